This design comes from an exercise in tuning for small area and a short achievable clock period on the open sky130 flow, not from production work.
Where RTL was checked, it was by simulation tests only, not by an equivalence proof against the original.
The runs stand in the order in which they began. Some may have run side by side, so a run need not build on the results above it, and the first need not be the original design.
Some runs may be left out. An edit can pass the tests and still lose a function that they never use.
For run 2, only the layout was checked, not whether the RTL still works.
No activity file was given, so power comes from the tool's default toggle rates.

==> design.v <==
`timescale 1ns / 1ps
module if_decode(instr, op_code, dest, op_reg1, imm_or_reg, op_reg2, sft_reg, imm, sft_imm);
parameter word_size = 32;
input [word_size-1:0]instr;
output imm_or_reg;
output [3:0]op_code,op_reg1,op_reg2,dest;
output [7:0]sft_reg;
output [3:0]sft_imm;
output [7:0]imm;
assign imm_or_reg = instr[25];
assign op_code = instr[24:21];
assign op_reg1 = instr[19:16];
assign dest = instr[15:12];
assign sft_reg = instr[11:4];
assign op_reg2 = instr[3:0];
assign sft_imm = instr[11:8];
assign imm = instr[7:0];
endmodule
`timescale 1ns / 1ps
module execute(nzcv_old,op_code,opr1,opr2,depi,dep,result,is_write,nzcv);
input depi;
input [3:0]nzcv_old;
input [3:0]op_code;
input [31:0]opr1,opr2,dep;
output reg [31:0]result;
output reg [3:0]nzcv;
reg [31:0]operand2;
reg cin, cout;
output reg is_write;
always @(*)
begin
    result = 32'b0;
    nzcv = nzcv_old;
    cin = 1'b0;
    cout = 1'b0;
    is_write = 1'b0;
    if(depi==1)
        operand2 = dep;
    else
        operand2 = opr2;
    case(op_code)
    4'b0000: 
    begin
        result = opr1 & operand2;
        if(result==0)
            nzcv[3] = 1'b1;
        else
            nzcv[3] = 1'b0;
        nzcv[2:0] = nzcv_old[2:0];
        is_write = 1;
    end 
    4'b0001:
    begin
        result = opr1 ^ operand2;
        if(result==0)
            nzcv[3] = 1'b1;
        else
            nzcv[3] = 1'b0;
        nzcv[2:0] = nzcv_old[2:0];
        is_write = 1;
    end 
    4'b0010:
    begin
        result = opr1 - operand2;
        if(result==0)
            nzcv[3] = 1'b1;
        else
            nzcv[3] = 1'b0;
        nzcv[2:0] = nzcv_old[2:0];
        is_write = 1;
    end
    4'b0011:
    begin
        result = operand2 - opr1;
        if(result==0)
            nzcv[3] = 1'b1;
        else
            nzcv[3] = 1'b0;
        nzcv[2:0] = nzcv_old[2:0];
        is_write = 1;
    end
    4'b0100:
    begin 
        {cin, result[30:0]} = opr1[30:0]+operand2[30:0];
        {cout, result[31]} = opr1[31]+operand2[31]+cin;
        nzcv[1] = cout;  
        nzcv[0] = cout^cin;
        nzcv[3:2] = nzcv_old[3:2];
        is_write = 1;
    end
    4'b0101:
    begin
        {cin, result[30:0]} = opr1[30:0]+operand2[30:0] + nzcv_old[1];
        {cout, result[31]} = opr1[31]+operand2[31]+cin;
        nzcv[1] = cout;  
        nzcv[0] = cout^cin;
        nzcv[3:2] = nzcv_old[3:2];
        is_write = 1;
    end 
    4'b0110:
    begin
        {cin, result[30:0]} = opr1[30:0]+ ~operand2[30:0]+ nzcv_old[1] -1; 
        {cout, result[31]} = cin + opr1[31]+ ~operand2[31];
	    nzcv[1]  = cout;	 
	    nzcv[0] = cin^cout;
	    nzcv[3:2] = nzcv_old[3:2];
	    is_write = 1;
    end
    4'b0111:
    begin
        {cin, result[30:0]} = operand2[30:0]+ ~opr1[30:0]+ nzcv_old[1] -1; 
	    {cout, result[31]} = cin + operand2[31] + ~opr1[31];
		nzcv[1] = cout;	 
		nzcv[0] = cin^cout;
        nzcv[3:2] = nzcv_old[3:2];
        is_write = 1;
    end
    4'b1000:
    begin
        result = opr1 & operand2;
        if(result==0)
            nzcv[3] = 1'b1;
        else
            nzcv[3] = 1'b0;
        nzcv[2:0] = nzcv_old[2:0];
        is_write = 0;
    end
    4'b1001:
    begin
        result = opr1 ^ operand2;
        if(result==0)
            nzcv[3] = 1'b1;
        else
            nzcv[3] = 1'b0;
        nzcv[2:0] = nzcv_old[2:0];
        is_write = 0;
    end
    4'b1010:
    begin 
        {cin, result[30:0]} = opr1[30:0]+operand2[30:0];
        {cout, result[31]} = opr1[31]+operand2[31]+cin;
        nzcv[1] = cout;  
        nzcv[0] = cout^cin;
        nzcv[3:2] = nzcv_old[3:2];
        is_write = 0;
    end
    4'b1011:
    begin
        {cin, result[30:0]} = opr1[30:0]+operand2[30:0];
        {cout, result[31]} = opr1[31]+operand2[31]+cin;
        nzcv[1] = cout;  
        nzcv[0] = cout^cin;
        nzcv[3:2] = nzcv_old[3:2];
        is_write = 0;
    end
    4'b1100:
    begin
        result = opr1 | operand2;
        if(result==0)
            nzcv[3] = 1'b1;
        else
            nzcv[3] = 1'b0;
        nzcv[2:0] = nzcv_old[2:0];
        is_write = 0;
    end
    4'b1101:
    begin
        result = operand2;
        if(result==0)
            nzcv[3] = 1'b1;
        else
            nzcv[3] = 1'b0;
        nzcv[2:0] = nzcv_old[2:0];
        is_write = 0;
    end
    4'b1110:
    begin
        result = opr1 & (~operand2);
        if(result==0)
            nzcv[3] = 1'b1;
        else
            nzcv[3] = 1'b0;
        nzcv[2:0] = nzcv_old[2:0];
        is_write = 0;
    end
    4'b1111:
    begin
        result = ~operand2;
        if(result==0)
            nzcv[3] = 1'b1;
        else
            nzcv[3] = 1'b0;
        nzcv[2:0] = nzcv_old[2:0];
        is_write = 0;
    end
    default:
        nzcv = nzcv_old;
    endcase    
end
endmodule
`timescale 1ns / 1ps
module write_back(clk,rst,instr,pos_show,pc,show);
input clk, rst;
input [31:0]instr;
input [3:0]pos_show;
output [3:0]pc;
output reg [15:0]show;
parameter reg_size = 32;
parameter r_file_size = 16;
reg [reg_size-1:0]register[r_file_size-1:0];
reg [3:0]PC;
integer k;
reg d;
reg [3:0]nzcv_old;
wire [3:0]nzcv;
wire [3:0]op_code,dest,op_reg1,op_reg2;
wire i_or_reg,is_write;
wire [7:0]imm,sft_reg;
wire [3:0]sft_imm;
reg [3:0]op_code_ex;
reg [reg_size-1:0]opr1,opr2;
reg [3:0]dest_old;
reg [31:0]result_old;
wire [31:0]result;
assign pc = PC;
if_decode first_stage(.instr(instr),
                      .op_code(op_code),
                      .dest(dest),
                      .op_reg1(op_reg1),
                      .imm_or_reg(i_or_reg), 
                      .op_reg2(op_reg2),
                      .sft_reg(sft_reg),
                      .imm(imm),
                      .sft_imm(sft_imm));
execute second_stage(.nzcv_old(nzcv_old),
                     .op_code(op_code_ex),
                     .opr1(opr1),
                     .opr2(opr2),
                     .depi(d),
                     .dep(result_old),
                     .result(result),
                     .is_write(is_write),
                     .nzcv(nzcv));
always @(posedge clk)
begin 
    show <= register[pos_show][15:0];
    op_code_ex <= op_code;
    if(rst==1'b1)
    begin
        PC <= 4'b0000;
	for(k = 0; k < r_file_size-1; k = k+1)
	begin
    		register[k] = k*16;
	end
	register[r_file_size-1] = 4'b0000;
	dest_old <= 4'b0000;
	result_old <= 32'b0000_0000_0000_0000_0000_0000_0000_0000;
	nzcv_old <= 4'b0000;
	opr1 <= 32'b0;
	opr2 <= 32'b0;
	d <= 1'b0;
    end
    else
    begin
        if(PC==4'b1111)
            PC <= 4'b0000;
        else
            PC <= PC+4'b0001;
        if(is_write==1)
            register[dest_old] = result;
        register[0] = 0;
        if(dest_old==op_reg2)
            d <= 1;
        else
            d <= 0;
        dest_old <= dest;
        result_old <= result;
        nzcv_old <= nzcv;
        opr1 <= register[op_reg1];
        if(i_or_reg==1)
            opr2 <= imm>>(2*sft_imm);
        else
            if(sft_reg[0]==0)
                case(sft_reg[2:1])
                2'b00:  opr2 <= register[op_reg2]>>sft_reg[7:3];  
                2'b01:  opr2 <= register[op_reg2]<<sft_reg[7:3];
                2'b10:  opr2 <= register[op_reg2]>>>sft_reg[7:3]; 
                2'b11:  opr2 <= register[op_reg2]<<<sft_reg[7:3]; 
                endcase
           else
                case(sft_reg[2:1])
                2'b00:  opr2 <= register[op_reg2]>>register[sft_reg[7:4]][4:0];  
                2'b01:  opr2 <= register[op_reg2]<<register[sft_reg[7:4]][4:0];
                2'b10:  opr2 <= register[op_reg2]>>>register[sft_reg[7:4]][4:0];
                2'b11:  opr2 <= register[op_reg2]<<<register[sft_reg[7:4]][4:0];
                endcase 
    end
end  
endmodule
==> run.sh <==
#!/bin/bash
# synth_recipe.tcl (not shown) runs the flow's synth.tcl, then flattens the netlist and writes it again
# the make line also repeats each setting of config.mk as NAME=value (left out here)
make -C /OpenROAD-flow-scripts/flow DESIGN_CONFIG=/design/flow/config.mk WORK_HOME=/design/flow/orfs CLKGATE_MAP_FILE= SYNTH_SCRIPT=/design/flow/synth_recipe.tcl finish
==> config.mk <==
export PLATFORM = sky130hd
export DESIGN_NAME = write_back
export DESIGN_NICKNAME = write_back
export VERILOG_FILES = /design/flow/design.v
export SDC_FILE = /design/flow/constraint.sdc
export NUM_CORES = 4
export LEC_CHECK = 0
export CAP_MARGIN = 20
export CORE_MARGIN = 2
export CORE_UTILIZATION = 40
export SLEW_MARGIN = 20
==> constraint.sdc <==
create_clock -name core_clock -period 10.0 [get_ports {clk}]
set_input_delay 2.0000 -clock core_clock [delete_from_list [all_inputs] [get_ports {clk}]]
set_output_delay 2.0000 -clock core_clock [all_outputs]
set_load 0.01 [all_outputs]
==> reports/results.ini, run 1 <==
[power]
combPwrFrac_pct = 32.5
p_sw_share_pct = 39.5
p_clk_share_pct = 36.5
p_leak_nw = 20.5
power_density_nw_per_um2 = 140
p_int_w = 0.00494
ir_worst_vdd_mv = 0.133
seqPwrFrac_pct = 31.0
p_switching_w = 0.00323

[synthesis]
synthCells = 7051
synthFlopType = dfxtp_1
yosys.cell_types.count = 103
synth-seq-cells = 606
syn_avg_cell_area_sq_um = 7.40
synthesis.nets = 7348
yosysTopAreaCellShare_pct = 23.2
yosys.area.top_type = dfxtp_1
synth.area.top_cells = dfxtp_1 (23%), nor2_1 (7.3%), mux2i_1 (6.3%)
netlist_area_sq_um = 52200
async_flop_share_pct = 0
synth_edf_count = 0
ys_seq_area_share_pct = 23.2
ys.warnings.count = 3

[cells_and_area]
drive_above_1_share_pct = 9.89
final_util_pct = 45.0
area_delta_synth_final_pct = 11.6
fin_nets = 7198

[clocking]
cts_setup_buffers = 0
numCtsBuffers = 74
clock_path_buffers = 3
cts.repair.resized = 0
clockRootBuffer = clkbuf_16
h-tree-depth = 3
clk_latency_ps = 730
cts_sinks = 606
clk_pin_slew_ps = 60
ctsHoldBuffers = 0
cts_tree = built

[grt]
groute.usage.overall_pct = 46.5
grt_pass1_wl_microns = 444000
grt_max_degree = 194
antenna_found_initial = 35
grt_overflow = 0
grt_pass1_vias = 58500

[die]
dieArea_sq_um = 133000
initial_core_util_pct = 40.3
die_w_microns = 365
chipHeight_microns = 365
ioPinCount = 58
rows = 132
design.core.area_sq_um = 129000

[setup_path]
start_kind = flop
cp-end-kind = flop
rr_endpoint = opr2[3]
worstPathMaxFanout = 17
r2r-start = d
critPathSlowestCell = nor3_1
critPathKind = reg2reg
worstPathRequired_ps = 10540
rrSetupSlack_ps = 810
crit_top_cell = buf_4
r2r_cells = 28
max_stage_delay_ps = 750
cp_data_arrival_time_ps = 9730

[sta]
fin_crit_sh_pct = 91.9
relSlewSlack_pct = 6.09
setup_viol = 0
drv_slew = 0
rsz0062_at_grt = false
finalSetupTns_ps = 0
finClkSkew_ps = 79.1
worst_pin_slew_ps = 1400
final_hold_viol_count = 0
fmax_mhz = 109
min_period_ps = 9190

[drt]
viasPerCell = 7.32
drt_iter0_drc = 12700
dr_total_vias = 63800
routed_wl_microns = 323000
postRouteAntennaNets = 0
routedWlPerCell_microns = 37.0
first_pass_iters = 13
drc = 0

[place]
port_buffers = 50
gp_congestion = 1.11
hpwl_microns = 228000

[hold_path]
hold_path.class = reg2reg
min_to = PC[3]
min_from = PC[3]
hold_depth = 2

[job]
cap_violations = 0

[run_status]
status = timing/DRC/antenna clean

[per-stage QoR]
stage	setup slack, ps	hold slack, ps	instance area, sq um	cells	power, W
finish	814	507	58200	8718	0.00817
global route	609	527	58200	8707	0.00832
CTS	1290	507	58100	8695	0.00799
detailed placement	1270	493	55500	8564	0.00506
global placement	1340	481	55500	8564	0.00505
floorplan	1900	442	52200	7051	0.00407
[worst max path at each step]
stage / cells past startpoint / start / slack [ps] / end
floorplan: 33 / d / 1900 / opr2[16]
global placement: 29 / d / 1340 / opr2[28]
detailed placement: 31 / d / 1270 / opr2[22]
CTS: 29 / d / 1290 / opr2[28]
global route: 28 / d / 610 / opr2[3]
finish: 28 / d / 810 / opr2[3]
[critical path, delay by kind of cell (launching register included)]
kind / cells / cell delay (ps)
adder cells (fa/ha/maj): 2 / 1000
AND/OR/NAND/NOR: 7 / 2280
AO/OA/AOI/OAI: 12 / 3140
XOR/XNOR: 1 / 210
multiplexers: 2 / 910
flip-flops: 1 / 530
buffers and inverters: 4 / 960
[state kept, by name, indices dropped and copies added (netlist names)]
signal      count
nzcv_old        1
opr1           32
opr2           32
register      480
d               1
dest_old        4
result_old     32
op_code_ex      4
PC              4
show           16
[per-layer routing]
metal	GRT usage [%]	vias to the layer above	part of all wire, %
li1	-	26200	-
met1	57.8	30400	36
met4	33.6	20	9.2
met5	0.835	-	0.042
met3	18.0	1611	16
met2	65.0	5647	39
[logic make-up after synthesis]
kind of cell | count (synthesis) | synth area share (%)
compound gates | 2489 | 32.6
xor+xnor | 121 | 2.06
fa+ha+maj | 259 | 6.77
buf+inv | 803 | 5.88
flops | 606 | 23.2
mux | 376 | 7.63
simple gates | 2397 | 21.8
[cells in the final DEF, fill, tap and decap left out, types with 69 or more instances in the layout]
master       n
nor2_1     974
dfxtp_1    602
a21oi_1    535
nand2_1    421
o21ai_0    337
mux2i_1    326
buf_4      301
o22ai_1    241
a211oi_1   228
a22oi_1    228
ha_1       220
inv_1      208
nand3_1    148
nor3_1     143
xnor2_1    102
nand4_1     86
nor2b_1     83
nor4_1      79
a221oi_1    78
clkbuf_16   74
o211ai_1    73
a31oi_1     69
[power groups by stage]
stage | sequential [W] | clock (W) | combinational [W]
after global routing | 0.00253 | 0.00306 | 0.00272
final | 0.00253 | 0.00298 | 0.00266
after CTS | 0.00253 | 0.00297 | 0.00249
after detailed placement | 0.00258 | 0 | 0.00248
after floorplan | 0.00255 | 0 | 0.00152
after global placement | 0.00258 | 0 | 0.00247
[cells in the mapped netlist, types with 66 or more instances]
cell type and n:
o21ai_0 338, nand4_1 86, o22ai_1 242, o211ai_1 73
a22oi_1 228, a31oi_1 70, nand2_1 428, nor2_1 1008
a221oi_1 78, a21o_1 67, a21oi_1 536, nand3_1 155
nand2b_1 66, nor3_1 156, nor4_1 81, nor2b_1 84
inv_1 210, ha_1 220, mux2i_1 326, buf_1 75
a211oi_1 233, xnor2_1 102, dfxtp_1 606, clkbuf_1 481
[layout make-up]
cell class	instances	area, sq um
flip-flops and latches	606	12100
well taps	1742	2180
repair buffers	359	2900
clock buffers	97	2050
multi-input cells	5642	37500
inverters	218	818
fillers	13300	71200
clock inverters	34	576
diodes	20	50.0
==> run 2, diff against run 1 <==
==> design.v (replaced) <==
module if_decode(val, amt, left, imm_form, imm, rot, opr2);
input  [31:0] val;
input  [4:0]  amt;
input         left, imm_form;
input  [7:0]  imm;
input  [3:0]  rot;
output [31:0] opr2;
wire [31:0] sh = left ? (val << amt) : (val >> amt);
wire [7:0]  ish = imm >> {rot, 1'b0};
assign opr2 = imm_form ? {24'b0, ish} : sh;
endmodule
module execute(op, a, b, c_in, result, c_out);
input  [3:0]  op;
input  [31:0] a, b;
input         c_in;
output reg [31:0] result;
output reg        c_out;
wire inv_a = (op == 4'b0011) | (op == 4'b0111);
wire inv_b = (op == 4'b0010) | (op == 4'b0110);
wire m     = (op == 4'b0110) | (op == 4'b0111);    
wire [31:0] x = a ^ {32{inv_a}};
wire [31:0] y = b ^ {32{inv_b}};
wire [31:0] s = ~(x ^ y);
wire [31:0] k = x | y;
wire [31:0] xa = m ? s : x;
wire [31:0] ya = m ? {k[30:0], 1'b0} : y;
wire cin0 = (op == 4'b0010) | (op == 4'b0011) |
            (((op == 4'b0101) | m) & c_in);
wire [32:0] sum = {1'b0, xa} + {1'b0, ya} + {32'b0, cin0};
wire c31 = sum[31] ^ xa[31] ^ ya[31];
always @(*) begin
    result = sum[31:0];
    c_out  = c_in;
    case (op)
    4'b0000, 4'b1000: result = a & b;
    4'b0001, 4'b1001: result = a ^ b;
    4'b1100: result = a | b;
    4'b1101: result = b;
    4'b1110: result = a & ~b;
    4'b1111: result = ~b;
    4'b0100, 4'b0101, 4'b1010, 4'b1011: c_out = sum[32];
    4'b0110, 4'b0111: begin
        result = {~sum[31], sum[30:0]};
        c_out  = ~(((c31 ^ k[30]) & x[31]) | ((c31 ^ k[30]) & y[31]) | (x[31] & y[31]));
    end
    default: ;
    endcase
end
endmodule
module write_back(clk,rst,instr,pos_show,pc,show);
input clk, rst;
input [31:0]instr;
input [3:0]pos_show;
output [3:0]pc;
output reg [15:0]show;
reg [31:0] r [1:15];
reg [3:0]  PC;
reg [3:0]  op_ex, dest_ex;
reg        c_flag;
reg [31:0] opr1, opr2;
assign pc = PC;
wire [3:0] op   = instr[24:21];
wire [3:0] rn   = instr[19:16];
wire [3:0] rd   = instr[15:12];
wire [3:0] rm   = instr[3:0];
wire [3:0] rs   = instr[11:8];
function [31:0] rd_port(input [3:0] i, input [32*15-1:0] rr);
    integer j;
    begin
        rd_port = 32'd0;
        for (j = 1; j < 16; j = j + 1)
            rd_port = rd_port | ({32{i == j}} & rr[32*(j-1) +: 32]);
    end
endfunction
wire [32*15-1:0] rflat;
genvar g;
generate for (g = 1; g < 16; g = g + 1) begin : fl
    assign rflat[32*(g-1) +: 32] = r[g];
end endgenerate
wire [31:0] result;
wire        c_new;
execute alu(.op(op_ex), .a(opr1), .b(opr2), .c_in(c_flag), .result(result), .c_out(c_new));
wire we = ~op_ex[3] & (dest_ex != 4'd0);
wire [31:0] rn_val = rd_port(rn, rflat);
wire [31:0] rs_val = rd_port(rs, rflat);
wire [31:0] rm_val = rd_port(rm, rflat);
wire [31:0] ps_val = rd_port(pos_show, rflat);
wire [4:0] amt_reg = (we && dest_ex == rs) ? result[4:0] : rs_val[4:0];
wire [4:0] amt = instr[4] ? amt_reg : instr[11:7];
wire [31:0] opr2_sh;
if_decode sh(.val(rm_val), .amt(amt), .left(instr[5]), .imm_form(instr[25]),
             .imm(instr[7:0]), .rot(instr[11:8]), .opr2(opr2_sh));
wire [31:0] wd_lo = result & {32{~rst}};
wire [31:0] wd_hi = result | {32{rst}};
integer k;
always @(posedge clk) begin
    show  <= ps_val[15:0];
    op_ex <= op;
    for (k = 1; k < 16; k = k + 1)
        if (rst | (we & dest_ex == k))
            r[k] <= {wd_lo[31:8],
                     ((k & 8) && k != 15) ? wd_hi[7] : wd_lo[7],
                     ((k & 4) && k != 15) ? wd_hi[6] : wd_lo[6],
                     ((k & 2) && k != 15) ? wd_hi[5] : wd_lo[5],
                     ((k & 1) && k != 15) ? wd_hi[4] : wd_lo[4],
                     wd_lo[3:0]};
    if (rst) begin
        PC      <= 4'd0;
        dest_ex <= 4'd0;
        c_flag  <= 1'b0;
        opr1    <= 32'd0;
        opr2    <= 32'd0;
    end else begin
        PC <= PC + 4'd1;
        dest_ex <= rd;
        c_flag  <= c_new;
        opr1    <= (we && dest_ex == rn) ? result : rn_val;
        opr2    <= (dest_ex == rm) ? result : opr2_sh;
    end
end
endmodule
==> run 2 against run 1 <==
Largest power group is now registers. Non-clock buffer count down 193. Global-route usage decreased by 13 points. Combinational power down 17%. Wire length down 51%. Sequential power up 32%. Highest routed layer unchanged. Hold slack lost 35 ps. Critical path type unchanged. Final cell count shrank 48%. Via count decreased by 49%. Still clean. Die area shrank 32%. Synthesized cell count is 53% lower. Critical endpoint is now r[3][29]. Clock-buffer cell count fell by 19. Setup slack gained 2000 ps.
==> reports/results.ini, run 2 <==
[run_status]
status = timing/DRC/antenna clean  ; unchanged

[place]
place_area_sq_um = 37300  ; was 55500 sq um
place_ws_ps = 2640  ; was 1270 ps
gp_congestion = 1.01  ; was 1.11
port_buffers = 50  ; unchanged
hpwl_microns = 98300  ; was 228000 microns
place_inst = 4401  ; was 8564

[die]
die_w_microns = 301  ; was 365 microns
chipHeight_microns = 301  ; was 365 microns
rows = 109  ; was 132
initial_core_util_pct = 40.2  ; was 40.3%
ioPinCount = 58  ; unchanged
dieArea_sq_um = 90800  ; was 133000 sq um
design.core.area_sq_um = 88000  ; was 129000 sq um

[setup_path]
critPathKind = reg2reg  ; unchanged
start_kind = flop  ; unchanged
worstPathMaxFanout = 34  ; was 17
rrSetupSlack_ps = 2850  ; was 810 ps
rr_endpoint = r[3][29]  ; was opr2[3]
cp-end-kind = flop  ; unchanged
r2r-start = op_ex[0]  ; was d
worstPathRequired_ps = 10320  ; was 10540 ps
cp_data_arrival_time_ps = 7460  ; was 9730 ps
r2r_cells = 20  ; was 28

[synthesis]
ys_seq_area_share_pct = 46.0  ; was 23.2%
synth.area.top_cells = edfxtp_1 (41%), a22oi_1 (6.5%), mux2i_1 (5.5%)  ; was dfxtp_1 (23%), nor2_1 (7.3%), mux2i_1 (6.3%)
yosys.cell_types.count = 97  ; was 103
synthCells = 3339  ; was 7051
synth_edf_count = 480  ; was 0
synthFlopType = edfxtp_1  ; was dfxtp_1
netlist_area_sq_um = 35400  ; was 52200 sq um
yosys.area.top_type = edfxtp_1  ; was dfxtp_1
yosysTopAreaCellShare_pct = 40.7  ; was 23.2%
ys.warnings.count = 3  ; unchanged
synth.most_common_cell = edfxtp_1  ; was nor2_1
synth-seq-cells = 573  ; was 606
async_flop_share_pct = 0  ; unchanged
syn_avg_cell_area_sq_um = 10.6  ; was 7.40 sq um
synthesis.nets = 3475  ; was 7348
synth_common_cells = edfxtp_1 (480), a22oi_1 (306), nor2_1 (201)  ; was nor2_1 (1008), dfxtp_1 (606), a21oi_1 (536)

[clocking]
cts_sinks = 573  ; was 606
cts.repair.resized = 0  ; unchanged
h-tree-depth = 2  ; was 3
numCtsBuffers = 61  ; was 74
clock_path_buffers = 3  ; unchanged
cts_tree = built  ; unchanged
clk_pin_slew_ps = 70  ; was 60 ps
ctsHoldBuffers = 0  ; unchanged
clk_latency_ps = 700  ; was 730 ps
clockRootBuffer = clkbuf_16  ; unchanged
cts_setup_buffers = 0  ; unchanged

[drt]
routedWlPerCell_microns = 35.1  ; was 37.0 microns
dr_total_vias = 32700  ; was 63800
routed_wl_microns = 159000  ; was 323000 microns
viasPerCell = 7.24  ; was 7.32
first_pass_iters = 11  ; was 13
drt_iter0_drc = 7002  ; was 12700
drc = 0  ; unchanged
postRouteAntennaNets = 0  ; unchanged

[grt]
grt_overflow = 0  ; unchanged
groute.usage.overall_pct = 33.9  ; was 46.5%
grt_pass1_vias = 30700  ; was 58500
grt_pass1_wl_microns = 223000  ; was 444000 microns
grt_max_degree = 59  ; was 194
antenna_found_initial = 5  ; was 35

[power]
p_clk_share_pct = 29.6  ; was 36.5%
power_density_nw_per_um2 = 200  ; was 140 nW/um^2
ir_worst_vdd_mv = 0.170  ; was 0.133 mV
combPwrFrac_pct = 28.0  ; was 32.5%
seqPwrFrac_pct = 42.4  ; was 31.0%
p_switching_w = 0.00279  ; was 0.00323 W
p_sw_share_pct = 35.4  ; was 39.5%
p_int_w = 0.00507  ; was 0.00494 W
p_leak_nw = 14.1  ; was 20.5 nW

[cells_and_area]
final_util_pct = 44.8  ; was 45.0%
final_common_cell = edfxtp_1  ; was nor2_1
drive_above_1_share_pct = 11.3  ; was 9.89%
largest_reg_flops = 480  ; unchanged
area_delta_synth_final_pct = 11.3  ; was 11.6%
largestRegisters = r x480, opr1 x32, opr2 x32
fin_area_sq_um = 39400  ; was 58200 sq um
fin_nets = 3435  ; was 7198
instances_no_fill = 4518  ; was 8718
mostFrequentLayoutCells = edfxtp_1 (480), a22oi_1 (305), mux2i_1 (194), nor2_1 (186), nand2_1 (150)  ; was nor2_1 (974), dfxtp_1 (602), a21oi_1 (535), nand2_1 (421), o21ai_0 (337)

[sta]
finalSetupTns_ps = 0  ; unchanged
final_hold_viol_count = 0  ; unchanged
layout_setup_ws_ps = 2850  ; was 814 ps
rsz0062_at_grt = false  ; unchanged
drv_slew = 0  ; unchanged
relSlewSlack_pct = 12.7  ; was 6.09%
fmax_mhz = 140  ; was 109 MHz
finClkSkew_ps = 42.0  ; was 79.1 ps
min_period_ps = 7150  ; was 9190 ps
worst_pin_slew_ps = 1310  ; was 1400 ps
fin_crit_sh_pct = 71.5  ; was 91.9%
setup_viol = 0  ; unchanged

[hold_path]
hold_path.class = reg2reg  ; unchanged
hold_depth = 1  ; was 2
min_to = PC[0]  ; was PC[3]
min_from = PC[0]  ; was PC[3]

[job]
cap_violations = 0  ; unchanged

## run 2: cell type report
| type | instances | area (sq um) |
|---|---|---|
| Fill cell | 8265 | 48600 |
| Multi-Input combinational cell | 2401 | 17900 |
| Clock inverter | 37 | 367 |
| Sequential cell | 573 | 16300 |
| Antenna cell | 2 | 5.00 |
| Tap cell | 1165 | 1460 |
| Inverter | 96 | 360 |
| Clock buffer | 78 | 1680 |
| Timing Repair Buffer | 166 | 1370 |
## run 2: power by group through the flow
| stage | sequential [W] | combinational [W] | clock, W |
|---|---|---|---|
| detailed placement | 0.00335 | 0.00209 | 0 |
| CTS | 0.00331 | 0.00210 | 0.00234 |
| floorplan | 0.00325 | 0.00131 | 0 |
| global route | 0.00335 | 0.00231 | 0.00243 |
| global placement | 0.00336 | 0.00208 | 0 |
| finish | 0.00333 | 0.00220 | 0.00233 |
## run 2: worst max-delay path by stage
stage | start | end | slack (ps) | cells past startpoint
after floorplan | op_ex[1] | r[10][31] | 4040 | 23
after global placement | instr[9] | opr2[1] | 2590 | 13
after detailed placement | instr[9] | opr2[1] | 2640 | 13
after CTS | op_ex[0] | r[3][29] | 2990 | 20
after global routing | op_ex[0] | r[4][29] | 2570 | 20
final | op_ex[0] | r[3][29] | 2850 | 20
## run 2: kinds of logic (layout without fill, tap and decap cells)
group / count (synthesis) / count (layout) / share of synthesized area (%)
other cells: 0 / 2 / 0
mux: 265 / 265 / 8.07
xor+xnor: 101 / 101 / 2.50
fa+ha+maj: 98 / 98 / 3.51
flops: 573 / 573 / 46.0
buf+inv: 365 / 377 / 4.24
simple gates: 753 / 753 / 10.6
compound gates: 1184 / 1184 / 25.1
## run 2: layer usage
layer	GRT usage, %	routed length [microns]
met5	0	66
met4	18.4	10700
met3	12.3	24200
met2	49.6	66000
met1	43.5	57700
## run 2: critical path, cell delays in order, from the launching register on
cell and delay (ps):
dfxtp_1 300, buf_4 220, inv_1 80, buf_4 390
and2_2 260, buf_4 460, xnor2_1 180, ha_1 310
mux2i_1 70, ha_1 350, and3b_1 210, o21ai_0 120
a211oi_1 230, buf_4 180, a41oi_1 290, o41ai_1 940
a31oi_1 250, a22oi_1 400, xnor2_1 110, o21ai_1 510
nor2b_1 900
## run 2: per-stage QoR
step                total power [W]  hold WS (ps)
detailed placement          0.00544           461
floorplan                   0.00457           469
global route                0.00809           493
finish                      0.00786           471
CTS                         0.00774           475
global placement            0.00544           445
==> run 3, diff against run 2 <==
==> design.v (replaced) <==
module if_decode(val, amt, left, opr2);
input  [31:0] val;
input  [4:0]  amt;
input         left;
output [31:0] opr2;
wire [31:0] s = val >> amt;
genvar i;
generate for (i = 0; i < 32; i = i + 1) begin : rv
    assign opr2[i] = left ? s[31 - i] : s[i];
end endgenerate
endmodule
module execute(op, a, b, c_in, result, c_out);
input  [3:0]  op;
input  [31:0] a, b;
input         c_in;
output [31:0] result;
output        c_out;
wire arith = (op[3:2] == 2'b01) | (op[3:1] == 3'b001) | (op[3:1] == 3'b101);
wire inv_a = (op == 4'b0011) | (op == 4'b0111);
wire inv_b = (op == 4'b0010) | (op == 4'b0110);
wire m     = (op == 4'b0110) | (op == 4'b0111);    
wire inc   = (op == 4'b0010) | (op == 4'b0011) | ((op == 4'b0101) & c_in);
wire dec   = m & ~c_in;
wire [31:0] x = a ^ {32{inv_a}};
wire [31:0] w = x ^ {32{dec}};
wire [32:0] z [0:5];                  
assign z[0] = {w, 1'b1};
genvar l, i;
generate for (l = 0; l < 5; l = l + 1) begin : zl
    for (i = 0; i < 33; i = i + 1) begin : zb
        if (i >= (1 << l)) begin : n
            assign z[l+1][i] = z[l][i] & z[l][i - (1 << l)];
        end else begin : w_
            assign z[l+1][i] = z[l][i];
        end
    end
end endgenerate
wire [32:0] mask = z[5] & {33{inc | dec}};
wire [31:0] xs = x ^ mask[31:0];
wire [31:0] y  = b ^ {32{inv_b}};
wire [31:0] gg [0:5];
wire [31:0] tt [0:5];
assign gg[0] = xs & y;
assign tt[0] = xs | y;
generate for (l = 0; l < 5; l = l + 1) begin : lv
    for (i = 0; i < 32; i = i + 1) begin : bt
        if (i >= (1 << l)) begin : n
            assign gg[l+1][i] = gg[l][i] | (tt[l][i] & gg[l][i - (1 << l)]);
            assign tt[l+1][i] = tt[l][i] & tt[l][i - (1 << l)];
        end else begin : w_
            assign gg[l+1][i] = gg[l][i];
            assign tt[l+1][i] = tt[l][i];
        end
    end
end endgenerate
wire [32:0] c = {gg[5], 1'b0};
wire [31:0] sum = (x ^ (y ^ mask[31:0])) ^ c[31:0];
reg [31:0] l1, l0;
always @(*) begin
    case (op)
    4'b0000, 4'b1000: begin l1 = a;        l0 = 32'd0; end
    4'b0001, 4'b1001: begin l1 = ~a;       l0 = a;     end
    4'b1100:          begin l1 = ~32'd0;   l0 = a;     end
    4'b1101:          begin l1 = ~32'd0;   l0 = 32'd0; end
    4'b1110:          begin l1 = 32'd0;    l0 = a;     end
    default:          begin l1 = 32'd0;    l0 = ~32'd0; end
    endcase
end
wire [31:0] lg;
generate for (i = 0; i < 32; i = i + 1) begin : lb
    assign lg[i] = b[i] ? l1[i] : l0[i];
end endgenerate
assign result = arith ? {sum[31] ^ m, sum[30:0]} : lg;
wire y31 = y[31];
wire cin_ref = c[31] ^ ~mask[31];
assign c_out = m ? ~((cin_ref & x[31]) | (cin_ref & y31) | (x[31] & y31)) :
               ((op[3:1] == 3'b010) | (op[3:1] == 3'b101)) ? (c[32] | mask[32]) : c_in;
endmodule
module write_back(clk,rst,instr,pos_show,pc,show);
input clk, rst;
input [31:0]instr;
input [3:0]pos_show;
output [3:0]pc;
output reg [15:0]show;
reg [31:0] r [1:15];
reg [3:0]  PC;
reg [3:0]  op_ex, dest_ex;
reg        c_flag;
reg [31:0] opr1;
reg [31:0] opr2_raw;
reg [4:0]  amt_ex;
reg        left_ex;
assign pc = PC;
wire [3:0] op   = instr[24:21];
wire [3:0] rn   = instr[19:16];
wire [3:0] rd   = instr[15:12];
wire [3:0] rm   = instr[3:0];
wire [3:0] rs   = instr[11:8];
wire       imm_form = instr[25];
wire       left = instr[5];
wire [32*15-1:0] rflat;
genvar g;
generate for (g = 1; g < 16; g = g + 1) begin : fl
    assign rflat[32*(g-1) +: 32] = r[g];
end endgenerate
function [31:0] rd_oh(input [15:1] s, input [32*15-1:0] rr);
    integer j;
    begin
        rd_oh = 32'd0;
        for (j = 1; j < 16; j = j + 1)
            rd_oh = rd_oh | ({32{s[j]}} & rr[32*(j-1) +: 32]);
    end
endfunction
function [15:1] onehot(input [3:0] i);
    integer j;
    for (j = 1; j < 16; j = j + 1)
        onehot[j] = (i == j);
endfunction
function [31:0] rev(input [31:0] v);
    integer j;
    for (j = 0; j < 32; j = j + 1)
        rev[j] = v[31 - j];
endfunction
wire [31:0] b;
if_decode shifter(.val(opr2_raw), .amt(amt_ex), .left(left_ex), .opr2(b));
wire [31:0] result;
wire        c_new;
execute alu(.op(op_ex), .a(opr1), .b(b), .c_in(c_flag), .result(result), .c_out(c_new));
wire we = ~op_ex[3] & (dest_ex != 4'd0);
wire [31:0] rn_val = rd_oh(onehot(rn), rflat);
wire [31:0] rs_val = rd_oh(onehot(rs), rflat);
wire [31:0] rm_val = rd_oh(onehot(rm), rflat);
wire [31:0] ps_val = rd_oh(onehot(pos_show), rflat);
wire        fwd = (dest_ex == rm);
wire [4:0]  amt_reg = (we && dest_ex == rs) ? result[4:0] : rs_val[4:0];
wire [4:0]  amt = imm_form ? {instr[11:8], 1'b0} : instr[4] ? amt_reg : instr[11:7];
wire [31:0] opr2_val = imm_form ? {24'd0, instr[7:0]} : left ? rev(rm_val) : rm_val;
wire [31:0] wd_lo = result & {32{~rst}};
wire [31:0] wd_hi = result | {32{rst}};
integer k;
always @(posedge clk) begin
    show  <= ps_val[15:0];
    op_ex <= op;
    for (k = 1; k < 16; k = k + 1)
        if (rst | (we & dest_ex == k))
            r[k] <= {wd_lo[31:8],
                     ((k & 8) && k != 15) ? wd_hi[7] : wd_lo[7],
                     ((k & 4) && k != 15) ? wd_hi[6] : wd_lo[6],
                     ((k & 2) && k != 15) ? wd_hi[5] : wd_lo[5],
                     ((k & 1) && k != 15) ? wd_hi[4] : wd_lo[4],
                     wd_lo[3:0]};
    if (rst) begin
        PC       <= 4'd0;
        dest_ex  <= 4'd0;
        c_flag   <= 1'b0;
        opr1     <= 32'd0;
        opr2_raw <= 32'd0;
        amt_ex   <= 5'd0;
        left_ex  <= 1'b0;
    end else begin
        PC       <= PC + 4'd1;
        dest_ex  <= rd;
        c_flag   <= c_new;
        opr1     <= (we && dest_ex == rn) ? result : rn_val;
        opr2_raw <= fwd ? result : opr2_val;
        amt_ex   <= fwd ? 5'd0 : amt;
        left_ex  <= ~fwd & ~imm_form & left;
    end
end
endmodule
--- a/config.mk
+++ b/config.mk
@@ -8,4 +8,6 @@
 export CAP_MARGIN = 20
 export CORE_MARGIN = 2
 export CORE_UTILIZATION = 40
+export SETUP_SLACK_MARGIN = 5
 export SLEW_MARGIN = 20
+export TNS_END_PERCENT = 100
==> run 3 against run 2 <==
Area after synthesis grew 1.8%. Via count grew 9.7%. Die area grew 1.8%. Sequential share of layout area shrank 3.8 points. Sequential power grew 2%. Critical path type is now in2reg. Clock skew shrank 23 ps. Global-route usage grew 0.58 points. Highest routed layer unchanged. Critical path depth shrank 11.
==> reports/results.ini, run 3 <==
[cells_and_area]
final_common_cell = edfxtp_1  ; unchanged
multiInputGateArea_sq_um = 20500  ; was 17900 sq um
area_delta_synth_final_pct = 21.6  ; was 11.3%
largest_reg_flops = 480  ; unchanged
final_util_pct = 48.9  ; was 44.8%
n_fill_cell = 7974  ; was 8265
fin_nets = 3700  ; was 3435
register_area_sq_um = 16400  ; was 16300 sq um
largestRegisters = r x480, opr1 x32, opr2_raw x32  ; was r x480, opr1 x32, opr2 x32
mostFrequentLayoutCells = edfxtp_1 (480), a22oi_1 (392), buf_4 (242), nor2_1 (184), nand3_1 (165)  ; was edfxtp_1 (480), a22oi_1 (305), mux2i_1 (194), nor2_1 (186), nand2_1 (150)
drive_above_1_share_pct = 23.2  ; was 11.3%

[drt]
dr_total_vias = 35900  ; was 32700
drc = 0  ; unchanged
viasPerCell = 7.35  ; was 7.24
routed_wl_microns = 168000  ; was 159000 microns
drt_iter0_drc = 7637  ; was 7002
routedWlPerCell_microns = 34.4  ; was 35.1 microns
first_pass_iters = 13  ; was 11
postRouteAntennaNets = 0  ; unchanged

[synthesis]
synth_mux_area_share_pct = 4.76  ; was 8.07%
synth_xor_area_share_pct = 4.22  ; was 2.50%
synthFlopType = edfxtp_1  ; unchanged
synth_top_family_by_area = compound AO/OA/AOI/OAI gates  ; unchanged
yosys.area.top_type = edfxtp_1  ; unchanged
async_flop_share_pct = 0  ; unchanged
yosysTopAreaCellShare_pct = 40.0  ; was 40.7%
synth_edf_count = 480  ; unchanged
synth-simple-area-share_pct = 13.8  ; was 10.6%
synth-seq-cells = 579  ; was 573
yosys.cell_types.count = 111  ; was 97
ys.warnings.count = 3  ; unchanged
synth_common_cells = edfxtp_1 (480), a22oi_1 (401), nor2_1 (235)  ; was edfxtp_1 (480), a22oi_1 (306), nor2_1 (201)
synthesis.nets = 3591  ; was 3475
synth.area.top_cells = edfxtp_1 (40%), a22oi_1 (8.4%), dfxtp_1 (5.5%)  ; was edfxtp_1 (41%), a22oi_1 (6.5%), mux2i_1 (5.5%)
synth-compound-area-share_pct = 27.5  ; was 25.1%
ys_seq_area_share_pct = 45.5  ; was 46.0%
synth-adder-area-share_pct = 0.459  ; was 3.51%
synth.most_common_cell = edfxtp_1  ; unchanged
synthCells = 3552  ; was 3339
syn_avg_cell_area_sq_um = 10.1  ; was 10.6 sq um
netlist_area_sq_um = 36000  ; was 35400 sq um

[power]
ir_worst_vdd_mv = 0.107  ; was 0.170 mV
p_leak_nw = 14.7  ; was 14.1 nW
power_density_nw_per_um2 = 184  ; was 200 nW/um^2

[hold_path]
min_to = PC[0]  ; unchanged
hold_path.class = reg2reg  ; unchanged
min_from = PC[0]  ; unchanged
hold_depth = 1  ; unchanged

[sta]
finalSetupTns_ps = 0  ; unchanged
setup_viol = 0  ; unchanged
final_hold_viol_count = 0  ; unchanged
min_period_ps = 5160  ; was 7150 ps
drv_slew = 0  ; unchanged
rsz0062_at_grt = true  ; was false
fmax_mhz = 194  ; was 140 MHz
worst_pin_slew_ps = 1190  ; was 1310 ps
relSlewSlack_pct = 20.1  ; was 12.7%
fin_crit_sh_pct = 51.6  ; was 71.5%
finClkSkew_ps = 19.1  ; was 42.0 ps

[setup_path]
start_kind = primary input  ; was flop
r2r_cells = 19  ; was 20
r2r-start = amt_ex[1]  ; was op_ex[0]
critPathSlowestCell = clkdlybuf4s50_1  ; was o41ai_1
worstPathRequired_ps = 10420  ; was 10320 ps
critPathKind = in2reg  ; was reg2reg
max_stage_delay_ps = 910  ; was 940 ps
rr_endpoint = r[2][18]  ; was r[3][29]
worstPathMaxFanout = 27  ; was 34
rrSetupSlack_ps = 4860  ; was 2850 ps
cp_data_arrival_time_ps = 5580  ; was 7460 ps
crit_chain = clkdlybuf4s50_1, nand2b_1, nor2_4, buf_4, a22o_1, a221oi_1, nand3_1, nor3_1, a211oi_1  ; was buf_4, inv_1, buf_4, and2_2, buf_4, xnor2_1, ha_1, mux2i_1, ha_1, and3b_1, o21ai_0, a211oi_1, buf_4, a41oi_1, o41ai_1, a31oi_1, a22oi_1, xnor2_1, o21ai_1, nor2b_1
cp-end-kind = flop  ; unchanged

[die]
die_w_microns = 304  ; was 301 microns
dieArea_sq_um = 92500  ; was 90800 sq um
ioPinCount = 58  ; unchanged
initial_core_util_pct = 40.2  ; about the same
rows = 110  ; was 109
chipHeight_microns = 304  ; was 301 microns
design.core.area_sq_um = 89600  ; was 88000 sq um

[grt]
grt_pass1_wl_microns = 236000  ; was 223000 microns
groute.usage.overall_pct = 34.5  ; was 33.9%
grt_overflow = 0  ; unchanged
antenna_found_initial = 4  ; was 5
grt_pass1_vias = 32900  ; was 30700
use_met3_pct = 11.6  ; was 12.3%
use_met1_pct = 43.9  ; was 43.5%
use_met2_pct = 50.9  ; was 49.6%
grt_max_degree = 58  ; was 59
top_usage_layer = met2  ; unchanged

[clocking]
cts_tree = built  ; unchanged
clk_latency_ps = 640  ; was 700 ps
numCtsBuffers = 56  ; was 61
clockRootBuffer = clkbuf_16  ; unchanged
clk_pin_slew_ps = 70  ; about the same
clock_path_buffers = 3  ; unchanged
ctsHoldBuffers = 0  ; unchanged
cts_sinks = 579  ; was 573
h-tree-depth = 2  ; unchanged

[job]
cap_violations = 0  ; unchanged

[run_status]
status = timing/DRC/antenna clean  ; unchanged

[place]
port_buffers = 50  ; unchanged
gp_congestion = 0.983  ; was 1.01
hpwl_microns = 97900  ; was 98300 microns

run 3: cell count changes in the layout (fill, tap and decap cells not counted), sizes merged, moves of 79 or more:
| cell | delta |
|---|---|
| nand3 | +79 |
| mux2i | -139 |
| a22oi | +96 |
| o21ai | +92 |
| ha | -95 |
| buf | +167 |
run 3: cell families after synthesis:
| kind of cell | count (synthesis) |
|---|---|
| compound gates | 1330 |
| simple gates | 993 |
| flops | 579 |
| buf+inv | 335 |
| xor+xnor | 170 |
| mux | 129 |
| fa+ha+maj | 16 |
run 3: where the power goes:
group	internal (W)	switching (W)	total, W	leakage (nW)
Clock	0.00126	0.000971	0.00223	0.947
Sequential	0.00306	0.000331	0.00339	5.71
Combinational	0.000932	0.00153	0.00246	8.02
Total	0.00525	0.00283	0.00808	14.7
run 3: what timing repair did:
item                       4_1_cts  5_1_grt
resized for setup              254      179
cloned                           8        8
buffers inserted               107       66
pin swaps                       68       79
setup endpoints to repair      501      344
run 3: metrics by stage:
step | area (sq um) | power (W) | instances | setup WS (ps) | hold slack [ps]
detailed placement | 37900 | 0.00528 | 4590 | 2890 | 458
floorplan | 36000 | 0.00448 | 3552 | 5340 | 469
finish | 43800 | 0.00808 | 4885 | 4840 | 461
global route | 43800 | 0.00830 | 4884 | 4820 | 485
global placement | 37900 | 0.00528 | 4590 | 3000 | 448
CTS | 42200 | 0.00777 | 4810 | 4970 | 473
run 3: area by class of cell:
| cell class | count | share of cell area, % |
|---|---|---|
| Multi-Input combinational cell | 2641 | 46.7 |
| Sequential cell | 579 | 37.5 |
| Timing Repair Buffer | 349 | 7.66 |
| Clock buffer | 66 | 3.41 |
| Tap cell | 1176 | 3.36 |
| Clock inverter | 39 | 0.971 |
| Inverter | 34 | 0.328 |
| Antenna cell | 1 | 0.00571 |
run 3: how the worst max path moves through the flow:
stage               from         to  slack, ps  cells past startpoint
3_3_place_gp   amt_ex[1]  r[11][25]       3000                     17
6_report       instr[18]   opr1[12]       4840                      9
4_1_cts        amt_ex[1]   r[6][24]       4970                     18
5_1_grt        amt_ex[1]   r[2][18]       4820                     19
2_1_floorplan  amt_ex[1]  r[10][25]       5340                     19
3_5_place_dp   amt_ex[1]  r[11][25]       2890                     17
run 3: worst max-delay path, delay by kind of cell:
family	cells	cell delay, ps
compound gates	3	1150
buf+inv	2	1520
simple gates	4	890
run 3: per-layer routing:
layer,share of wire (%),wire length (microns),up-vias
li1,-,-,14600
met1,35,59400,17100
met2,42,70600,3357
met3,15,25400,821
met4,7.5,12700,4
met5,0.044,74,-
==> run 4, diff against run 3 <==
--- a/design.v
+++ b/design.v
@@ -19,42 +19,14 @@
 wire inv_a = (op == 4'b0011) | (op == 4'b0111);
 wire inv_b = (op == 4'b0010) | (op == 4'b0110);
 wire m     = (op == 4'b0110) | (op == 4'b0111);    
-wire inc   = (op == 4'b0010) | (op == 4'b0011) | ((op == 4'b0101) & c_in);
 wire dec   = m & ~c_in;
-wire [31:0] x = a ^ {32{inv_a}};
-wire [31:0] w = x ^ {32{dec}};
-wire [32:0] z [0:5];                  
-assign z[0] = {w, 1'b1};
-genvar l, i;
-generate for (l = 0; l < 5; l = l + 1) begin : zl
-    for (i = 0; i < 33; i = i + 1) begin : zb
-        if (i >= (1 << l)) begin : n
-            assign z[l+1][i] = z[l][i] & z[l][i - (1 << l)];
-        end else begin : w_
-            assign z[l+1][i] = z[l][i];
-        end
-    end
-end endgenerate
-wire [32:0] mask = z[5] & {33{inc | dec}};
-wire [31:0] xs = x ^ mask[31:0];
+wire c0    = (op == 4'b0010) | (op == 4'b0011) | ((op == 4'b0101) & c_in);
+wire [31:0] x  = a ^ {32{inv_a}};
+wire [31:0] xs = dec ? x - 32'd1 : x;
 wire [31:0] y  = b ^ {32{inv_b}};
-wire [31:0] gg [0:5];
-wire [31:0] tt [0:5];
-assign gg[0] = xs & y;
-assign tt[0] = xs | y;
-generate for (l = 0; l < 5; l = l + 1) begin : lv
-    for (i = 0; i < 32; i = i + 1) begin : bt
-        if (i >= (1 << l)) begin : n
-            assign gg[l+1][i] = gg[l][i] | (tt[l][i] & gg[l][i - (1 << l)]);
-            assign tt[l+1][i] = tt[l][i] & tt[l][i - (1 << l)];
-        end else begin : w_
-            assign gg[l+1][i] = gg[l][i];
-            assign tt[l+1][i] = tt[l][i];
-        end
-    end
-end endgenerate
-wire [32:0] c = {gg[5], 1'b0};
-wire [31:0] sum = (x ^ (y ^ mask[31:0])) ^ c[31:0];
+wire [32:0] s33 = {1'b0, xs} + {1'b0, y} + {32'd0, c0};
+wire        c31 = s33[31] ^ xs[31] ^ y[31];
+wire        borrow = dec & (x[30:0] == 31'd0);
 reg [31:0] l1, l0;
 always @(*) begin
     case (op)
@@ -67,14 +39,14 @@
     endcase
 end
 wire [31:0] lg;
+genvar i;
 generate for (i = 0; i < 32; i = i + 1) begin : lb
     assign lg[i] = b[i] ? l1[i] : l0[i];
 end endgenerate
-assign result = arith ? {sum[31] ^ m, sum[30:0]} : lg;
-wire y31 = y[31];
-wire cin_ref = c[31] ^ ~mask[31];
-assign c_out = m ? ~((cin_ref & x[31]) | (cin_ref & y31) | (x[31] & y31)) :
-               ((op[3:1] == 3'b010) | (op[3:1] == 3'b101)) ? (c[32] | mask[32]) : c_in;
+assign result = arith ? {s33[31] ^ m, s33[30:0]} : lg;
+wire cin_ref = c31 ^ ~borrow;
+assign c_out = m ? ~((cin_ref & x[31]) | (cin_ref & y[31]) | (x[31] & y[31])) :
+               ((op[3:1] == 3'b010) | (op[3:1] == 3'b101)) ? s33[32] : c_in;
 endmodule
 module write_back(clk,rst,instr,pos_show,pc,show);
 input clk, rst;
--- a/config.mk
+++ b/config.mk
@@ -5,6 +5,7 @@
 export SDC_FILE = /design/flow/constraint.sdc
 export NUM_CORES = 4
 export LEC_CHECK = 0
+export ABC_AREA = 1
 export CAP_MARGIN = 20
 export CORE_MARGIN = 2
 export CORE_UTILIZATION = 40
==> run 4 against run 3 <==
Clock power increased by 14%. Clock-buffer cell count increased by 27. First-iteration DRC count decreased by 16%. Hold slack improved by 1.8 ps. Die area decreased by 6.2%. Area after synthesis decreased by 6.3%. Combinational power decreased by 15%. Global-route usage increased by 3.3 points. Register-to-register slack improved by 280 ps. Design area decreased by 11%. Sequential share of layout area increased by 4.6 points. Non-clock buffer count decreased by 161. Largest power group unchanged. Highest routed layer unchanged.
==> reports/results.ini, run 4 <==
[synthesis]
synth-seq-cells = 579  ; unchanged
netlist_area_sq_um = 33800  ; was 36000 sq um
synthFlopType = edfxtp_1  ; unchanged
synth_edf_count = 480  ; unchanged
ys_seq_area_share_pct = 48.6  ; was 45.5%
synth_top_family_by_area = simple AND/OR/NAND/NOR gates  ; was compound AO/OA/AOI/OAI gates
synth_common_cells = nand2_1 (977), inv_1 (525), edfxtp_1 (480)  ; was edfxtp_1 (480), a22oi_1 (401), nor2_1 (235)
synth-compound-area-share_pct = 16.9  ; was 27.5%
async_flop_share_pct = 0  ; unchanged
yosys.area.top_type = edfxtp_1  ; unchanged
synthesis.nets = 4142  ; was 3591
synth.area.top_cells = edfxtp_1 (43%), nand2_1 (11%), dfxtp_1 (5.9%)  ; was edfxtp_1 (40%), a22oi_1 (8.4%), dfxtp_1 (5.5%)
synth-adder-area-share_pct = 1.30  ; was 0.459%
ys.warnings.count = 3  ; unchanged
syn_avg_cell_area_sq_um = 8.29  ; was 10.1 sq um
synth.most_common_cell = nand2_1  ; was edfxtp_1
synth-simple-area-share_pct = 22.2  ; was 13.8%
yosys.cell_types.count = 66  ; was 111
synth_xor_area_share_pct = 2.84  ; was 4.22%
yosysTopAreaCellShare_pct = 42.7  ; was 40.0%
synth_mux_area_share_pct = 0  ; was 4.76%
synthCells = 4070  ; was 3552

[drt]
viasPerCell = 6.52  ; was 7.35
routed_wl_microns = 168000  ; about the same
drt_iter0_drc = 6442  ; was 7637
routedWlPerCell_microns = 31.8  ; was 34.4 microns
first_pass_iters = 9  ; was 13
drc = 0  ; unchanged
postRouteAntennaNets = 0  ; unchanged
dr_total_vias = 34500  ; was 35900

[die]
die_w_microns = 295  ; was 304 microns
chipHeight_microns = 295  ; was 304 microns
design.core.area_sq_um = 83600  ; was 89600 sq um
rows = 106  ; was 110
dieArea_sq_um = 86700  ; was 92500 sq um
initial_core_util_pct = 40.4  ; was 40.2%
ioPinCount = 58  ; unchanged

[cells_and_area]
largest_reg_flops = 480  ; unchanged
drive_above_1_share_pct = 8.94  ; was 23.2%
largestRegisters = r x480, opr1 x32, opr2_raw x32  ; unchanged
final_common_cell = nand2_1  ; was edfxtp_1
mostFrequentLayoutCells = nand2_1 (965), inv_1 (520), edfxtp_1 (480), nand3_1 (355), nor2_1 (241)  ; was edfxtp_1 (480), a22oi_1 (392), buf_4 (242), nor2_1 (184), nand3_1 (165)
area_delta_synth_final_pct = 15.2  ; was 21.6%
fin_area_sq_um = 38900  ; was 43800 sq um
fin_nets = 4230  ; was 3700
instances_no_fill = 5293  ; was 4885

[power]
p_sw_share_pct = 35.2  ; was 35.1%
ir_worst_vdd_mv = 0.156  ; was 0.107 mV
p_switching_w = 0.00279  ; was 0.00283 W
p_clk_share_pct = 32.0  ; was 27.6%
seqPwrFrac_pct = 41.7  ; was 41.9%
power_density_nw_per_um2 = 204  ; was 184 nW/um^2
p_leak_nw = 15.7  ; was 14.7 nW
p_total_w = 0.00794  ; was 0.00808 W
combPwrFrac_pct = 26.3  ; was 30.5%
p_int_w = 0.00514  ; was 0.00525 W

[sta]
rsz0062_at_grt = true  ; unchanged
final_hold_viol_count = 0  ; unchanged
relSlewSlack_pct = 15.9  ; was 20.1%
fmax_mhz = 193  ; was 194 MHz
min_period_ps = 5190  ; was 5160 ps
setup_viol = 0  ; unchanged
holdWs_ps = 463  ; was 461 ps
drv_slew = 0  ; unchanged
worst_pin_slew_ps = 1260  ; was 1190 ps
finalSetupTns_ps = 0  ; unchanged
fin_crit_sh_pct = 51.9  ; was 51.6%
finClkSkew_ps = 32.4  ; was 19.1 ps

[clocking]
numCtsBuffers = 67  ; was 56
h-tree-depth = 3  ; was 2
ctsHoldBuffers = 0  ; unchanged
cts_tree = built  ; unchanged
clk_latency_ps = 640  ; about the same
clock_path_buffers = 3  ; unchanged
clockRootBuffer = clkbuf_16  ; unchanged
clk_pin_slew_ps = 60  ; was 70 ps
cts_sinks = 579  ; unchanged

[grt]
grt_max_degree = 46  ; was 58
groute.usage.overall_pct = 37.8  ; was 34.5%
antenna_found_initial = 7  ; was 4
grt_pass1_wl_microns = 231000  ; was 236000 microns
grt_pass1_vias = 31300  ; was 32900
grt_overflow = 0  ; unchanged

[setup_path]
max_stage_delay_ps = 690  ; was 910 ps
critPathKind = in2reg  ; unchanged
critPathSlowestCell = clkdlybuf4s50_1  ; unchanged
cp.depth = 13  ; was 9
path_delay_family = buffers and inverters  ; unchanged
worstPathRequired_ps = 10460  ; was 10420 ps
cp-end-kind = flop  ; unchanged
crit_top_cell = nand2_1
start_kind = primary input  ; unchanged
worstPathMaxFanout = 15  ; was 27
cp_data_arrival_time_ps = 5650  ; was 5580 ps
r2r_cells = 20  ; was 19
cp_num_buf_inv = 5  ; was 2
crit_chain = clkdlybuf4s50_1, nand2_1, inv_1, nand2_1, buf_4, clkinv_2, buf_4, nand2_1, nand3_1, a211oi_1, nand3_1, o21ai_0, a21oi_1  ; was clkdlybuf4s50_1, nand2b_1, nor2_4, buf_4, a22o_1, a221oi_1, nand3_1, nor3_1, a211oi_1

[run_status]
status = timing/DRC/antenna clean  ; unchanged

[place]
place_area_sq_um = 36100  ; was 37900 sq um
gp_congestion = 1.02  ; was 0.983
place_inst = 5150  ; was 4590
port_buffers = 50  ; unchanged
hpwl_microns = 111000  ; was 97900 microns

[hold_path]
hold_path.class = reg2reg  ; unchanged
hold_depth = 1  ; unchanged

[job]
cap_violations = 0  ; unchanged

## run 4: changes by cell type after synthesis, moves of 70 or more
cell      change
o22ai_1     +120
inv_1       +495
nor3_1       -76
clkbuf_1    -113
a222oi_1     -91
xnor2_1     -140
a22oi_1     -395
nand3_1     +194
nand2_1     +811
a22o_1       -70
## run 4: timing repair
action / in CTS / in global routing
pin swaps: 3 / 9
setup buffers: 9 / 6
cloned: 1 / 3
gates resized for setup: 38 / 43
setup endpoints to repair: 453 / 381
## run 4: final cells by class
type                    count  area [sq um]
diodes                      5          12.5
clock buffers              93          1900
clock inverters            26           323
fillers                  8205         44700
inverters                 541          2050
multi-input cells        2780         15200
flip-flops and latches    579         16400
well taps                1080          1350
repair buffers            188          1670
repair inverters            1          7.51
## run 4: kinds of logic after synthesis
kind of cell,count (synthesis)
simple gates,1757
compound gates,887
flops,579
fa+ha+maj,34
buf+inv,714
xor+xnor,99
## run 4: power by group through the flow
stage,Combinational [W],Sequential [W],Clock (W)
6_report,0.00209,0.00331,0.00254
5_1_grt,0.00219,0.00334,0.00263
4_1_cts,0.00194,0.00329,0.00253
3_5_place_dp,0.00190,0.00334,0
3_3_place_gp,0.00190,0.00334,0
2_1_floorplan,0.00110,0.00328,0
## run 4: layer usage
layer  vias to the layer above  track usage [%]  routed length, microns
li1                      14400                -                       -
met1                     16200             46.9                   59200
met2                      3026             54.7                   68100
met3                       813             14.4                   26700
met4                        12             24.5                   14000
met5                         -             1.02                     175
## run 4: path summary, 6_finish.rpt
kind,from,endpoint,slack [ps]
setup / recovery,instr[3],opr2_raw[25],4810
hold / removal,PC[0],PC[0],460
setup reg to reg,amt_ex[2],r[13][26],5140
hold reg to reg,PC[0],PC[0],460
## run 4: metrics by stage
stage	utilization (%)	setup slack (ps)
floorplan	-	5580
global placement	43.2	3640
detailed placement	43.2	3590
CTS	46.2	5000
global route	46.5	4970
finish	46.5	4810
==> run 5, diff against run 4 <==
==> design.v (replaced) <==
module if_decode(val, amt, left, fill, opr2);
input  [31:0] val;
input  [4:0]  amt;
input         left, fill;
output [31:0] opr2;
wire [63:0] s = {{32{fill}}, val} >> amt;
genvar i;
generate for (i = 0; i < 32; i = i + 1) begin : rv
    assign opr2[i] = left ? s[31 - i] : s[i];
end endgenerate
endmodule
module execute(x, y, arith, sub, adc, m, cupd, tt_l, rst, c_in, wd_lo, wd_hi, c_out);
input  [31:0] x;       
input  [31:0] y;       
input         arith;   
input         sub;     
input         adc;     
input         m;       
input         cupd;    
input  [3:0]  tt_l;    
input         rst;
input         c_in;
output [31:0] wd_lo;   
output [31:0] wd_hi;   
output        c_out;
wire        dec = m & ~c_in;
wire        c0  = sub | (adc & c_in);
wire [31:0] xs  = dec ? x - 32'd1 : x;
wire [32:0] s33 = {1'b0, xs} + {1'b0, y} + {32'd0, c0};
wire        c31 = s33[31] ^ xs[31] ^ y[31];
wire        borrow = dec & (x[30:0] == 31'd0);
wire [31:0] lg;
genvar i;
generate for (i = 0; i < 32; i = i + 1) begin : lb
    assign lg[i] = y[i] ? (x[i] ? tt_l[3] : tt_l[2]) : (x[i] ? tt_l[1] : tt_l[0]);
end endgenerate
wire [31:0] res = arith ? {s33[31] ^ m, s33[30:0]} : lg;
assign wd_lo = res & {32{~rst}};
assign wd_hi = res | {32{rst}};
wire cin_ref = c31 ^ ~borrow;
assign c_out = m ? ~((cin_ref & x[31]) | (cin_ref & y[31]) | (x[31] & y[31])) :
               cupd ? s33[32] : c_in;
endmodule
module write_back(clk,rst,instr,pos_show,pc,show);
input clk, rst;
input [31:0]instr;
input [3:0]pos_show;
output [3:0]pc;
output reg [15:0]show;
reg [31:0] r_n [1:15];             
reg [3:0]  PC;
reg [3:0]  dest_ex;
reg        we_ex;
reg        c_flag;
reg [31:0] opr1, opr2_raw;
reg [4:0]  amt_ex;
reg        left_ex, fill_ex;
reg        arith_ex, sub_ex, adc_ex, m_ex, cupd_ex;
reg [3:0]  tt_ex;
assign pc = PC;
wire [3:0] op   = instr[24:21];
wire [3:0] rn   = instr[19:16];
wire [3:0] rd   = instr[15:12];
wire [3:0] rm   = instr[3:0];
wire [3:0] rs   = instr[11:8];
wire       imm_form = instr[25];
wire       left = instr[5];
wire inv_a = (op == 4'b0011) | (op == 4'b0111);
wire inv_b = (op == 4'b0010) | (op == 4'b0110);
wire arith = (op[3:2] == 2'b01) | (op[3:1] == 3'b001) | (op[3:1] == 3'b101);
wire sub   = (op == 4'b0010) | (op == 4'b0011);
wire adc   = (op == 4'b0101);
wire m     = (op == 4'b0110) | (op == 4'b0111);
wire cupd  = (op[3:1] == 3'b010) | (op[3:1] == 3'b101);
reg [3:0] tt;                        
always @(*) begin
    case (op)
    4'b0000, 4'b1000: tt = 4'b1000;
    4'b0001, 4'b1001: tt = 4'b0110;
    4'b1100:          tt = 4'b1110;
    4'b1101:          tt = 4'b1100;
    4'b1110:          tt = 4'b0010;
    4'b1111:          tt = 4'b0011;
    default:          tt = 4'b0000;
    endcase
end
wire [32*15-1:0] rflat;
genvar g;
generate for (g = 1; g < 16; g = g + 1) begin : fl
    assign rflat[32*(g-1) +: 32] = ~r_n[g];
end endgenerate
function [31:0] rd_oh(input [15:1] s, input [32*15-1:0] rr);
    integer j;
    begin
        rd_oh = 32'd0;
        for (j = 1; j < 16; j = j + 1)
            rd_oh = rd_oh | ({32{s[j]}} & rr[32*(j-1) +: 32]);
    end
endfunction
function [15:1] onehot(input [3:0] i);
    integer j;
    for (j = 1; j < 16; j = j + 1)
        onehot[j] = (i == j);
endfunction
function [31:0] rev(input [31:0] v);
    integer j;
    for (j = 0; j < 32; j = j + 1)
        rev[j] = v[31 - j];
endfunction
wire [31:0] y;
if_decode shifter(.val(opr2_raw), .amt(amt_ex), .left(left_ex), .fill(fill_ex), .opr2(y));
wire [31:0] wd_lo, wd_hi;            
wire        c_new;
execute alu(.x(opr1), .y(y), .arith(arith_ex), .sub(sub_ex), .adc(adc_ex), .m(m_ex),
            .cupd(cupd_ex), .tt_l(tt_ex), .rst(rst), .c_in(c_flag),
            .wd_lo(wd_lo), .wd_hi(wd_hi), .c_out(c_new));
wire [31:0] rn_val = rd_oh(onehot(rn), rflat);
wire [31:0] rs_val = rd_oh(onehot(rs), rflat);
wire [31:0] rm_val = rd_oh(onehot(rm), rflat);
wire [31:0] ps_val = rd_oh(onehot(pos_show), rflat);
wire        fwd = (dest_ex == rm);
wire [4:0]  amt_reg = (we_ex && dest_ex == rs) ? wd_lo[4:0] : rs_val[4:0];
wire [4:0]  amt = imm_form ? {instr[11:8], 1'b0} : instr[4] ? amt_reg : instr[11:7];
wire [31:0] opr2_val = imm_form ? {24'd0, instr[7:0]} : left ? rev(rm_val) : rm_val;
wire [31:0] opr1_val = (we_ex && dest_ex == rn) ? wd_lo : rn_val;
integer k;
always @(posedge clk) begin
    show     <= ps_val[15:0];
    arith_ex <= arith;
    sub_ex   <= sub;
    adc_ex   <= adc;
    m_ex     <= m;
    cupd_ex  <= cupd;
    tt_ex    <= tt;
    fill_ex  <= inv_b;
    for (k = 1; k < 16; k = k + 1)
        if (rst | (we_ex & dest_ex == k))
            r_n[k] <= ~{wd_lo[31:8],
                     ((k & 8) && k != 15) ? wd_hi[7] : wd_lo[7],
                     ((k & 4) && k != 15) ? wd_hi[6] : wd_lo[6],
                     ((k & 2) && k != 15) ? wd_hi[5] : wd_lo[5],
                     ((k & 1) && k != 15) ? wd_hi[4] : wd_lo[4],
                     wd_lo[3:0]};
    if (rst) begin
        PC       <= 4'd0;
        dest_ex  <= 4'd0;
        we_ex    <= 1'b0;
        c_flag   <= 1'b0;
        opr1     <= {32{inv_a}};
        opr2_raw <= {32{inv_b}};
        amt_ex   <= 5'd0;
        left_ex  <= 1'b0;
    end else begin
        PC       <= PC + 4'd1;
        dest_ex  <= rd;
        we_ex    <= ~op[3] & (rd != 4'd0);
        c_flag   <= c_new;
        opr1     <= opr1_val ^ {32{inv_a}};
        opr2_raw <= (fwd ? wd_lo : opr2_val) ^ {32{inv_b}};
        amt_ex   <= fwd ? 5'd0 : amt;
        left_ex  <= ~fwd & ~imm_form & left;
    end
end
endmodule
==> flow/run.sh (new file) <==
#!/bin/bash
set -euo pipefail
export SETUP_SLACK_MARGIN=6.1
bash standard.sh > standard_flow.log 2>&1
==> standard.sh (new file) <==
#!/bin/bash
# synth_recipe.tcl (not shown) runs the flow's synth.tcl, then flattens the netlist and writes it again
# the make line also repeats each setting of config.mk as NAME=value (left out here)
make -C /OpenROAD-flow-scripts/flow DESIGN_CONFIG=/design/flow/config.mk WORK_HOME=/design/flow/orfs CLKGATE_MAP_FILE= SYNTH_SCRIPT=/design/flow/synth_recipe.tcl "${@:-finish}"
--- a/config.mk
+++ b/config.mk
@@ -8,7 +8,8 @@
 export ABC_AREA = 1
 export CAP_MARGIN = 20
 export CORE_MARGIN = 2
-export CORE_UTILIZATION = 40
-export SETUP_SLACK_MARGIN = 5
+export CORE_UTILIZATION = 70
+export CTS_CLUSTER_DIAMETER = 100
+export CTS_CLUSTER_SIZE = 22
 export SLEW_MARGIN = 20
 export TNS_END_PERCENT = 100
removed: run.sh
==> run 5 against run 4 <==
The run now fails in global routing. Synthesized cell count up 1.2%. Area after synthesis grew 0.40%.
==> reports/results.ini, run 5 <==
[run_status]
status = aborted with a tool error  ; was timing/DRC/antenna clean
failing_step = global routing
error_line = [ERROR GRT-0232] Routing congestion too high. Check the congestion heatmap in the GUI.

[clocking]
clockRootBuffer = clkbuf_16  ; unchanged
cts_sinks = 586  ; was 579
h-tree-depth = 1  ; was 3
ctsHoldBuffers = 0  ; unchanged
clock_path_buffers = 3  ; unchanged
numCtsBuffers = 31  ; was 67

[synthesis]
netlist_area_sq_um = 33900  ; was 33800 sq um
synth-seq-cells = 586  ; was 579
ys_seq_area_share_pct = 48.8  ; was 48.6%
yosysTopAreaCellShare_pct = 42.5  ; was 42.7%
synth.most_common_cell = nand2_1  ; unchanged
yosys.area.top_type = edfxtp_1  ; unchanged
synth_common_cells = nand2_1 (932), edfxtp_1 (480), nand3_1 (452)  ; was nand2_1 (977), inv_1 (525), edfxtp_1 (480)
async_flop_share_pct = 0  ; unchanged
synthCells = 4118  ; was 4070
yosys.cell_types.count = 66  ; unchanged
synthesis.nets = 4191  ; was 4142
synthFlopType = edfxtp_1  ; unchanged
synth.area.top_cells = edfxtp_1 (43%), nand2_1 (10%), o22ai_1 (6.8%)  ; was edfxtp_1 (43%), nand2_1 (11%), dfxtp_1 (5.9%)
ys.warnings.count = 2  ; was 3
synth_edf_count = 480  ; unchanged
syn_avg_cell_area_sq_um = 8.23  ; was 8.29 sq um

[sta]
worst_endpoint_kind = sequential cell input
worstEndpointGrtRepair = r_n[11][31]$_DFFE_PP_/D

[die]
ioPinCount = 58  ; unchanged
chipHeight_microns = 224  ; was 295 microns
rows = 80  ; was 106
initial_core_util_pct = 71.0  ; was 40.4%
die_w_microns = 224  ; was 295 microns

[grt]
grt_max_degree = 52
antenna_found_initial = 30
groute.usage.overall_pct = 83.7
grt_overflow = 11

[place]
port_buffers = 50  ; unchanged
hpwl_microns = 98800  ; was 111000 microns
gp_congestion = 1.15  ; was 1.02
place_ws_ps = 4290  ; was 3590 ps

==> run 5: power by group through the flow <==
stage	Combinational [W]	Sequential (W)	Clock [W]
CTS	0.00161	0.00319	0.00140
detailed placement	0.00144	0.00325	0
floorplan	0.000923	0.00317	0
global placement	0.00141	0.00322	0
==> run 5: stage by stage <==
step	instance area (sq um)	hold slack (ps)	power [W]	std cells	utilization, %
2_1_floorplan	33900	455	0.00409	4118	-
3_3_place_gp	35000	425	0.00463	4661	73.2
3_5_place_dp	35000	445	0.00469	4661	73.2
4_1_cts	37700	465	0.00620	4771	79.0
==> run 5: worst min-delay path by stage <==
| stage | slack, ps | depth (start not counted) | to | from |
|---|---|---|---|---|
| global placement | 420 | 1 | PC[0] | PC[0] |
| detailed placement | 440 | 1 | PC[0] | PC[0] |
| floorplan | 450 | 1 | PC[0] | PC[0] |
| CTS | 460 | 1 | PC[0] | PC[0] |
==> run 5: per-layer routing <==
| layer | GRT overflow | GRT usage (%) |
|---|---|---|
| met1 | 0 | 86.8 |
| met2 | 3 | 91.5 |
| met3 | 3 | 76.4 |
| met4 | 5 | 77.1 |
| met5 | 0 | 58.8 |
==> run 5: logic make-up after synthesis <==
group | synth area share (%)
compound gates | 15.5
xor+xnor | 1.14
fa+ha+maj | 1.34
buf+inv | 6.86
flops | 48.8
simple gates | 26.3
==> run 5: what timing repair did <==
| action | in CTS |
|---|---|
| resized for setup | 317 |
| setup buffers | 47 |
| endpoints found under the setup margin | 519 |
| cloned | 5 |
| pin swaps | 48 |
==> run 6, diff against run 5 <==
--- a/config.mk
+++ b/config.mk
@@ -8,7 +8,7 @@
 export ABC_AREA = 1
 export CAP_MARGIN = 20
 export CORE_MARGIN = 2
-export CORE_UTILIZATION = 70
+export CORE_UTILIZATION = 55
 export CTS_CLUSTER_DIAMETER = 100
 export CTS_CLUSTER_SIZE = 22
 export SLEW_MARGIN = 20
==> run 6 against run 5 <==
The run now finishes clean. Synthesized cell count unchanged. Area after synthesis is the same.
==> reports/results.ini, run 6 <==
[die]
chipHeight_microns = 252  ; was 224 microns
design.core.area_sq_um = 60600
ioPinCount = 58  ; unchanged
die_w_microns = 252  ; was 224 microns
initial_core_util_pct = 55.9  ; was 71.0%
dieArea_sq_um = 63600
rows = 90  ; was 80

[place]
hpwl_microns = 104000  ; was 98800 microns
gp_congestion = 1.09  ; was 1.15
port_buffers = 50  ; unchanged

[drt]
drt_iter0_drc = 7305
viasPerCell = 7.30
dr_total_vias = 37000
drc = 0
routed_wl_microns = 169000
routedWlPerCell_microns = 33.5
first_pass_iters = 17
postRouteAntennaNets = 0

[synthesis]
syn_avg_cell_area_sq_um = 8.23  ; unchanged
netlist_area_sq_um = 33900  ; unchanged
synth_edf_count = 480  ; unchanged
ys_seq_area_share_pct = 48.8  ; unchanged
yosys.area.top_type = edfxtp_1  ; unchanged
synth.area.top_cells = edfxtp_1 (43%), nand2_1 (10%), o22ai_1 (6.8%)  ; unchanged
async_flop_share_pct = 0  ; unchanged
ys.warnings.count = 2  ; unchanged
synth.most_common_cell = nand2_1  ; unchanged
synth_common_cells = nand2_1 (932), edfxtp_1 (480), nand3_1 (452)  ; unchanged
synthCells = 4118  ; unchanged
yosys.cell_types.count = 66  ; unchanged
yosysTopAreaCellShare_pct = 42.5  ; unchanged
synthesis.nets = 4191  ; unchanged
synthFlopType = edfxtp_1  ; unchanged
synth-seq-cells = 586  ; unchanged

[sta]
finalSetupTns_ps = 0
drv_slew = 0
holdWs_ps = 467
fin_crit_sh_pct = 40.6
min_period_ps = 4060
final_hold_viol_count = 0
setup_viol = 0
relSlewSlack_pct = 30.1
worst_pin_slew_ps = 1040
finClkSkew_ps = 50.2
fmax_mhz = 246
rsz0062_at_grt = true

[hold_path]
hold_path.class = reg2reg
min_from = PC[0]

[power]
combPwrFrac_pct = 30.1
p_int_w = 0.00431
power_density_nw_per_um2 = 165
seqPwrFrac_pct = 47.2
ir_worst_vdd_mv = 0.196
p_clk_share_pct = 22.7
p_sw_share_pct = 36.8
p_switching_w = 0.00251
p_leak_nw = 15.6

[clocking]
clk_latency_ps = 630
ctsHoldBuffers = 0  ; unchanged
numCtsBuffers = 34  ; was 31
h-tree-depth = 2  ; was 1
cts_sinks = 586  ; unchanged
clockRootBuffer = clkbuf_16  ; unchanged
clk_pin_slew_ps = 90
cts_tree = built
clock_path_buffers = 3  ; unchanged

[grt]
grt_max_degree = 42
groute.usage.overall_pct = 51.1
grt_pass1_wl_microns = 231000
grt_pass1_vias = 33600
antenna_found_initial = 10
grt_overflow = 0

[cells_and_area]
area_delta_synth_final_pct = 21.8
fin_nets = 4313
final_common_cell = nand2_1
mostFrequentLayoutCells = nand2_1 (816), edfxtp_1 (480), o22ai_1 (370), nor2_1 (356), nand3_1 (323)
largest_reg_flops = 480
largestRegisters = r_n x480, opr1 x32, opr2_raw x32
drive_above_1_share_pct = 20.7

[run_status]
status = timing/DRC/antenna clean  ; was aborted with a tool error

[setup_path]
cp_data_arrival_time_ps = 4530
r2r-start = amt_ex[0]
worstPathMaxFanout = 14
critPathKind = in2reg
startpoint = instr[16]
start_kind = primary input
cp-end-kind = flop
worstPathRequired_ps = 10470

[job]
cap_violations = 0

[run 6: cell counts after synthesis]
Identical to the previous run, type by type.
[run 6: cell type report]
class                   instances  area, sq um
diodes                         12         30.0
flip-flops and latches        586        16600
repair buffers                273         3130
fillers                      4779        19300
clock buffers                  56          955
inverters                     376         1600
well taps                     782          978
clock inverters                 6         93.8
repair inverters                3         23.8
multi-input cells            2966        17900
[run 6: power groups by stage]
stage	clock network [W]	registers, W	logic [W]
CTS	0.00153	0.00319	0.00169
global placement	0	0.00324	0.00147
detailed placement	0	0.00325	0.00149
finish	0.00155	0.00322	0.00205
floorplan	0	0.00317	0.000923
global route	0.00161	0.00323	0.00212
[run 6: critical path, cell delays in order]
cell and delay [ps]:
clkdlybuf4s15_2 310, inv_1 170, nor2_4 190, buf_4 170, nand2_8 140, inv_1 490
a21oi_1 200, a41oi_2 530, nand2_1 150, xor2_1 160
[run 6: metrics by stage]
step / utilization, % / cells / area [sq um] / power [W] / setup slack [ps]
final: 68.1 / 5060 / 41300 / 0.00682 / 5940
after global routing: 68.1 / 5049 / 41300 / 0.00697 / 5910
after CTS: 64.1 / 4973 / 38800 / 0.00641 / 6040
after detailed placement: 58.1 / 4833 / 35200 / 0.00474 / 3800
after global placement: 58.1 / 4833 / 35200 / 0.00471 / 3800
after floorplan: - / 4118 / 33900 / 0.00409 / 5890
[run 6: timing repair]
action                     4_1_cts  5_1_grt
cloned                          12        7
pin swaps                       39       99
gates resized for setup        391      416
buffers inserted                66       68
setup endpoints to repair      546      949
[run 6: metal layers]
metal / vias up / share of wire, % / GRT usage [%]
li1: 14900 / - / -
met1: 16800 / 31 / 59.4
met2: 3907 / 40 / 71.6
met3: 1313 / 17 / 22.9
met4: 19 / 11 / 43.3
met5: - / 0.28 / 3.32
[run 6: kinds of logic after synthesis]
| group | after synthesis | share of synthesized area [%] |
|---|---|---|
| buffers and inverters | 567 | 6.86 |
| adders and majority gates | 35 | 1.34 |
| and+or+nand+nor | 2047 | 26.3 |
| xor gates and xnor gates | 44 | 1.14 |
| DFF | 586 | 48.8 |
| AOI/OAI and AO/OA | 839 | 15.5 |
[run 6: path summary, 6_finish.rpt]
path	cells past startpoint	slack [ps]	end
max reg2reg	28	6120	opr2_raw[23]
min	1	470	PC[0]
max	10	5940	opr1[12]
min reg2reg	1	470	PC[0]
==> run 7, diff against run 6 <==
--- a/config.mk
+++ b/config.mk
@@ -8,7 +8,7 @@
 export ABC_AREA = 1
 export CAP_MARGIN = 20
 export CORE_MARGIN = 2
-export CORE_UTILIZATION = 55
+export CORE_UTILIZATION = 48
 export CTS_CLUSTER_DIAMETER = 100
 export CTS_CLUSTER_SIZE = 22
 export SLEW_MARGIN = 20
==> run 7 against run 6 <==
Clock-buffer cell count shrank 2. Global-route usage decreased by 8.7 points. Critical path depth is 4 lower. Wire length fell by 3.5%. Clock power increased by 3%. Combinational power decreased by 3%. Sequential cell count stayed put.
==> reports/results.ini, run 7 <==
[run_status]
status = timing/DRC/antenna clean  ; unchanged

[cells_and_area]
mostFrequentLayoutCells = nand2_1 (842), edfxtp_1 (480), o22ai_1 (370), nor2_1 (363), nand3_1 (351)  ; was nand2_1 (816), edfxtp_1 (480), o22ai_1 (370), nor2_1 (356), nand3_1 (323)
largest_reg_flops = 480  ; unchanged
drive_above_1_share_pct = 19.1  ; was 20.7%
instances_no_fill = 5226  ; was 5060
final_common_cell = nand2_1  ; unchanged
fin_nets = 4330  ; was 4313
largestRegisters = r_n x480, opr1 x32, opr2_raw x32  ; unchanged
final_util_pct = 58.7  ; was 68.1%
n_fill_cell = 6278  ; was 4779
area_delta_synth_final_pct = 21.3  ; was 21.8%

[drt]
dr_total_vias = 35400  ; was 37000
drc = 0  ; unchanged
drt_iter0_drc = 6032  ; was 7305
routedWlPerCell_microns = 31.3  ; was 33.5 microns
viasPerCell = 6.77  ; was 7.30
postRouteAntennaNets = 0  ; unchanged
first_pass_iters = 10  ; was 17
routed_wl_microns = 164000  ; was 169000 microns

[sta]
finalSetupTns_ps = 0  ; unchanged
rsz0062_at_grt = true  ; unchanged
setup_viol = 0  ; unchanged
finClkSkew_ps = 39.5  ; was 50.2 ps
final_hold_viol_count = 0  ; unchanged
fin_crit_sh_pct = 40.0  ; was 40.6%
worst_pin_slew_ps = 958  ; was 1040 ps
min_period_ps = 4000  ; was 4060 ps
relSlewSlack_pct = 36.1  ; was 30.1%
fmax_mhz = 250  ; was 246 MHz
drv_slew = 0  ; unchanged

[setup_path]
critPathKind = in2reg  ; unchanged
max_stage_delay_ps = 680  ; was 530 ps
worstPathMaxFanout = 49  ; was 14
r2r_cells = 16  ; was 28
cp_data_arrival_time_ps = 4220  ; was 4530 ps
critPathSlowestCell = buf_4  ; was a41oi_2
cp-end-kind = flop  ; unchanged
r2r-start = amt_ex[0]  ; unchanged
crit_top_cell = buf_4  ; was inv_1
crit_chain = buf_2, buf_4, inv_2, buf_8, o21ai_4, buf_4  ; was clkdlybuf4s15_2, inv_1, nor2_4, buf_4, nand2_8, inv_1, a21oi_1, a41oi_2, nand2_1, xor2_1
rr_endpoint = r_n[6][5]  ; was opr2_raw[23]
rrSetupSlack_ps = 6120  ; about the same
start_kind = primary input  ; unchanged
worstPathRequired_ps = 10220  ; was 10470 ps

[hold_path]
min_from = PC[0]  ; unchanged
hold_depth = 1  ; unchanged
min_to = PC[0]  ; unchanged
hold_path.class = reg2reg  ; unchanged

[synthesis]
synthCells = 4118  ; unchanged
ys.warnings.count = 2  ; unchanged
yosysTopAreaCellShare_pct = 42.5  ; unchanged
ys_seq_area_share_pct = 48.8  ; unchanged
netlist_area_sq_um = 33900  ; unchanged
async_flop_share_pct = 0  ; unchanged
synth.area.top_cells = edfxtp_1 (43%), nand2_1 (10%), o22ai_1 (6.8%)  ; unchanged
synth_edf_count = 480  ; unchanged
synthFlopType = edfxtp_1  ; unchanged
yosys.area.top_type = edfxtp_1  ; unchanged
synth_common_cells = nand2_1 (932), edfxtp_1 (480), nand3_1 (452)  ; unchanged
yosys.cell_types.count = 66  ; unchanged
synthesis.nets = 4191  ; unchanged
synth.most_common_cell = nand2_1  ; unchanged
syn_avg_cell_area_sq_um = 8.23  ; unchanged
synth-seq-cells = 586  ; unchanged

[clocking]
ctsHoldBuffers = 0  ; unchanged
clk_pin_slew_ps = 80  ; was 90 ps
numCtsBuffers = 35  ; was 34
clk_latency_ps = 620  ; was 630 ps
cts_sinks = 586  ; unchanged
cts_tree = built  ; unchanged
clockRootBuffer = clkbuf_16  ; unchanged
clock_path_buffers = 3  ; unchanged
h-tree-depth = 2  ; unchanged

[power]
p_sw_share_pct = 36.5  ; was 36.8%
power_density_nw_per_um2 = 165  ; about the same
p_clk_share_pct = 23.4  ; was 22.7%
p_switching_w = 0.00248  ; was 0.00251 W
p_int_w = 0.00432  ; was 0.00431 W
p_total_w = 0.00679  ; was 0.00682 W
combPwrFrac_pct = 29.3  ; was 30.1%
p_leak_nw = 15.6  ; about the same
seqPwrFrac_pct = 47.3  ; was 47.2%
ir_worst_vdd_mv = 0.195  ; was 0.196 mV

[die]
initial_core_util_pct = 48.4  ; was 55.9%
design.core.area_sq_um = 70000  ; was 60600 sq um
chipHeight_microns = 270  ; was 252 microns
rows = 97  ; was 90
dieArea_sq_um = 72700  ; was 63600 sq um
die_w_microns = 270  ; was 252 microns
ioPinCount = 58  ; unchanged

[grt]
groute.usage.overall_pct = 42.4  ; was 51.1%
grt_pass1_wl_microns = 222000  ; was 231000 microns
grt_max_degree = 50  ; was 42
grt_pass1_vias = 31400  ; was 33600
grt_overflow = 0  ; unchanged
antenna_found_initial = 6  ; was 10

[place]
port_buffers = 50  ; unchanged
gp_congestion = 1.04  ; was 1.09
place_inst = 5002  ; was 4833
hpwl_microns = 104000  ; about the same

[job]
cap_violations = 0  ; unchanged

-- run 7: cell counts after synthesis --
No cell type changed its count.
-- run 7: layer usage --
layer / track usage (%) / up-vias / part of all wire [%]
li1: - / 14900 / -
met1: 53.8 / 16500 / 35
met2: 62.0 / 3118 / 41
met3: 12.7 / 879 / 15
met4: 29.3 / 6 / 9.0
met5: 0 / - / 0.064
-- run 7: worst max-delay path by stage --
stage,from,end,cells past startpoint
floorplan,rst,r_n[12][0],5
global placement,instr[0],opr2_raw[22],13
detailed placement,instr[0],opr2_raw[22],13
CTS,pos_show[2],show[10],8
global route,instr[3],opr2_raw[11],16
finish,rst,r_n[11][8],6
-- run 7: worst max-delay path, delay by kind of cell --
kind,cells,cell delay (ps)
compound gates,1,140
buf+inv,5,1830
-- run 7: cells by family (layout without fill, tap and decap cells) --
group	Yosys count	in the layout	share of synthesized area (%)
adders and majority gates	35	35	1.34
buffers and inverters	567	731	6.86
other	0	3	0
AOI/OAI and AO/OA	839	839	15.5
DFF	586	586	48.8
and+or+nand+nor	2047	2048	26.3
xor gates and xnor gates	44	44	1.14
-- run 7: layout make-up --
cell class / instances / area (sq um) / share of cell area [%]
timing repair inverter: 1 / 5.00 / 0.0122
inverter: 376 / 1570 / 3.83
sequential: 586 / 16600 / 40.3
clock inverter: 9 / 116 / 0.283
timing repair buffer: 291 / 3240 / 7.87
antenna: 3 / 7.51 / 0.0183
multi-input combinational: 2966 / 17500 / 42.5
tap: 940 / 1180 / 2.86
clock buffer: 54 / 968 / 2.36
-- run 7: what timing repair did --
action | in CTS | in global routing
cloned | 6 | 5
endpoints found under the setup margin | 620 | 650
resized for setup | 327 | 367
pin swaps | 29 | 91
setup buffers | 54 | 93
-- run 7: through the flow --
| step | hold WS [ps] | instance area, sq um | worst slack, ps |
|---|---|---|---|
| 6_report | 457 | 41100 | 6000 |
| 5_1_grt | 482 | 41100 | 5970 |
| 4_1_cts | 458 | 38600 | 6010 |
| 3_5_place_dp | 435 | 35500 | 4080 |
| 3_3_place_gp | 434 | 35500 | 4100 |
| 2_1_floorplan | 455 | 33900 | 5890 |
-- run 7: power by group through the flow --
stage | Combinational [W] | Clock, W | Sequential (W)
after floorplan | 0.000923 | 0 | 0.00317
after global placement | 0.00150 | 0 | 0.00325
after detailed placement | 0.00150 | 0 | 0.00325
after CTS | 0.00168 | 0.00159 | 0.00319
after global routing | 0.00207 | 0.00167 | 0.00323
final | 0.00199 | 0.00159 | 0.00321
==> run 8, diff against run 7 <==
--- a/config.mk
+++ b/config.mk
@@ -12,4 +12,4 @@
 export CTS_CLUSTER_DIAMETER = 100
 export CTS_CLUSTER_SIZE = 22
 export SLEW_MARGIN = 20
-export TNS_END_PERCENT = 100
+export TNS_END_PERCENT = 0
==> run 8 against run 7 <==
Sequential power is essentially flat. Total power shrank 1.3%. Clock skew grew 19 ps. Wire length grew 0.69%. Hold slack lost 11 ps. Highest routed layer unchanged. Largest power group unchanged. Clock-buffer cell count grew 2. Combinational power shrank 6%. Sequential cell count is the same. Sequential share of layout area grew 1.4 points. Critical path type unchanged. Critical path depth is the same. Global-route usage grew 1.0 points. Die area is the same.
==> reports/results.ini, run 8 <==
[cells_and_area]
drive_above_1_share_pct = 15.4  ; was 19.1%
final_util_pct = 56.8  ; was 58.7%
mostFrequentLayoutCells = nand2_1 (864), edfxtp_1 (480), nand3_1 (390), nor2_1 (375), o22ai_1 (370)  ; was nand2_1 (842), edfxtp_1 (480), o22ai_1 (370), nor2_1 (363), nand3_1 (351)
instances_no_fill = 5172  ; was 5226
fin_nets = 4274  ; was 4330
largest_reg_flops = 480  ; unchanged
n_fill_cell = 6453  ; was 6278
final_common_cell = nand2_1  ; unchanged
largestRegisters = r_n x480, opr1 x32, opr2_raw x32  ; unchanged
area_delta_synth_final_pct = 17.3  ; was 21.3%

[grt]
antenna_found_initial = 5  ; was 6
grt_max_degree = 57  ; was 50
grt_overflow = 0  ; unchanged
grt_pass1_wl_microns = 226000  ; was 222000 microns
groute.usage.overall_pct = 43.4  ; was 42.4%
grt_pass1_vias = 31100  ; was 31400

[place]
gp_congestion = 1.05  ; was 1.04
port_buffers = 50  ; unchanged
place_inst = 5004  ; was 5002
hpwl_microns = 105000  ; was 104000 microns

[setup_path]
cp-end-kind = flop  ; unchanged
critPathKind = in2reg  ; unchanged
r2r-start = amt_ex[0]  ; unchanged
cp_data_arrival_time_ps = 4350  ; was 4220 ps
worstPathMaxFanout = 56  ; was 49
r2r_cells = 18  ; was 16
rr_endpoint = opr1[2]  ; was r_n[6][5]
startpoint = rst  ; unchanged
crit_end = r_n[4][17]  ; was r_n[11][8]
start_kind = primary input  ; unchanged
rrSetupSlack_ps = 6000  ; was 6120 ps
worstPathRequired_ps = 10220  ; about the same

[synthesis]
synthCells = 4118  ; unchanged
synth.area.top_cells = edfxtp_1 (43%), nand2_1 (10%), o22ai_1 (6.8%)  ; unchanged
ys_seq_area_share_pct = 48.8  ; unchanged
async_flop_share_pct = 0  ; unchanged
synth_common_cells = nand2_1 (932), edfxtp_1 (480), nand3_1 (452)  ; unchanged
yosys.cell_types.count = 66  ; unchanged
yosys.area.top_type = edfxtp_1  ; unchanged
synth-seq-cells = 586  ; unchanged
synthesis.nets = 4191  ; unchanged
yosysTopAreaCellShare_pct = 42.5  ; unchanged
ys.warnings.count = 2  ; unchanged
synth_edf_count = 480  ; unchanged
syn_avg_cell_area_sq_um = 8.23  ; unchanged
synth.most_common_cell = nand2_1  ; unchanged
synthFlopType = edfxtp_1  ; unchanged
netlist_area_sq_um = 33900  ; unchanged

[sta]
relSlewSlack_pct = 33.2  ; was 36.1%
fmax_mhz = 243  ; was 250 MHz
finalSetupTns_ps = 0  ; unchanged
fin_crit_sh_pct = 41.2  ; was 40.0%
setup_viol = 0  ; unchanged
rsz0062_at_grt = true  ; unchanged
holdWs_ps = 447  ; was 457 ps
min_period_ps = 4120  ; was 4000 ps
worst_pin_slew_ps = 1000  ; was 958 ps
drv_slew = 0  ; unchanged
final_hold_viol_count = 0  ; unchanged
finClkSkew_ps = 58.5  ; was 39.5 ps

[clocking]
clk_latency_ps = 630  ; was 620 ps
clock_path_buffers = 3  ; unchanged
h-tree-depth = 2  ; unchanged
cts_sinks = 586  ; unchanged
cts_tree = built  ; unchanged
numCtsBuffers = 35  ; unchanged
clk_pin_slew_ps = 80  ; about the same
clockRootBuffer = clkbuf_16  ; unchanged

[drt]
dr_total_vias = 34800  ; was 35400
viasPerCell = 6.72  ; was 6.77
drc = 0  ; unchanged
postRouteAntennaNets = 0  ; unchanged
routed_wl_microns = 165000  ; was 164000 microns
drt_iter0_drc = 6124  ; was 6032
routedWlPerCell_microns = 31.8  ; was 31.3 microns
wl_met1_microns = 57900  ; was 56700 microns
routed.top_layer = met5  ; unchanged
wl_met3_microns = 24400  ; was 24900 microns
first_pass_iters = 9  ; was 10
wl_met2_microns = 68500  ; was 67100 microns

[die]
design.core.area_sq_um = 70000  ; unchanged
ioPinCount = 58  ; unchanged
chipHeight_microns = 270  ; unchanged
rows = 97  ; unchanged
initial_core_util_pct = 48.4  ; unchanged
dieArea_sq_um = 72700  ; unchanged
die_w_microns = 270  ; unchanged

[hold_path]
hold_depth = 1  ; unchanged
hold_path.class = reg2reg  ; unchanged

[power]
ir_worst_vdd_mv = 0.163  ; was 0.195 mV
power_density_nw_per_um2 = 169  ; was 165 nW/um^2
p_leak_nw = 15.0  ; was 15.6 nW

[job]
cap_violations = 0  ; unchanged

[run_status]
status = timing/DRC/antenna clean  ; unchanged

-- run 8: how the worst min path moves through the flow --
stage | from | to
2_1_floorplan | PC[0] | PC[0]
3_3_place_gp | PC[0] | PC[0]
3_5_place_dp | PC[0] | PC[0]
4_1_cts | PC[0] | PC[0]
5_1_grt | PC[0] | PC[0]
6_report | PC[0] | PC[0]
-- run 8: repair_timing --
item                       CTS  global route
hold buffers                 0             0
setup endpoints to repair  568           628
gates resized for setup    264           247
buffers inserted            39            52
pin swaps                   28            67
cloned                       5             4
-- run 8: layout make-up --
class                           instances  area (sq um)  area share, %
Clock buffer                           56          1010           2.53
Timing Repair inverter                  1          5.00         0.0126
Tap cell                              940          1180           2.96
Timing Repair Buffer                  236          2520           6.33
Inverter                              376          1530           3.85
Multi-Input combinational cell       2965         16800           42.4
Antenna cell                            5          12.5         0.0315
Sequential cell                       586         16600           41.7
Clock inverter                          7           103          0.258
-- run 8: cells by family after synthesis --
kind of cell | synth area share (%)
DFF | 48.8
and+or+nand+nor | 26.3
AOI/OAI and AO/OA | 15.5
buffers and inverters | 6.86
xor gates and xnor gates | 1.14
adders and majority gates | 1.34
-- run 8: metal layers --
layer  up-vias  track usage [%]
met5         -            0.132
met1     16300             54.8
met4         8             27.5
li1      14800                -
met3       769             14.4
met2      2918             63.9
-- run 8: report_power, final --
part	leakage, nW	internal (W)	switching (W)
logic	9.40	0.000572	0.00131
clock network	0.530	0.000722	0.000890
registers	5.06	0.00299	0.000223
total	15.0	0.00428	0.00243
-- run 8: per-stage QoR --
stage | total power (W) | setup slack [ps] | area (sq um)
after CTS | 0.00645 | 5950 | 38200
after global routing | 0.00690 | 5830 | 39700
after global placement | 0.00477 | 4120 | 35500
after floorplan | 0.00409 | 5890 | 33900
after detailed placement | 0.00477 | 4120 | 35500
final | 0.00671 | 5880 | 39700
-- run 8: worst max-delay path, stage by stage --
cell and delay (ps):
buf_2 80, buf_4 670, inv_2 60, buf_6 360, o31ai_4 350, buf_4 690
==> run 9, diff against run 8 <==
--- a/config.mk
+++ b/config.mk
@@ -8,7 +8,7 @@
 export ABC_AREA = 1
 export CAP_MARGIN = 20
 export CORE_MARGIN = 2
-export CORE_UTILIZATION = 48
+export CORE_UTILIZATION = 42
 export CTS_CLUSTER_DIAMETER = 100
 export CTS_CLUSTER_SIZE = 22
 export SLEW_MARGIN = 20
==> run 9 against run 8 <==
Setup slack got worse by 160 ps. Design area fell by 3.2%. Still clean. Critical path depth increased by 2. Clock-buffer cell count decreased by 3. Total power shrank 4.8%. Sequential power hardly changed. Sequential cell count stayed put. Largest power group unchanged. Die area up 14%. Clock power is 12% lower.
==> reports/results.ini, run 9 <==
[setup_path]
worstPathRequired_ps = 10420  ; was 10220 ps
r2r_cells = 24  ; was 18
rr_endpoint = opr2_raw[26]  ; was opr1[2]
cp_data_arrival_time_ps = 4700  ; was 4350 ps
crit_end = show[5]  ; was r_n[4][17]
rrSetupSlack_ps = 5950  ; was 6000 ps
r2r-start = m_ex  ; was amt_ex[0]
worstPathMaxFanout = 14  ; was 56
critPathKind = in2reg  ; unchanged
start_kind = primary input  ; unchanged
startpoint = pos_show[0]  ; was rst
cp-end-kind = flop  ; unchanged

[synthesis]
synth-seq-cells = 586  ; unchanged
synth_common_cells = nand2_1 (932), edfxtp_1 (480), nand3_1 (452)  ; unchanged
yosysTopAreaCellShare_pct = 42.5  ; unchanged
synth.most_common_cell = nand2_1  ; unchanged
netlist_area_sq_um = 33900  ; unchanged
syn_avg_cell_area_sq_um = 8.23  ; unchanged
ys_seq_area_share_pct = 48.8  ; unchanged
synthFlopType = edfxtp_1  ; unchanged
synth_edf_count = 480  ; unchanged
ys.warnings.count = 2  ; unchanged
yosys.area.top_type = edfxtp_1  ; unchanged
async_flop_share_pct = 0  ; unchanged
synth.area.top_cells = edfxtp_1 (43%), nand2_1 (10%), o22ai_1 (6.8%)  ; unchanged
synthesis.nets = 4191  ; unchanged
yosys.cell_types.count = 66  ; unchanged
synthCells = 4118  ; unchanged

[clocking]
cts_sinks = 586  ; unchanged
cts_tree = built  ; unchanged
ctsHoldBuffers = 0  ; unchanged
clockRootBuffer = clkbuf_16  ; unchanged
numCtsBuffers = 31  ; was 35
h-tree-depth = 1  ; was 2
clk_latency_ps = 670  ; was 630 ps
clk_pin_slew_ps = 90  ; was 80 ps
clock_path_buffers = 3  ; unchanged

[run_status]
status = timing/DRC/antenna clean  ; unchanged

[drt]
drc = 0  ; unchanged
wl_met3_microns = 22800  ; was 24400 microns
drt_iter0_drc = 5490  ; was 6124
postRouteAntennaNets = 0  ; unchanged
first_pass_iters = 9  ; unchanged
routed_wl_microns = 162000  ; was 165000 microns
wl_met1_microns = 58200  ; was 57900 microns
routed.top_layer = met5  ; unchanged
viasPerCell = 6.53  ; was 6.72
dr_total_vias = 34100  ; was 34800
routedWlPerCell_microns = 30.9  ; was 31.8 microns
wl_met2_microns = 67900  ; was 68500 microns

[place]
place_ws_ps = 3880  ; was 4120 ps
gp_congestion = 1.02  ; was 1.05
hpwl_microns = 106000  ; was 105000 microns
place_area_sq_um = 35600  ; was 35500 sq um
port_buffers = 50  ; unchanged

[cells_and_area]
largestRegisters = r_n x480, opr1 x32, opr2_raw x32  ; unchanged
mostFrequentLayoutCells = nand2_1 (897), edfxtp_1 (480), nand3_1 (406), nor2_1 (383), o22ai_1 (370)  ; was nand2_1 (864), edfxtp_1 (480), nand3_1 (390), nor2_1 (375), o22ai_1 (370)
fin_nets = 4214  ; was 4274
drive_above_1_share_pct = 11.8  ; was 15.4%
area_delta_synth_final_pct = 13.6  ; was 17.3%
final_common_cell = nand2_1  ; unchanged
fin_area_sq_um = 38500  ; was 39700 sq um
largest_reg_flops = 480  ; unchanged
final_util_pct = 48.0  ; was 56.8%

[job]
cap_violations = 0  ; unchanged

[sta]
fmax_mhz = 233  ; was 243 MHz
setup_viol = 0  ; unchanged
rsz0062_at_grt = true  ; unchanged
finalSetupTns_ps = 0  ; unchanged
worst_pin_slew_ps = 1190  ; was 1000 ps
fin_crit_sh_pct = 42.9  ; was 41.2%
finClkSkew_ps = 54.8  ; was 58.5 ps
min_period_ps = 4290  ; was 4120 ps
final_hold_viol_count = 0  ; unchanged
relSlewSlack_pct = 20.7  ; was 33.2%
layout_setup_ws_ps = 5710  ; was 5880 ps
drv_slew = 0  ; unchanged

[grt]
grt_max_degree = 58  ; was 57
antenna_found_initial = 5  ; unchanged
grt_overflow = 0  ; unchanged
grt_pass1_vias = 30900  ; was 31100
grt_pass1_wl_microns = 224000  ; was 226000 microns
groute.usage.overall_pct = 37.9  ; was 43.4%

[die]
ioPinCount = 58  ; unchanged
chipHeight_microns = 288  ; was 270 microns
design.core.area_sq_um = 80200  ; was 70000 sq um
dieArea_sq_um = 83000  ; was 72700 sq um
rows = 104  ; was 97
initial_core_util_pct = 42.3  ; was 48.4%
die_w_microns = 288  ; was 270 microns

[power]
power_density_nw_per_um2 = 166  ; was 169 nW/um^2
p_leak_nw = 14.5  ; was 15.0 nW
p_total_w = 0.00638  ; was 0.00671 W
ir_worst_vdd_mv = 0.155  ; was 0.163 mV

[hold_path]
hold_path.class = reg2reg  ; unchanged

[run 9: critical path: stages]
cell and delay (ps):
clkdlybuf4s50_1 500, inv_1 70, nand2_1 110, nor2_1 130, inv_1 800, o22ai_1 130, a2111oi_0 530, o2111ai_1 420
[run 9: layer usage]
metal / vias to the layer above / track usage [%]
met4: 2 / 24.1
met3: 684 / 11.8
li1: 14700 / -
met1: 16000 / 47.8
met5: - / 0
met2: 2737 / 56.5
[run 9: worst min path at each step]
stage	slack (ps)	depth (start not counted)	to	startpoint
6_report	460	1	PC[0]	PC[0]
5_1_grt	480	1	PC[0]	PC[0]
4_1_cts	460	1	PC[0]	PC[0]
3_5_place_dp	440	1	PC[0]	PC[0]
3_3_place_gp	440	1	PC[0]	PC[0]
2_1_floorplan	450	1	PC[0]	PC[0]
[run 9: repair_timing]
| action | 4_1_cts | 5_1_grt |
|---|---|---|
| gates resized for setup | 248 | 104 |
| pin swaps | 12 | 24 |
| buffers inserted | 27 | 24 |
| setup endpoints to repair | 513 | 514 |
| cloned | 3 | 0 |
| hold endpoints to repair | 0 | 0 |
[run 9: logic make-up (layout without fill, tap and decap cells)]
group                    Yosys count  after routing  synth area share, %
adder cells (fa/ha/maj)           35             35                 1.34
AO/OA/AOI/OAI                    839            839                 15.5
XOR/XNOR                          44             44                 1.14
other                              0              4                    0
AND/OR/NAND/NOR                 2047           2048                 26.3
flip-flops                       586            586                 48.8
buffers and inverters            567            613                 6.86
[run 9: cell type report]
class                           count  area (sq um)
Timing Repair inverter              1          5.00
Clock inverter                      4          37.5
Inverter                          376          1480
Antenna cell                        4          10.0
Fill cell                        7765         41700
Sequential cell                   586         16500
Multi-Input combinational cell   2966         16400
Clock buffer                       53           868
Tap cell                         1060          1330
Timing Repair Buffer              179          1860
[run 9: power by group]
group          total, W  internal (W)  switching [W]
Sequential      0.00321       0.00299       0.000224
Combinational   0.00176      0.000505        0.00125
Clock           0.00142      0.000598       0.000819
Total           0.00638       0.00409        0.00229
[run 9: stage by stage]
| stage | hold slack, ps | cells |
|---|---|---|
| 2_1_floorplan | 455 | 4118 |
| 3_3_place_gp | 436 | 5114 |
| 3_5_place_dp | 438 | 5114 |
| 4_1_cts | 462 | 5201 |
| 5_1_grt | 478 | 5225 |
| 6_report | 462 | 5229 |

-- what the ideal ports hide --
The flow's constraints put no driver on any port. The routed layouts listed below were extracted and timed again, unchanged, in two steps. Step 1, drivers: a clkbuf_16 drives clk and a buf_2 each remaining input, both assumed. Step 2 adds t to the input delays and takes it off the output delays; t is the mean of the earliest and latest rising clock arrival at the registers after step 1. Input paths then give back, and output paths get back, about the clock's delay inside the block. Slacks: ideal / step 1 / step 2; pairs: ideal / step 1.
run | t, ns | slack for setup (ns) | worst data-port slew with drivers (ns)
run 1 | 0.772 | 0.814 / 0.814 / 0.814 | 0.18
run 2 | 0.742 | 2.855 / 2.855 / 2.382 | 0.12
run 3 | 0.685 | 4.837 / 4.864 / 4.182 | 0.09
run 4 | 0.689 | 4.815 / 4.858 / 4.169 | 0.04
run 6 | 0.669 | 5.943 / 5.942 / 5.273 | 0.14
run 7 | 0.663 | 5.997 / 6.042 / 5.378 | 0.04
run 8 | 0.664 | 5.877 / 5.918 / 5.254 | 0.05
run 9 | 0.709 | 5.712 / 5.755 / 5.046 | 0.13
After both steps setup and hold are still met in every run listed. The setup slack of run 6, which loses most, moves by -0.001 ns with the drivers and by -0.670 ns with both steps.
